This is an optimization exercise on Yosys and OpenROAD, whose aim is small area and a short achievable clock period, not a production implementation. The RTL was checked by simulation tests, not by an equivalence proof against the original design. The runs stand in the order in which they began. Some may have run side by side, so a run need not build on the results above it, and the first need not be the original design. The series may have gaps, and a smaller design here may also do less where the tests do not look. Power is estimated from default activity; no workload was simulated.

### flow/config.mk
export PLATFORM = sky130hd
export DESIGN_NAME = scheduler
export DESIGN_NICKNAME = scheduler
export VERILOG_FILES = /design/flow/design.v
export SDC_FILE = /design/flow/constraint.sdc
export NUM_CORES = 4
export LEC_CHECK = 0
export CAP_MARGIN = 20
export CORE_MARGIN = 2
export CORE_UTILIZATION = 40
export PLACE_DENSITY = 0.6
export SLEW_MARGIN = 20
### flow/constraint.sdc
create_clock -name core_clock -period 11.0 [get_ports {clk}]
set_input_delay 2.2000 -clock core_clock [delete_from_list [all_inputs] [get_ports {clk}]]
set_output_delay 2.2000 -clock core_clock [all_outputs]
set_load 0.01 [all_outputs]
### flow/design.v
package CORE_PKG;
parameter NUM_PREGS = 64;
parameter NUM_AREGS = 32;
parameter RS_ENTRIES = 16;
parameter NUM_FUS = 4;
typedef struct packed {
    logic [$clog2(NUM_PREGS)-1:0] dst_preg;
    logic [$clog2(NUM_PREGS)-1:0] src1_preg;
    logic [$clog2(NUM_PREGS)-1:0] src2_preg;
    logic [31:0] imm_val;
    logic instr_valid;
    logic [31:0] pc;
} disp_packet_t;
endpackage
module rotating_priority_arbiter #(
    parameter NUM_REQUESTS = 4
)(
    input logic     clk,
    input logic     rst,
    input logic     [(NUM_REQUESTS-1):0] req,
    output logic    [($clog2(NUM_REQUESTS)-1):0] gnt,
    output logic    gnt_valid
);
logic [(NUM_REQUESTS-1):0] mask;
logic [($clog2(NUM_REQUESTS)-1):0] curr_priority;
always_comb begin : MaskSelect
    mask = '1;
    mask = mask >> curr_priority;
end
logic [(NUM_REQUESTS-1):0] masked_req;
logic [(NUM_REQUESTS-1):0] curr_req;
logic flag;
always_comb begin
    flag = 1'b0;
    gnt = '0;
    gnt_valid = 1'b0;
    masked_req = req & mask;
    curr_req = masked_req == 0 ? req : masked_req;
    for(int i = NUM_REQUESTS-1; i >= 0; i--) begin
        if(curr_req[i] == 1'b1) begin
            flag = 1'b1;
            gnt = i;
            gnt_valid = 1'b1;
        end
    end 
end
always_ff @(posedge clk) begin
    if(rst) begin
        curr_priority <= '0;
    end else if(gnt_valid) begin
        curr_priority <= curr_priority + 1;
    end else begin
        curr_priority <= curr_priority;
    end
end
endmodule
import CORE_PKG::*;
module select
#()(
    input logic clk,
    input logic rst,
    input logic [RS_ENTRIES-1:0] reqs,                        
    output logic [$clog2(RS_ENTRIES)-1:0] grant,              
    output logic grant_valid                                 
);
rotating_priority_arbiter #(
    .NUM_REQUESTS(RS_ENTRIES)
) request_arbiter (
        .clk(clk),
        .rst(rst),
        .req(reqs),
        .gnt(grant),
        .gnt_valid(grant_valid)
);
endmodule
import CORE_PKG::*;
module wakeup
(
    input logic clk,
    input logic rst,
    input logic disp_valid,                                    
    input logic  [(RS_ENTRIES * NUM_FUS)-1:0] dependency_mask,  
    output logic [$clog2(RS_ENTRIES)-1:0] free_entry_out,      
    output logic full_out,                                     
    output logic [RS_ENTRIES-1:0] reqs,                        
    input logic [$clog2(RS_ENTRIES)-1:0] grant,                
    input logic grant_valid,                                   
    input logic [(RS_ENTRIES * NUM_FUS)-1:0] ready_mask,       
    input logic [$clog2(RS_ENTRIES)-1:0] retire_entry,         
    input logic retire_valid                                   
);
logic [RS_ENTRIES-1:0] entry_valid;
logic [RS_ENTRIES-1:0] entry_granted;
logic [$clog2(RS_ENTRIES)-1:0] free_entry;
logic full;
logic [(RS_ENTRIES*NUM_FUS)-1:0] dependency_matrix_row [RS_ENTRIES];  
always_ff @( posedge clk ) begin 
    if (rst) begin
        for(int i = 0; i < RS_ENTRIES; i++) begin
            entry_valid[i] <= 1'b0;
            entry_granted[i] <= 1'b0;
            for(int j =0; j < RS_ENTRIES * NUM_FUS; j++) begin
                dependency_matrix_row[i][j] <= 0;
            end
        end 
    end else begin
        for (int i = 0; i < RS_ENTRIES; i++) begin
            if (disp_valid && !full && i == free_entry) begin
                dependency_matrix_row[i] <= dependency_mask & ~ready_mask;
                entry_valid[i] <= 1'b1;
            end else begin
                dependency_matrix_row[i] <= dependency_matrix_row[i] & ~ready_mask;
            end
        end
        if(grant_valid) begin
            entry_granted[grant] <= 1'b1; 
        end
        if(retire_valid) begin
            entry_valid[retire_entry] <= 1'b0;
            entry_granted[retire_entry] <= 1'b0;
        end
    end     
end
always_comb begin
    for(int i = 0; i < RS_ENTRIES; i++) begin
        reqs[i] = (dependency_matrix_row[i] == '0) & entry_valid[i] & ~entry_granted[i];  
    end 
end
logic flag;  
always_comb begin
    free_entry = '0;
    full = 1'b1;
    flag = 1'b0;
    for (int i = 0; i < RS_ENTRIES; i++) begin
        if (!entry_valid[i] && !flag) begin
            free_entry = i;
            full = 1'b0;
            flag = 1'b1;
        end
    end
    free_entry_out = free_entry;
    full_out = full;
end
endmodule
import CORE_PKG::*;
module scheduler #(
    parameter PKT_W = 3*$clog2(NUM_PREGS) + 32 + 1 + 32    
)(
    input logic clk,
    input logic rst,
    output logic [RS_ENTRIES-1:0] local_ready_mask,
    input logic [(RS_ENTRIES * NUM_FUS)-1:0] global_ready_mask,
    input logic [PKT_W-1:0] disp_pkt,
    input logic disp_valid,
    input logic [(RS_ENTRIES * NUM_FUS)-1:0] dependency_mask,
    output logic [$clog2(RS_ENTRIES)-1:0] rs_entry_idx,
    output logic rs_full,
    input logic [($clog2(RS_ENTRIES))-1:0] retire_rs_entry,
    input logic retire_rs_valid,
    output logic [PKT_W-1:0] sched_pkt,
    output logic fire_valid,
    output logic [($clog2(RS_ENTRIES))-1:0] fire_entry
);
logic [(RS_ENTRIES)-1:0] reqs;
logic [($clog2(RS_ENTRIES))-1:0] grant;
logic grant_valid;
logic [$clog2(RS_ENTRIES)-1:0] free_entry;
logic full;
assign rs_entry_idx = free_entry;
assign rs_full = full;
wakeup wakeup (
    .clk(clk),
    .rst(rst),
    .disp_valid(disp_valid),                                 
    .dependency_mask(dependency_mask), 
    .free_entry_out(free_entry),
    .full_out(full),
    .reqs(reqs),
    .grant(grant),
    .grant_valid(grant_valid),
    .ready_mask(global_ready_mask),
    .retire_entry(retire_rs_entry),        
    .retire_valid(retire_rs_valid)        
);
always_comb begin : ClearDepedencies
    local_ready_mask = '0;
    if(retire_rs_valid) begin
        local_ready_mask[retire_rs_entry] = 1'b1;
    end
end
select select (
    .clk(clk),
    .rst(rst),
    .reqs(reqs),
    .grant(grant),
    .grant_valid(grant_valid) 
);
logic [PKT_W-1:0] payload_ram [RS_ENTRIES];
logic [PKT_W-1:0] payload_ram_out;
always_comb begin
    payload_ram_out = payload_ram[grant];
end
always_ff @(posedge clk) begin
    if(rst) begin
        for(int i = 0; i < RS_ENTRIES; i++) begin
            payload_ram[i] <= '0;
        end
    end else begin
        if(disp_valid && !full) begin
           payload_ram[free_entry] <= disp_pkt;
        end
    end
end
assign sched_pkt = payload_ram_out;
assign fire_valid = grant_valid; 
assign fire_entry = grant;
endmodule
### flow/run.sh
#!/bin/bash
# synth_recipe.tcl (not shown) runs the flow's synth.tcl, then flattens the netlist and writes it again
# the make line also repeats each setting of config.mk as NAME=value (left out here)
make -C /OpenROAD-flow-scripts/flow DESIGN_CONFIG=/design/flow/config.mk WORK_HOME=/design/flow/orfs CLKGATE_MAP_FILE= SYNTH_SCRIPT=/design/flow/synth_recipe.tcl finish
==> results of run 1 <==
[through the flow]
| stage | setup WS [ps] | power [µW] | util, % | hold slack [ps] |
|---|---|---|---|---|
| 4_1_cts | 637 | 20400 | 46.0 | 452 |
| 3_5_place_dp | 1630 | 11400 | 42.6 | 444 |
| 3_3_place_gp | 1600 | 11400 | 42.6 | 436 |
| 5_1_grt | 468 | 20800 | 46.0 | 466 |
| 2_1_floorplan | 4730 | 10700 | - | 431 |
| 6_report | 315 | 20300 | 46.0 | 451 |
[worst max-delay path by stage]
stage	startpoint	endpoint	slack, ps
finish	wakeup.dependency_matrix_row[13][13]	sched_pkt[72]	320
global route	wakeup.dependency_matrix_row[13][13]	sched_pkt[72]	470
CTS	wakeup.dependency_matrix_row[13][13]	sched_pkt[72]	640
detailed placement	wakeup.dependency_matrix_row[13][13]	sched_pkt[72]	1630
global placement	wakeup.dependency_matrix_row[13][8]	sched_pkt[72]	1600
floorplan	select.request_arbiter.curr_priority[1]	sched_pkt[61]	4730
[cell type report]
cell class	count	area (µm²)
diodes	19	47.5
well taps	3496	4370
repair buffers	527	5030
clock buffers	367	7750
multi-input cells	6923	40100
flip-flops and latches	2388	61100
inverters	32	160
clock inverters	110	1050
fillers	23800	140000
[worst min-delay path, stage by stage, from the launching register on]
cell and delay, ps:
dfxtp_1 300, nand2_1 50, a21oi_1 50
[per-layer routing]
metal	GRT usage (%)	up-vias
met3	5.84	1139
met5	0	-
li1	-	36100
met1	38.7	41400
met4	15.3	32
met2	47.3	5073
[cells by family (layout without fill, tap and decap cells)]
group / after synthesis / in the layout / share of synthesized area [%]
other: 0 / 19 / 0
multiplexers: 452 / 452 / 4.40
AND/OR/NAND/NOR: 4900 / 4900 / 23.4
flip-flops: 2388 / 2388 / 58.3
XOR/XNOR: 5 / 5 / 0.0418
adder cells (fa/ha/maj): 12 / 12 / 0.143
buffers and inverters: 983 / 1036 / 3.85
AO/OA/AOI/OAI: 1554 / 1554 / 9.87
[cell usage after synthesis (4+ instances only)]
master | n | share of area, %
a32oi_1 | 4 | 0.033
mux2i_1 | 381 | 3.6
inv_1 | 32 | 0.11
o211a_1 | 20 | 0.19
nand3b_1 | 4 | 0.029
mux2_2 | 71 | 0.76
a221o_1 | 35 | 0.33
or4_1 | 20 | 0.14
and2_1 | 1347 | 8.0
a31oi_1 | 138 | 0.82
nor2_1 | 649 | 2.3
nand3_1 | 254 | 1.2
or2_2 | 66 | 0.39
buf_6 | 14 | 0.15
a21oi_1 | 541 | 2.6
ha_1 | 12 | 0.14
nand2_1 | 1725 | 6.2
buf_1 | 114 | 0.41
a211oi_1 | 35 | 0.25
a21boi_1 | 36 | 0.26
buf_2 | 77 | 0.37
nor4_1 | 410 | 2.4
clkbuf_1 | 713 | 2.6
o21a_1 | 20 | 0.14
a211o_1 | 25 | 0.21
dfxtp_1 | 1060 | 20
a21o_1 | 4 | 0.029
nor2b_1 | 6 | 0.036
a22oi_1 | 517 | 3.7
buf_4 | 30 | 0.21
a21boi_0 | 4 | 0.029
o221a_1 | 16 | 0.17
and3_1 | 201 | 1.2
o221ai_1 | 18 | 0.15
nor4b_1 | 24 | 0.20
and4_1 | 5 | 0.042
nand4_1 | 105 | 0.63
nor3_1 | 50 | 0.24
o21ai_1 | 4 | 0.019
o21ai_0 | 51 | 0.24
edfxtp_1 | 1328 | 38
o2111ai_1 | 23 | 0.19
nand2b_1 | 14 | 0.084
o211ai_1 | 34 | 0.24
[flip-flops by register name (all words and copies together) (netlist names)]
| signal | count |
|---|---|
| payload_ram | 1328 |
| wakeup.dependency_matrix_row | 1024 |
| wakeup.entry_granted | 16 |
| wakeup.entry_valid | 16 |
| select.request_arbiter.curr_priority | 4 |
[power groups by stage]
stage / clock (µW) / combinational [µW] / sequential, µW
2_1_floorplan: 0 / 733 / 9920
3_3_place_gp: 0 / 1460 / 9920
3_5_place_dp: 0 / 1460 / 9930
4_1_cts: 9150 / 1470 / 9740
5_1_grt: 9490 / 1540 / 9760
6_report: 9090 / 1490 / 9740
==> summary.txt, run 1 <==
R2R depth=18; Clock Tree Root=clkbuf_16; Worst setup SP type=flip-flop; num ports=roughly 330; Final Skew=107 ps; slowest CP cell=nor4_1; worst rel slew slack=11.2%; uppermost layer routed=met5; reg2reg start=wakeup.dependency_matrix_row[13][13]; Bufs and invs on worst path=3; DR pass1 iterations=8; core box area=approximately 260,000 µm²; die width=between 500 and 600 µm; power share of the clock group=roughly 45%; clock latency (worst-skew pair)=960 ps; WL per Instance=29.6 µm; metal2 WL=187,000 µm; Seq/Total Area, Yosys=58.3%; Tcrit/Tclk final=97.1%; Sw Pwr=4870 µW; post-synthesis instance total=10,300; Reg power frac=47.9%; pwr dens=170 nW/µm²; drt drc=0; Congestion Overflow GR=0; Nets=slightly above 10,000; Gate power share=7.3%; gpl congestion=0.969; Layout area overhead=14.1%; critical path peak fanout=73; most common cell after layout, fill and taps aside=nand2_1; port bufs=327; P_int=~15,000 µW; Crit path depth=17; fin. max-slew vios=0; worst slew pin tran=1320 ps; Setup Viol. Count Final=0; synthesized area=105,000 µm²; routed via count=about 84,000; Detail Route met3 WL=42,400 µm; Post-CTS Resized=0; vias in the first global route=79,500; DP Area=111,000 µm²; syn_nets=10,500; first-pass GRT wire length=about 580,000 µm; HPWL after detailed placement=240,000 µm; critical path's largest stage delay=1100 ps; max frequency=about 94 MHz; M1 wire length=roughly 160,000 µm; Distinct cells, synth=80; syn_area_per_cell=10.2 µm²; Yosys reg bits=around 2,400; Worst EP arrival=~8500 ps; row count=187; Fin Setup TNS=0 ps; DRT iter0 DRCs=11,700; CTS buffer count=~280; top_reg_cell synth=edfxtp_1; worst hold endpoint=wakeup.dependency_matrix_row[7][27]; Sw Ratio=24.0%; largest net degree at the start of global routing=148; cell mode on critical path=nor4_1; maximum VDD drop=0.164 mV; non-filler cells, final=13,900; R2R Setup Slk=just under 4000 ps; setup bufs post-CTS=0; max-cap violation count=0; final hold violations=0; DR vias/cell=6.04; Post-Place Cells=13,400; CTS tree=yes; RSZ-0062 raised after global routing=false; H-tree levels=5; Initial Util=40.3%; CP Capture Type=output pin; Period minus WS final=10,680 ps; cell family with most CP delay=compound AO/OA/AOI/OAI gates; HP Class=reg2reg; cell depth of the worst hold path=2; leakage=0.0442 µW; gr usage total=29.8%; CP Cell Sequence=nor4_1, nand4_1, nor4_1, nand3_1, o2111ai_1, nor3_1, buf_4, a31oi_1, a22oi_1, a311oi_2, o21a_4, nor3_4, buf_12, a221o_1, a21boi_1, o221ai_1, clkdlybuf4s50_1; maximum clock path buffer count=4; initial antenna violation count=44; most frequent cells in the layout=nand2_1, and2_1, edfxtp_1; crit path kind=reg2out; final instance area=120,000 µm²; min-delay src=wakeup.dependency_matrix_row[7][27]; Post-synth EDFFs=1,328; layout cell share with drive strength beyond 1=slightly below 8%; Clk pin slew, worst setup/hold paths=approximately 60 ps; status=finished clean; CTS Sinks=about 2,400; Post-DRT Antenna Nets=0; WL final=slightly above 400,000 µm; Synth Warn #=4; Die Ht=516 µm; post-cts hold buffer count=0; CP required=8800 ps; Die ar.=266,000 µm²; Async SR Flop Fraction=0%; R2R Path End=wakeup.entry_granted[10]
==> run 2: changes to the inputs <==
==> flow/design.v (replaced) <==
package CORE_PKG;
parameter NUM_PREGS = 64;
parameter NUM_AREGS = 32;
parameter RS_ENTRIES = 16;
parameter NUM_FUS = 4;
typedef struct packed {
    logic [$clog2(NUM_PREGS)-1:0] dst_preg;
    logic [$clog2(NUM_PREGS)-1:0] src1_preg;
    logic [$clog2(NUM_PREGS)-1:0] src2_preg;
    logic [31:0] imm_val;
    logic instr_valid;
    logic [31:0] pc;
} disp_packet_t;
endpackage
import CORE_PKG::*;
module scheduler #(
    parameter PKT_W = 3*$clog2(NUM_PREGS) + 32 + 1 + 32    
)(
    input logic clk,
    input logic rst,
    output logic [RS_ENTRIES-1:0] local_ready_mask,
    input logic [(RS_ENTRIES * NUM_FUS)-1:0] global_ready_mask,
    input logic [PKT_W-1:0] disp_pkt,
    input logic disp_valid,
    input logic [(RS_ENTRIES * NUM_FUS)-1:0] dependency_mask,
    output logic [$clog2(RS_ENTRIES)-1:0] rs_entry_idx,
    output logic rs_full,
    input logic [($clog2(RS_ENTRIES))-1:0] retire_rs_entry,
    input logic retire_rs_valid,
    output logic [PKT_W-1:0] sched_pkt,
    output logic fire_valid,
    output logic [($clog2(RS_ENTRIES))-1:0] fire_entry
);
localparam int N = RS_ENTRIES;
localparam int M = RS_ENTRIES * NUM_FUS;
localparam int IW = $clog2(RS_ENTRIES);
logic [N-1:0]     valid_q;
logic [N-1:0]     granted_q;
logic [M-1:0]     dep_q [N];
logic [PKT_W-1:0] payload_q [N];
logic [N-1:0]     free_oh_q;
logic [N-1:0]     gnt_oh_q;
logic             fire_valid_q;
logic [IW-1:0]    fire_entry_q;
logic             full_q;
logic [IW-1:0]    free_idx_q;
logic [N-1:0] retire_oh;
always_comb begin
    retire_oh = '0;
    if (retire_rs_valid) retire_oh[retire_rs_entry] = 1'b1;
end
assign local_ready_mask = retire_oh;
logic [M-1:0]  keep_col;      
logic [M-1:0]  new_col;       
logic [N-1:0]  disp_row;
logic [M-1:0]  dep_d [N];
logic [N-1:0]  valid_d, granted_d, req_d, gnt_oh_d, free_oh_d;
logic [IW-1:0] fire_entry_d, free_idx_d;
assign keep_col = ~(global_ready_mask | {M{rst}});
assign new_col  = dependency_mask & keep_col;
assign disp_row = {N{disp_valid}} & free_oh_q;
always_comb begin
    for (int i = 0; i < N; i++) begin
        dep_d[i]     = (dep_q[i] & keep_col) | (new_col & {M{disp_row[i]}});
        valid_d[i]   = ~rst & ~retire_oh[i] & (valid_q[i] | disp_row[i]);
        granted_d[i] = ~rst & ~retire_oh[i] & (granted_q[i] | gnt_oh_q[i]);
        req_d[i]     = valid_d[i] & ~granted_d[i] & ~(|dep_d[i]);
    end
end
always_comb begin
    logic seen_r, seen_f;
    seen_r = 1'b0;
    seen_f = 1'b0;
    fire_entry_d = '0;
    free_idx_d = '0;
    for (int i = 0; i < N; i++) begin
        gnt_oh_d[i]  = req_d[i] & ~seen_r;
        free_oh_d[i] = ~valid_d[i] & ~seen_f;
        if (gnt_oh_d[i])  fire_entry_d = i[IW-1:0];
        if (free_oh_d[i]) free_idx_d = i[IW-1:0];
        seen_r = seen_r | req_d[i];
        seen_f = seen_f | ~valid_d[i];
    end
end
always_ff @(posedge clk) begin
    valid_q      <= valid_d;
    granted_q    <= granted_d;
    gnt_oh_q     <= gnt_oh_d;
    fire_valid_q <= |req_d;
    fire_entry_q <= fire_entry_d;
    free_oh_q    <= free_oh_d;
    full_q       <= &valid_d;
    free_idx_q   <= free_idx_d;
    for (int i = 0; i < N; i++) dep_q[i] <= dep_d[i];
end
always_ff @(posedge clk) begin
    for (int i = 0; i < N; i++)
        if (free_oh_q[i]) payload_q[i] <= disp_pkt;
end
always_comb begin
    sched_pkt = '0;
    for (int i = 0; i < N; i++)
        sched_pkt = sched_pkt | (payload_q[i] & {PKT_W{gnt_oh_q[i]}});
end
assign fire_valid   = fire_valid_q;
assign fire_entry   = fire_entry_q;
assign rs_full      = full_q;
assign rs_entry_idx = free_idx_q;
endmodule
==> summary.txt, run 2 <==
area fraction of the dominant cell type after synthesis=a little under half; setup bufs post-CTS=0; vias in the first global route=59,000; CTS Sinks=2,426; Sw Ratio=between 20% and 30%; gr usage total=26.2%; status=finished clean; most frequent cells in the layout=edfxtp_1, nor2_1, dfxtp_1; biggest regs=payload_q (1328), dep_q (1024); fin. max-slew vios=0; pwr dens=184 nW/µm²; row count=171; drt drc=0; P_int=~14,000 µW; Post-synth EDFFs=about 1,300; CP required=8800 ps; top post-synthesis cells by count=edfxtp_1, dfxtp_1, nor2_1; Layout area overhead=14.6%; CTS buffer count=228; HPWL after detailed placement=167,000 µm; syn_area_per_cell=12.8 µm²; Final Skew=70.4 ps; RSZ-0062 raised after global routing=false; Initial Util=around two fifths; Reg power frac=52.7%; Gate power share=4.0%; syn_nets=7,021; gpl congestion=about 0.91; top_reg_cell synth=edfxtp_1; num ports=328; worst hold endpoint=dep_q[1][42]; max FFs per register=~1,300; max-cap violation count=0; most common cell after layout, fill and taps aside=edfxtp_1; R2R Path End=fire_entry_q[0]; layout cell share with drive strength beyond 1=8.28%; CTS tree=yes; worst rel slew slack=~17%; Fill cells=19,000; R2R Setup Slk=between 6000 and 7000 ps; Clk pin slew, worst setup/hold paths=60 ps; core box area=217,000 µm²; min-delay src=dep_q[1][42]; CP Capture Type=output pin; critical path peak fanout=10; Fin Hold WS=450 ps; maximum VDD drop=0.181 mV; Async SR Flop Fraction=0%; first-pass GRT wire length=426,000 µm; DRT iter0 DRCs=slightly above 9,000; power share of the clock group=43.3%; crit path kind=in2out; Worst setup SP type=primary input; die width=~470 µm; final hold violations=0; Worst EP arrival=approximately 5200 ps; post-synthesis instance total=between 6,000 and 7,000; largest net degree at the start of global routing=210; DR pass1 iterations=8; Period minus WS final=7360 ps; WL final=~300,000 µm; DR vias/cell=6.39; fin util=46.0%; routed via count=63,100; Yosys top cell by area=edfxtp_1; HP Class=reg2reg; register area=62,000 µm²; cell depth of the worst hold path=2; Synth Warn #=4; Die ar.=221,000 µm²; Seq/Total Area, Yosys=71.1%; Distinct cells, synth=56; Nets=around 7,000; WL per Instance=between 30 and 40 µm; worst slew pin tran=1230 ps; reg2reg start=free_oh_q[12]; Yosys reg bits=2,426; Sw Pwr=4060 µW; Die Ht=about 470 µm; Tcrit/Tclk final=approximately two thirds; maximum clock path buffer count=3; port bufs=327; leakage=0.0319 µW; Post-DRT Antenna Nets=0; count leader, synth=edfxtp_1; Worst setup startpoint=retire_rs_entry[0]; Top reg by flops=payload_q; Post-CTS Resized=0; Clock Tree Root=clkbuf_16; worst slack at placement=3670 ps; Setup Viol. Count Final=0; synthesized area=87,000 µm²; multi-input logic area=21,900 µm²; Congestion Overflow GR=0; max frequency=136 MHz; clock latency (worst-skew pair)=910 ps; H-tree levels=4; R2R depth=10; final setup margin=about 3600 ps; post-cts hold buffer count=0; Synth area leaders=edfxtp_1, dfxtp_1, a31oi_1; Fin Setup TNS=0 ps; initial antenna violation count=35
-- run 2: changes by cell type after synthesis, sizes merged, moves of 381 or more --
cell,delta
a21oi,-514
nor2,+441
mux2i,-381
nand2,-1711
a31oi,+881
a22oi,-516
and2,-1339
-- run 2: kinds of logic after synthesis --
logic type               share of synthesized area (%)
flip-flops                                        71.1
AO/OA/AOI/OAI                                     16.9
AND/OR/NAND/NOR                                   8.13
buffers and inverters                             3.76
adder cells (fa/ha/maj)                         0.0575
-- run 2: how the worst max path moves through the flow --
stage                           endpoint  cells after the start
floorplan           local_ready_mask[12]                      4
global placement    local_ready_mask[15]                      6
global route        local_ready_mask[15]                      8
detailed placement   local_ready_mask[0]                      6
finish               local_ready_mask[0]                      6
CTS                 local_ready_mask[15]                      6
-- run 2: layer usage --
| metal | GRT usage (%) | part of all wire (%) | vias to the layer above |
|---|---|---|---|
| met3 | 4.60 | 9.5 | 570 |
| li1 | - | - | 26600 |
| met1 | 36.4 | 41 | 32200 |
| met4 | 11.1 | 4.3 | 16 |
| met5 | 0 | 0.033 | - |
| met2 | 40.5 | 45 | 3652 |
-- run 2: worst max-delay path, cell delays in order --
cell and delay [ps]:
clkdlybuf4s50_1 740, inv_1 130, ha_1 410, or4b_1 510, nor2_2 490, clkdlybuf4s50_1 660
-- run 2: layout make-up --
class | instances | share of cell area [%]
timing repair buffer | 476 | 4.49
sequential | 2426 | 62.2
antenna | 13 | 0.0326
multi-input combinational | 3655 | 22.0
clock buffer | 324 | 6.42
clock inverter | 100 | 1.16
tap | 2854 | 3.58
inverter | 21 | 0.0791
-- run 2: per-stage QoR --
step / area (µm²) / instances / total power (µW)
2_1_floorplan: 87000 / 6798 / 10200
3_3_place_gp: 92000 / 9430 / 10500
3_5_place_dp: 92100 / 9432 / 10600
4_1_cts: 99600 / 9856 / 18400
5_1_grt: 99600 / 9865 / 18700
6_report: 99600 / 9869 / 18300
-- run 2: power groups by stage --
| stage | clock network, µW | logic [µW] | registers (µW) |
|---|---|---|---|
| 6_report | 7940 | 724 | 9650 |
| 5_1_grt | 8350 | 748 | 9650 |
| 4_1_cts | 8000 | 705 | 9650 |
| 3_5_place_dp | 0 | 703 | 9850 |
| 3_3_place_gp | 0 | 692 | 9850 |
| 2_1_floorplan | 0 | 334 | 9850 |
==> run 3: changes to the inputs <==
--- a/flow/design.v
+++ b/flow/design.v
@@ -14,2 +14,59 @@
 endpackage
+import CORE_PKG::*;
+module onehot_dec (
+    input  logic        v,
+    input  logic [3:0]  idx,
+    output logic [15:0] y
+);
+logic [3:0] lo, hi;
+for (genvar k = 0; k < 4; k++) begin : g_pre
+    assign lo[k] = v & (idx[1:0] == k);
+    assign hi[k] = (idx[3:2] == k);
+end
+for (genvar i = 0; i < 16; i++) begin : g_out
+    assign y[i] = hi[i/4] & lo[i%4];
+end
+endmodule
+import CORE_PKG::*;
+module aoi222 (
+    input  logic [2:0] a,
+    input  logic [2:0] b,
+    output logic       y
+);
+assign y = ~|(a & b);
+endmodule
+module nand6 (
+    input  logic [5:0] a,
+    output logic       y
+);
+assign y = ~&a;
+endmodule
+module pkt_bit_mux #(
+    parameter int N = RS_ENTRIES
+)(
+    input  logic [N-1:0] sel,
+    input  logic [N-1:0] data,
+    output logic         y
+);
+logic [5:0] t;
+for (genvar k = 0; k < 5; k++) begin : g_aoi
+    aoi222 u_aoi (.a(sel[3*k +: 3]), .b(data[3*k +: 3]), .y(t[k]));
+end
+assign t[5] = ~(sel[15] & data[15]);
+nand6 u_or (.a(t), .y(y));
+endmodule
+import CORE_PKG::*;
+module dep_row #(
+    parameter int M = RS_ENTRIES * NUM_FUS
+)(
+    input  logic [M-1:0] d,
+    input  logic [M-1:0] keep,
+    input  logic [M-1:0] newc,
+    input  logic         wr,
+    output logic [M-1:0] nxt,
+    output logic         zero
+);
+assign nxt  = (d & keep) | (newc & {M{wr}});
+assign zero = ~(|nxt);
+endmodule
 import CORE_PKG::*;
@@ -47,7 +104,4 @@
 logic [N-1:0] retire_oh;
-always_comb begin
-    retire_oh = '0;
-    if (retire_rs_valid) retire_oh[retire_rs_entry] = 1'b1;
-end
-assign local_ready_mask = retire_oh;
+onehot_dec u_lrm_dec (.v(retire_rs_valid), .idx(retire_rs_entry), .y(local_ready_mask));
+onehot_dec u_ret_dec (.v(retire_rs_valid), .idx(retire_rs_entry), .y(retire_oh));
 logic [M-1:0]  keep_col;      
@@ -61,8 +115,14 @@
 assign disp_row = {N{disp_valid}} & free_oh_q;
+logic [N-1:0] dep_zero;
+for (genvar i = 0; i < N; i++) begin : g_row
+    dep_row #(.M(M)) u_row (
+        .d(dep_q[i]), .keep(keep_col), .newc(new_col), .wr(disp_row[i]),
+        .nxt(dep_d[i]), .zero(dep_zero[i])
+    );
+end
 always_comb begin
     for (int i = 0; i < N; i++) begin
-        dep_d[i]     = (dep_q[i] & keep_col) | (new_col & {M{disp_row[i]}});
         valid_d[i]   = ~rst & ~retire_oh[i] & (valid_q[i] | disp_row[i]);
         granted_d[i] = ~rst & ~retire_oh[i] & (granted_q[i] | gnt_oh_q[i]);
-        req_d[i]     = valid_d[i] & ~granted_d[i] & ~(|dep_d[i]);
+        req_d[i]     = valid_d[i] & ~granted_d[i] & dep_zero[i];
     end
@@ -99,6 +159,8 @@
 end
-always_comb begin
-    sched_pkt = '0;
-    for (int i = 0; i < N; i++)
-        sched_pkt = sched_pkt | (payload_q[i] & {PKT_W{gnt_oh_q[i]}});
+for (genvar b = 0; b < PKT_W; b++) begin : g_rd
+    logic [N-1:0] col;
+    for (genvar i = 0; i < N; i++) begin : g_col
+        assign col[i] = payload_q[i][b];
+    end
+    pkt_bit_mux #(.N(N)) u_mux (.sel(gnt_oh_q), .data(col), .y(sched_pkt[b]));
 end
--- a/flow/config.mk
+++ b/flow/config.mk
@@ -11,2 +11,5 @@
 export PLACE_DENSITY = 0.6
+export SETUP_SLACK_MARGIN = 5
 export SLEW_MARGIN = 20
+export SYNTH_HIERARCHICAL = 1
+export SYNTH_MINIMUM_KEEP_SIZE = 0
==> summary.txt, run 3 <==
CTS Sinks=2,426; area fraction of the dominant cell type after synthesis=about half; Clk pin slew, worst setup/hold paths=60 ps; Yosys top cell by area=edfxtp_1; Setup Viol. Count Final=0; leakage=about 0.033 µW; met3 GRT Util=around 4.2%; DR vias/cell=6.16; Post-DRT Antenna Nets=0; Die Ht=~460 µm; Die ar.=209,000 µm²; Tcrit/Tclk final=54.5%; multi-input logic area=a little under 20,000 µm²; syn_nets=roughly 5,300; reg2reg start=free_oh_q[15]; Initial Util=40.2%; row count=166; CP required=11,770 ps; core box area=roughly 200,000 µm²; maximum VDD drop=0.174 mV; DRT iter0 DRCs=7,043; top_reg_cell synth=edfxtp_1; num ports=328; RSZ-0062 raised after global routing=true; Yosys reg bits=about 2,400; Top Usage Layer GRT=met2; max FFs per register=between 1,000 and 1,500; Synth Warn #=12; syn_area_per_cell=around 16 µm²; gr usage total=23.2%; final instance area=97,000 µm²; Congestion Overflow GR=0; Post-synth EDFFs=1,328; crit path kind=in2reg; worst slew pin tran=approximately 1200 ps; Synth area leaders=edfxtp_1, dfxtp_1, a22o_1; biggest regs=payload_q (1328), dep_q (1024); Nets=around 5,800; drt drc=0; critical path peak fanout=33; CTS buffer count=233; pwr dens=around 190 nW/µm²; top post-synthesis cells by count=edfxtp_1, dfxtp_1, a22o_1; Period minus WS final=6000 ps; GR Layer Usage met1=between 30 and 40%; layout cell share with drive strength beyond 1=10.5%; max frequency=167 MHz; WL per Instance=29.6 µm; min-delay src=granted_q[0]; most frequent cells in the layout=edfxtp_1, dfxtp_1, a22o_1; port bufs=327; cell depth of the worst hold path=1; Async SR Flop Fraction=0%; routed via count=52,300; fin. max-slew vios=0; status=finished clean; Top reg by flops=payload_q; Final Skew=around 78 ps; CTS tree=yes; H-tree levels=4; Clock Tree Root=clkbuf_16; Distinct cells, synth=62; R2R depth=9; DP Area=88,900 µm²; worst rel slew slack=22.5%; most common cell after layout, fill and taps aside=edfxtp_1; total power=18,300 µW; Fill cells=17,300; clock latency (worst-skew pair)=just under 900 ps; CP Capture Type=flip-flop; largest net degree at the start of global routing=65; register area=just over 60,000 µm²; Fin Setup TNS=0 ps; Worst EP arrival=6760 ps; synthesized area=between 80,000 and 90,000 µm²; vias in the first global route=a little over 50,000; max-cap violation count=0; DR pass1 iterations=9; maximum clock path buffer count=3; Seq/Total Area, Yosys=about three quarters; post-cts hold buffer count=0; initial antenna violation count=22; gpl congestion=0.822; count leader, synth=edfxtp_1; Fin Hold WS=roughly 460 ps; Worst setup SP type=primary input; final hold violations=0; first-pass GRT wire length=between 300,000 and 400,000 µm; GR Util met2=37.6%; HP Class=reg2reg; post-synthesis instance total=slightly above 5,000; Worst setup startpoint=disp_valid; HPWL after detailed placement=139,000 µm; Layout area overhead=18.0%; die width=around 460 µm; WL final=roughly 250,000 µm
-- run 3: cell count changes after synthesis, sizes merged, moves of 178 or more --
cell    delta
clkbuf   -352
a222oi   +415
a22o     +692
buf      -215
nor2     -959
a31oi   -1020
a221oi   -332
nand2    +178
o22ai    -327
-- run 3: modules after synthesis, one instance, submodules excluded, excerpt --
module,times used,area [µm²],cells
aoi222,415,10.0,1
scheduler,1,64000,2787
nand6,83,13.8,2
onehot_dec,2,118,23
-- run 3: path summary, 6_finish.rpt --
kind,to,slack (ps)
max,fire_entry_q[0],5000
min,granted_q[0],460
max reg2reg,fire_entry_q[0],6240
min reg2reg,granted_q[0],460
-- run 3: metal layers --
layer,up-vias,share of wire (%),wire length (µm)
li1,22600,-,-
met1,26700,40,102000
met2,2546,47,119000
met3,433,8.5,21500
met4,30,3.9,9750
met5,-,0.070,177
-- run 3: area by class of cell --
| class | instances | area share (%) |
|---|---|---|
| repair buffers | 462 | 4.53 |
| inverters | 10 | 0.0387 |
| well taps | 2688 | 3.47 |
| diodes | 5 | 0.0129 |
| flip-flops and latches | 2426 | 63.9 |
| multi-input cells | 2468 | 20.0 |
| clock buffers | 321 | 6.66 |
| clock inverters | 113 | 1.39 |
-- run 3: critical path, cell delays in order --
cell and delay (ps):
clkdlybuf4s50_1 400, buf_4 240, and2_2 540, buf_4 460
a22o_1 300, nor4_1 720, nand4_1 490, nor4b_2 680
nand3_2 200, o31a_1 300, o221ai_2 140
-- run 3: cell families after synthesis --
logic type	count (synthesis)	synth area share, %
compound gates	1485	16.4
buf+inv	139	1.34
flops	2426	75.2
simple gates	983	7.07
-- run 3: power by group --
group	switching, µW	internal [µW]	total (µW)
combinational	352	166	518
sequential	44.4	9620	9660
clock	3460	4640	8090
-- run 3: per-stage QoR --
stage	utilization, %	setup WS, ps	std cells
after floorplan	-	5020	5033
after global placement	43.5	3610	8052
after detailed placement	43.5	3610	8052
after CTS	47.4	5010	8488
after global routing	47.4	4960	8492
final	47.4	5000	8493
-- run 3: repair_timing --
action                                  4_1_cts  5_1_grt
resized for setup                            37       26
pin swaps                                     0        1
endpoints found under the setup margin       84       22
setup buffers                                 2        0
==> run 4: changes to the inputs <==
--- a/flow/design.v
+++ b/flow/design.v
@@ -100,3 +100,2 @@
 logic             fire_valid_q;
-logic [IW-1:0]    fire_entry_q;
 logic             full_q;
@@ -111,5 +110,5 @@
 logic [N-1:0]  valid_d, granted_d, req_d, gnt_oh_d, free_oh_d;
-logic [IW-1:0] fire_entry_d, free_idx_d;
+logic [IW-1:0] free_idx_d;
 assign keep_col = ~(global_ready_mask | {M{rst}});
-assign new_col  = dependency_mask & keep_col;
+assign new_col  = dependency_mask & keep_col & {M{disp_valid}};
 assign disp_row = {N{disp_valid}} & free_oh_q;
@@ -118,3 +117,3 @@
     dep_row #(.M(M)) u_row (
-        .d(dep_q[i]), .keep(keep_col), .newc(new_col), .wr(disp_row[i]),
+        .d(dep_q[i]), .keep(keep_col), .newc(new_col), .wr(free_oh_q[i]),
         .nxt(dep_d[i]), .zero(dep_zero[i])
@@ -133,3 +132,2 @@
     seen_f = 1'b0;
-    fire_entry_d = '0;
     free_idx_d = '0;
@@ -138,3 +136,2 @@
         free_oh_d[i] = ~valid_d[i] & ~seen_f;
-        if (gnt_oh_d[i])  fire_entry_d = i[IW-1:0];
         if (free_oh_d[i]) free_idx_d = i[IW-1:0];
@@ -149,3 +146,2 @@
     fire_valid_q <= |req_d;
-    fire_entry_q <= fire_entry_d;
     free_oh_q    <= free_oh_d;
@@ -167,3 +163,7 @@
 assign fire_valid   = fire_valid_q;
-assign fire_entry   = fire_entry_q;
+always_comb begin
+    fire_entry = '0;
+    for (int i = 0; i < N; i++)
+        if (gnt_oh_q[i]) fire_entry = fire_entry | IW'(i);
+end
 assign rs_full      = full_q;
==> flow/flow/run.sh (new file) <==
#!/bin/bash
# Standard layout, with two changes to how it is made:
#  - port buffers are plain buf_2 cells (buffer_ports otherwise picks a slow
#    delay buffer, since nothing is critical at the design's period);
#  - timing repair aims for a setup margin well above zero, so the resizer
#    works on the paths that set the achieved period.
# Each step's full output is in orfs/logs/; make's own output is in
# flow_make.log here.
set -euo pipefail
export BUFFER_PORTS_ARGS="-buffer_cell sky130_fd_sc_hd__buf_2"
export SETUP_SLACK_MARGIN=6.0
bash standard.sh > flow_make.log 2>&1
==> flow/standard.sh (new file) <==
#!/bin/bash
# synth_recipe.tcl (not shown) runs the flow's synth.tcl, then flattens the netlist and writes it again
# the make line also repeats each setting of config.mk as NAME=value (left out here)
make -C /OpenROAD-flow-scripts/flow DESIGN_CONFIG=/design/flow/config.mk WORK_HOME=/design/flow/orfs CLKGATE_MAP_FILE= SYNTH_SCRIPT=/design/flow/synth_recipe.tcl "${@:-finish}"
--- a/flow/config.mk
+++ b/flow/config.mk
@@ -9,5 +9,7 @@
 export CORE_MARGIN = 2
-export CORE_UTILIZATION = 40
-export PLACE_DENSITY = 0.6
-export SETUP_SLACK_MARGIN = 5
+export CORE_UTILIZATION = 55
+export CTS_BUF_LIST = sky130_fd_sc_hd__clkbuf_16
+export CTS_CLUSTER_DIAMETER = 50
+export CTS_CLUSTER_SIZE = 18
+export PLACE_DENSITY = 0.65
 export SLEW_MARGIN = 20
removed: flow/run.sh
==> summary.txt, run 4 <==
DR vias/cell=slightly below 7; row count=141; Post-DRT Antenna Nets=0; first-pass GRT wire length=346,000 µm; Async SR Flop Fraction=0%; HP Class=reg2reg; largest net degree at the start of global routing=between 100 and 150; reg2reg start=free_oh_q[4]; Setup Viol. Count Final=0; Die ar.=between 150,000 and 200,000 µm²; Congestion Overflow GR=0; drt drc=0; most common cell after layout, fill and taps aside=edfxtp_1; core box area=148,000 µm²; Distinct cells, synth=53; CP Capture Type=output pin; DP Area=86,000 µm²; Top reg by flops=payload_q; WL per Instance=32.0 µm; Initial Util=55.4%; Final Skew=30.2 ps; CP required=8800 ps; Period minus WS final=5460 ps; syn_area_per_cell=16.3 µm²; routed via count=52,200; crit path kind=in2out; Clk pin slew, worst setup/hold paths=70 ps; Synth area leaders=edfxtp_1, dfxtp_1, a22o_1; synthesized area=about 82,000 µm²; layout cell share with drive strength beyond 1=16.8%; final instance area=93,200 µm²; CTS tree=yes; Yosys top cell by area=edfxtp_1; Yosys reg bits=~2,400; Tcrit/Tclk final=49.7%; Worst setup startpoint=retire_rs_entry[1]; Seq/Total Area, Yosys=approximately three quarters; gr usage total=31.0%; CTS Sinks=2,422; fin. max-slew vios=0; maximum VDD drop=between 0.15 and 0.2 mV; WL final=242,000 µm; die width=between 300 and 400 µm; clock latency (worst-skew pair)=830 ps; num ports=328; status=finished clean; pwr dens=180 nW/µm²; DRT iter0 DRCs=roughly 6,800; syn_nets=5,232; Layout area overhead=13.8%; min-delay src=dep_q[3][25]; leakage=0.0328 µW; final hold violations=0; count leader, synth=edfxtp_1; port bufs=327; max frequency=183 MHz; gpl congestion=about 0.88; worst slew pin tran=about 1100 ps; initial antenna violation count=30; most frequent cells in the layout=edfxtp_1, dfxtp_1, a22o_1; area fraction of the dominant cell type after synthesis=around 50%; max-cap violation count=0; Nets=5,686; Fin Setup TNS=0 ps; max FFs per register=1,328; critical path peak fanout=2; CTS buffer count=180; post-synthesis instance total=5,013; DR pass1 iterations=9; Worst setup SP type=primary input; Post-synth EDFFs=1,328; Clock Tree Root=clkbuf_16; HPWL after detailed placement=126,000 µm; top post-synthesis cells by count=edfxtp_1, dfxtp_1, a22o_1; Synth Warn #=12; Worst EP arrival=3260 ps; Die Ht=about 390 µm; RSZ-0062 raised after global routing=true; worst rel slew slack=around a quarter; vias in the first global route=50,200; H-tree levels=4; biggest regs=payload_q (1328), dep_q (1024); top_reg_cell synth=edfxtp_1; maximum clock path buffer count=3
run 4: cell count changes in the layout (fill, tap and decap cells not counted), moves of 54 or more:
cell | before | now
buf_2 | 0 | 321
buf_4 | 115 | 35
clkbuf_1 | 62 | 0
nor2_1 | 128 | 70
nor2_4 | 0 | 55
clkdlybuf4s50_1 | 321 | 0
and2_1 | 63 | 9
run 4: logic make-up after synthesis:
family / count (synthesis) / share of synthesized area, %
flip-flops: 2422 / 75.4
AO/OA/AOI/OAI: 1471 / 16.3
AND/OR/NAND/NOR: 975 / 6.92
buffers and inverters: 145 / 1.36
run 4: layout make-up:
cell class / instances / area, µm²
antenna: 8 / 20.0
clock buffer: 188 / 4700
clock inverter: 125 / 1180
fill: 10700 / 54600
inverter: 7 / 26.3
multi-input combinational: 2446 / 20000
sequential: 2422 / 61900
tap: 1930 / 2410
timing repair buffer: 410 / 3010
run 4: worst paths after layout:
kind,slack (ps),endpoint,depth (start not counted)
setup / recovery,5540,local_ready_mask[0],4
hold / removal,490,dep_q[3][25],1
setup reg to reg,7010,fire_valid_q,11
hold reg to reg,490,dep_q[3][25],1
run 4: per-module statistics from Yosys, one instance, submodules excluded, excerpt:
module | flops+latches | cells
scheduler | 2422 | 2767
aoi222 | 0 | 1
onehot_dec | 0 | 23
nand6 | 0 | 2
run 4: per-layer routing:
layer	up-vias	global-route usage [%]	share of wire (%)
li1	22300	-	-
met1	26500	43.2	40
met2	2900	48.2	46
met3	461	6.59	11
met4	28	11.8	3.8
met5	-	0	0.076
run 4: repair_timing:
action / 4_1_cts / 5_1_grt
setup buffers: 17 / 5
gates resized for setup: 114 / 27
hold buffers: 0 / 0
pin swaps: 5 / 8
setup endpoints to repair: 120 / 30
cloned: 4 / 1
run 4: critical path: stages:
cell	delay, ps
buf_12	100
or3b_4	430
nor3_4	310
buf_2	210
run 4: where the power goes:
| group | switching, µW | internal (µW) |
|---|---|---|
| logic | 348 | 113 |
| registers | 36.4 | 9590 |
| clock network | 3220 | 3460 |
| total | 3610 | 13200 |
run 4: metrics by stage:
stage / cells / hold slack (ps) / utilization, % / power (µW) / setup slack, ps
after floorplan: 5013 / 456 / - / 10000 / 6000
after global placement: 7188 / 466 / 58.2 / 10300 / 3960
after detailed placement: 7188 / 469 / 58.2 / 10300 / 3930
after CTS: 7522 / 488 / 62.9 / 16800 / 5500
after global routing: 7531 / 496 / 63.0 / 17200 / 5540
final: 7536 / 486 / 63.1 / 16800 / 5540
==> run 5: changes to the inputs <==
--- a/flow/config.mk
+++ b/flow/config.mk
@@ -9,7 +9,4 @@
 export CORE_MARGIN = 2
-export CORE_UTILIZATION = 55
-export CTS_BUF_LIST = sky130_fd_sc_hd__clkbuf_16
-export CTS_CLUSTER_DIAMETER = 50
-export CTS_CLUSTER_SIZE = 18
-export PLACE_DENSITY = 0.65
+export CORE_UTILIZATION = 65
+export PLACE_DENSITY = 0.72
 export SLEW_MARGIN = 20
==> summary.txt, run 5 <==
port bufs=327; synthesized area=81,900 µm²; Period minus WS final=5190 ps; count leader, synth=edfxtp_1; cell family with most CP delay=simple AND/OR/NAND/NOR gates; Sw Pwr=3680 µW; Fill cells=7,589; Tcrit/Tclk final=47.2%; HP Class=reg2reg; fin. max-slew vios=0; syn_area_per_cell=16.3 µm²; final hold violations=0; WL per Instance=around 33 µm; drt drc=0; top_reg_cell synth=edfxtp_1; Synth area leaders=edfxtp_1, dfxtp_1, a22o_1; Synth Warn #=12; reg2reg start=free_oh_q[7]; leakage=0.0337 µW; R2R Path End=fire_valid_q; RSZ-0062 raised after global routing=true; Seq/Total Area, Yosys=75.4%; Final Skew=about 32 ps; Yosys top cell by area=edfxtp_1; min-delay src=dep_q[1][15]; status=finished clean; register area=61,900 µm²; largest net degree at the start of global routing=about 110; post-synthesis instance total=~5,000; core box area=125,000 µm²; power share of the clock group=approximately 43%; Bufs and invs on worst path=2; CTS Sinks=~2,400; die width=359 µm; most common cell after layout, fill and taps aside=edfxtp_1; layout cell share with drive strength beyond 1=17.8%; worst hold endpoint=dep_q[1][15]; maximum VDD drop=0.183 mV; final instance area=around 94,000 µm²; Gate power share=under 10%; DRT iter0 DRCs=just over 9,000; first-pass GRT wire length=346,000 µm; Sw Ratio=20.7%; clock latency (worst-skew pair)=between 800 and 900 ps; Initial Util=65.3%; worst rel slew slack=24.7%; DR vias/cell=7.26; Nets=5,755; Post-DRT Antenna Nets=0; Congestion Overflow GR=0; Fin Setup TNS=0 ps; Reg power frac=54.2%; H-tree levels=4; syn_nets=5,232; CTS buffer count=between 200 and 250; maximum clock path buffer count=3; area fraction of the dominant cell type after synthesis=48.7%; P_int=between 10,000 and 15,000 µW; Layout area overhead=15.4%; pwr dens=188 nW/µm²; Fin Hold WS=483 ps; vias in the first global route=51,900; WL final=242,000 µm; R2R Setup Slk=7000 ps; initial antenna violation count=28; slowest CP cell=or3b_4; max FFs per register=1,328; num ports=328; Setup Viol. Count Final=0; max-cap violation count=0; crit path kind=in2out; fin util=75.3%; routed via count=~54,000; Top reg by flops=payload_q; max frequency=approximately 190 MHz; non-filler cells, final=7,393; row count=130; cell depth of the worst hold path=1; Die Ht=359 µm; Die ar.=129,000 µm²; CP required=roughly 8800 ps; critical path's largest stage delay=roughly 410 ps; CP Cell Sequence=buf_12, or3b_4, nor3_2, buf_2; biggest regs=payload_q (1328), dep_q (1024); Yosys reg bits=~2,400; Async SR Flop Fraction=0%; CP Capture Type=output pin; HPWL after detailed placement=125,000 µm; most frequent cells in the layout=edfxtp_1, dfxtp_1, a22o_1; Worst setup SP type=primary input; gr usage total=36.4%; critical path peak fanout=4; gpl congestion=0.882; Post-synth EDFFs=1,328; Clock Tree Root=clkbuf_16; Distinct cells, synth=53; Post-Place Cells=6,919; DR pass1 iterations=8; R2R depth=11; CTS tree=yes; multi-input logic area=just under 20,000 µm²; worst slew pin tran=1130 ps; Worst EP arrival=2990 ps; top post-synthesis cells by count=edfxtp_1, dfxtp_1, a22o_1; Clk pin slew, worst setup/hold paths=60 ps; DP Area=85,700 µm²
## run 5: cell count changes in the layout (fill, tap and decap cells not counted), moves of 12 or more
cell / delta
clkbuf_1: +49
clkbuf_16: +43
buf_4: +27
clkbuf_8: +26
clkinv_2: +25
clkinv_1: +16
inv_1: -14
buf_12: -13
clkinv_4: -12
## run 5: worst max path at each step
stage / slack (ps) / depth (start not counted) / startpoint / to
2_1_floorplan: 6000 / 15 / rst / fire_valid_q
3_3_place_gp: 4150 / 13 / rst / fire_valid_q
3_5_place_dp: 4050 / 13 / rst / fire_valid_q
4_1_cts: 5840 / 4 / retire_rs_entry[0] / local_ready_mask[0]
5_1_grt: 5780 / 4 / retire_rs_entry[0] / local_ready_mask[0]
6_report: 5810 / 4 / retire_rs_entry[0] / local_ready_mask[0]
## run 5: stage by stage
step	worst slack, ps	power (µW)
CTS	5840	17800
floorplan	6000	10000
global placement	4150	10200
finish	5810	17800
detailed placement	4050	10300
global route	5780	18200
## run 5: final cells by class
class,instances,area share (%)
flip-flops and latches,2422,65.5
diodes,14,0.0371
multi-input cells,2446,21.0
inverters,7,0.0278
clock inverters,112,1.09
repair buffers,437,3.47
well taps,1650,2.18
clock buffers,305,6.64
## run 5: per-module statistics from Yosys, one instance, submodules excluded, excerpt
| module | flops+latches | cells inside |
|---|---|---|
| onehot_dec | 0 | 23 |
| aoi222 | 0 | 1 |
| scheduler | 2422 | 2767 |
| nand6 | 0 | 2 |
## run 5: power by group through the flow
stage,registers (µW),clock network [µW],logic [µW]
3_3_place_gp,9830,0,414
4_1_cts,9630,7700,442
5_1_grt,9640,8070,479
2_1_floorplan,9840,0,180
3_5_place_dp,9830,0,423
6_report,9640,7700,461
## run 5: timing repair
item,CTS,global route
hold endpoints to repair,0,0
resized for setup,104,31
setup buffers,19,16
cloned,4,4
hold buffers,0,0
endpoints found under the setup margin,120,44
pin swaps,4,10
## run 5: cells by family (layout without fill, tap and decap cells)
kind of cell	count (synthesis)	count (layout)	share of synthesized area [%]
DFF	2422	2422	75.4
AOI/OAI and AO/OA	1471	1471	16.3
other	0	14	0
and+or+nand+nor	975	975	6.92
buffers and inverters	145	861	1.36
## run 5: routing by layer
| metal | up-vias | global-route usage, % | part of all wire, % | wire length (µm) |
|---|---|---|---|---|
| met3 | 617 | 8.71 | 13 | 30900 |
| met5 | - | 0 | 0.062 | 151 |
| li1 | 22500 | - | - | - |
| met2 | 3815 | 55.2 | 45 | 110000 |
| met1 | 26700 | 49.9 | 37 | 89900 |
| met4 | 22 | 18.0 | 4.8 | 11700 |
## run 5: worst register-to-register path: cells and delay by family, from the launching register on
kind | cells | cell delay (ps)
AO/OA/AOI/OAI | 1 | 320
buffers and inverters | 3 | 1750
flip-flops | 1 | 810
AND/OR/NAND/NOR | 7 | 1000
==> run 6: changes to the inputs <==
--- a/flow/design.v
+++ b/flow/design.v
@@ -15,2 +15,6 @@
 import CORE_PKG::*;
+module g_inv  (input logic a, output logic y); assign y = ~a; endmodule
+module g_nand2 (input logic a, b, output logic y); assign y = ~(a & b); endmodule
+module g_nand3 (input logic a, b, c, output logic y); assign y = ~(a & b & c); endmodule
+module g_nor2 (input logic a, b, output logic y); assign y = ~(a | b); endmodule
 module onehot_dec (
@@ -20,9 +24,17 @@
 );
-logic [3:0] lo, hi;
+logic [3:0] idx_n, lo_n, hi_n;
+for (genvar j = 0; j < 4; j++) begin : g_in
+    g_inv u_inv (.a(idx[j]), .y(idx_n[j]));
+end
 for (genvar k = 0; k < 4; k++) begin : g_pre
-    assign lo[k] = v & (idx[1:0] == k);
-    assign hi[k] = (idx[3:2] == k);
+    g_nand3 u_lo (.a(v),
+                  .b(k[1] ? idx[1] : idx_n[1]),
+                  .c(k[0] ? idx[0] : idx_n[0]),
+                  .y(lo_n[k]));
+    g_nand2 u_hi (.a(k[1] ? idx[3] : idx_n[3]),
+                  .b(k[0] ? idx[2] : idx_n[2]),
+                  .y(hi_n[k]));
 end
 for (genvar i = 0; i < 16; i++) begin : g_out
-    assign y[i] = hi[i/4] & lo[i%4];
+    g_nor2 u_y (.a(lo_n[i%4]), .b(hi_n[i/4]), .y(y[i]));
 end
@@ -71,2 +83,13 @@
 endmodule
+module dep_col (
+    input  logic dm,
+    input  logic ready,
+    input  logic rst,
+    input  logic dv,
+    output logic keep,
+    output logic newc
+);
+assign keep = ~(ready | rst);
+assign newc = dm & dv & ~ready & ~rst;
+endmodule
 import CORE_PKG::*;
@@ -111,4 +134,6 @@
 logic [IW-1:0] free_idx_d;
-assign keep_col = ~(global_ready_mask | {M{rst}});
-assign new_col  = dependency_mask & keep_col & {M{disp_valid}};
+for (genvar j = 0; j < M; j++) begin : g_colsig
+    dep_col u_col (.dm(dependency_mask[j]), .ready(global_ready_mask[j]), .rst(rst),
+                   .dv(disp_valid), .keep(keep_col[j]), .newc(new_col[j]));
+end
 assign disp_row = {N{disp_valid}} & free_oh_q;
==> flow/flow/run.sh (replaced) <==
#!/bin/bash
# Standard layout, with three changes to how it is made:
#  - port buffers are plain buf_2 cells (buffer_ports otherwise picks a slow
#    delay buffer, since nothing is critical at the design's period);
#  - timing repair aims for a setup margin well above zero, so the resizer
#    works on the paths that set the achieved period;
#  - the retire pins and the local_ready_mask pins are placed together.
# Each step's full output is in orfs/logs/; make's own output is in
# flow_make.log here.
set -euo pipefail
export BUFFER_PORTS_ARGS="-buffer_cell sky130_fd_sc_hd__buf_2"
export SETUP_SLACK_MARGIN=6.0
export PRE_IO_PLACEMENT_TCL="$(pwd)/flow/io.tcl"
bash standard.sh > flow_make.log 2>&1
==> flow/flow/io.tcl (new file) <==
# Keep the retire inputs and the local_ready_mask outputs they drive
# (a purely combinational path) next to each other on one edge.
set lrm_lo {}
set lrm_hi {}
for {set i 0} {$i < 8} {incr i} { lappend lrm_lo "local_ready_mask\[$i\]" }
for {set i 8} {$i < 16} {incr i} { lappend lrm_hi "local_ready_mask\[$i\]" }
set ret {retire_rs_valid retire_rs_entry[0] retire_rs_entry[1] retire_rs_entry[2] retire_rs_entry[3]}
set names [concat $lrm_lo $ret $lrm_hi]
set pins {}
foreach n $names { lappend pins [get_ports $n] }
set_io_pin_constraint -group -order -pin_names $pins -region top:*
--- a/flow/config.mk
+++ b/flow/config.mk
@@ -9,4 +9,7 @@
 export CORE_MARGIN = 2
-export CORE_UTILIZATION = 65
-export PLACE_DENSITY = 0.72
+export CORE_UTILIZATION = 60
+export CTS_BUF_LIST = sky130_fd_sc_hd__clkbuf_16
+export CTS_CLUSTER_DIAMETER = 60
+export CTS_CLUSTER_SIZE = 24
+export PLACE_DENSITY = 0.68
 export SLEW_MARGIN = 20
==> summary.txt, run 6 <==
Yosys reg bits=2,422; syn_nets=between 5,000 and 6,000; H-tree levels=4; max frequency=201 MHz; routed via count=52,600; most common cell after layout, fill and taps aside=edfxtp_1; Nets=5,724; row count=135; syn_area_per_cell=16.4 µm²; Fin Setup TNS=0 ps; num ports=between 300 and 400; Post-synth EDFFs=about 1,300; worst slew pin tran=1120 ps; max FFs per register=1,328; port bufs=between 300 and 400; Tcrit/Tclk final=45.3%; crit path kind=reg2out; top post-synthesis cells by count=edfxtp_1, dfxtp_1, a22o_1; CP Capture Type=output pin; Setup Viol. Count Final=0; Worst setup startpoint=gnt_oh_q[10]; Layout area overhead=11.6%; RSZ-0062 raised after global routing=true; drt drc=0; Die Ht=374 µm; gpl congestion=0.865; Worst EP arrival=roughly 2800 ps; die width=374 µm; HPWL after detailed placement=approximately 130,000 µm; non-filler cells, final=between 7,000 and 8,000; Die ar.=140,000 µm²; core box area=136,000 µm²; register area=61,900 µm²; Fill cells=9,324; initial antenna violation count=27; Async SR Flop Fraction=0%; Synth Warn #=12; post-synthesis instance total=5,016; Synth area leaders=edfxtp_1, dfxtp_1, a22o_1; Period minus WS final=around 5000 ps; DR vias/cell=7.11; Post-DRT Antenna Nets=0; CP required=8800 ps; Top reg by flops=payload_q; max-cap violation count=0; WL final=238,000 µm; Clk pin slew, worst setup/hold paths=90 ps; most frequent cells in the layout=edfxtp_1, dfxtp_1, a22o_1; CTS tree=yes; min-delay src=granted_q[15]; count leader, synth=edfxtp_1; fin. max-slew vios=0; final hold violations=0; vias in the first global route=50,400; layout cell share with drive strength beyond 1=15.5%; Final Skew=22.1 ps; Post-Place Cells=between 7,000 and 8,000; DR pass1 iterations=9; clock latency (worst-skew pair)=slightly above 800 ps; synthesized area=82,300 µm²; Fin Hold WS=479 ps; Seq/Total Area, Yosys=between 70% and 80%; first-pass GRT wire length=341,000 µm; top_reg_cell synth=edfxtp_1; area fraction of the dominant cell type after synthesis=48.5%; Clock Tree Root=clkbuf_16; largest net degree at the start of global routing=between 80 and 90; biggest regs=payload_q (1328), dep_q (1024); critical path peak fanout=approximately 60; WL per Instance=32.1 µm; Yosys top cell by area=edfxtp_1; CTS buffer count=140; Worst setup SP type=flip-flop; Distinct cells, synth=53; CTS Sinks=2,422; status=finished clean; maximum VDD drop=about 0.15 mV; gr usage total=32.7%; reg2reg start=free_oh_q[1]; worst rel slew slack=25.0%; Initial Util=60.6%; maximum clock path buffer count=3; pwr dens=172 nW/µm²; HP Class=reg2reg; post-cts hold buffer count=0; DRT iter0 DRCs=7,697; leakage=0.0324 µW; multi-input logic area=19,700 µm²; Congestion Overflow GR=0
run 6: worst paths after layout:
kind / to / slack [ps] / depth (start not counted)
min: granted_q[15] / 480 / 2
min reg2reg: granted_q[15] / 480 / 2
max reg2reg: fire_valid_q / 6440 / 11
max: sched_pkt[18] / 6020 / 5
run 6: stage by stage:
stage	worst slack, ps	power, µW	area [µm²]	util, %
floorplan	6250	10000	82300	-
global placement	4090	10300	86200	63.5
detailed placement	3990	10300	86200	63.5
CTS	6000	15800	91400	67.3
global route	5980	16200	91800	67.6
finish	6020	15800	91800	67.6
run 6: cell families after synthesis:
group           after synthesis  synth area share [%]
buf+inv                     140                  1.32
simple gates                983                  7.38
compound gates             1471                  16.2
flops                      2422                  75.1
run 6: repair_timing:
action,in CTS,in global routing
setup endpoints to repair,106,36
pin swaps,0,5
resized for setup,71,52
gates cloned,2,3
buffers inserted,8,8
run 6: power breakdown:
group          total (µW)  leakage, µW  switching (µW)  internal (µW)
sequential           9620       0.0209            34.2           9580
combinational         459      0.00916             341            119
clock                5730      0.00230            3050           2680
run 6: cell type report:
type | count | share of cell area, %
Clock buffer | 151 | 4.11
Tap cell | 1781 | 2.43
Clock inverter | 98 | 0.936
Multi-Input combinational cell | 2454 | 21.5
Antenna cell | 9 | 0.0245
Inverter | 17 | 0.0749
Timing Repair Buffer | 470 | 3.58
Sequential cell | 2422 | 67.4
run 6: worst max-delay path, stage by stage, from the launching register on:
cell and delay (ps):
dfxtp_4 670, buf_12 460, a222oi_1 130, and4_1 220
nand3_1 250, buf_2 200
run 6: per-module statistics from Yosys, one instance, submodules excluded, excerpt:
module	cells	flip-flops and latches	copies in the design	cell area (µm²)
scheduler	2632	2422	1	63000
dep_col	2	0	64	16.3
nand6	2	0	83	13.8
aoi222	1	0	415	10.0
g_nand3	1	0	8	5.00
g_inv	1	0	8	3.75
g_nand2	1	0	8	3.75
g_nor2	1	0	32	3.75
run 6: routing by layer:
metal	part of all wire [%]	vias up	routed length, µm	global-route usage, %
met5	0.040	-	96	0
li1	-	22400	-	-
met2	47	3052	111000	51.3
met4	2.7	18	6480	9.83
met1	40	26800	94200	46.8
met3	11	383	25800	6.16
==> run 7: changes to the inputs <==
--- a/flow/config.mk
+++ b/flow/config.mk
@@ -9,3 +9,3 @@
 export CORE_MARGIN = 2
-export CORE_UTILIZATION = 60
+export CORE_UTILIZATION = 70
 export CTS_BUF_LIST = sky130_fd_sc_hd__clkbuf_16
@@ -13,3 +13,3 @@
 export CTS_CLUSTER_SIZE = 24
-export PLACE_DENSITY = 0.68
+export PLACE_DENSITY = 0.76
 export SLEW_MARGIN = 20
==> summary.txt, run 7 <==
status=finished clean; CP required=8800 ps; count leader, synth=edfxtp_1; Reg power frac=60.4%; R2R depth=10; Yosys top cell by area=edfxtp_1; Top Usage Layer GRT=met2; synthesized area=82,300 µm²; Seq/Total Area, Yosys=75.1%; row count=125; CTS tree=yes; max FFs per register=1,328; Fin Hold WS=~470 ps; met3 GRT Util=8.74%; Initial Util=70.7%; RSZ-0062 raised after global routing=true; first-pass GRT wire length=~340,000 µm; max frequency=198 MHz; most frequent cells in the layout=edfxtp_1, dfxtp_1, a22o_1; Nets=5,707; die width=between 300 and 400 µm; mux share of post-synthesis cell area=0%; WL final=231,000 µm; vias in the first global route=51,300; Gate power share=2.8%; gr usage total=37.6%; worst slew pin tran=1150 ps; R2R Setup Slk=a little under 7000 ps; HP Class=reg2reg; HPWL after detailed placement=about 120,000 µm; GR Util met2=between 50% and 60%; WL per Instance=32.5 µm; DRT iter0 DRCs=8,728; top_reg_cell synth=edfxtp_1; Synth area leaders=edfxtp_1, dfxtp_1, a22o_1; Clock Tree Root=clkbuf_16; Sw Pwr=3350 µW; slowest CP cell=nor2_4; CTS buffer count=139; biggest regs=payload_q (1328), dep_q (1024); final hold violations=0; P_int=12,600 µW; H-tree levels=4; CP Capture Type=output pin; total power=15,900 µW; area fraction in compound gates after synthesis=16.2%; register area=61,900 µm²; Congestion Overflow GR=0; core box area=about 120,000 µm²; most common cell after layout, fill and taps aside=edfxtp_1; Post-Synth Adder-Cell Area=0%; reg2reg start=free_oh_q[8]; drt drc=0; maximum VDD drop=0.175 mV; syn_area_per_cell=16.4 µm²; multi-input logic area=between 15,000 and 20,000 µm²; Die Ht=347 µm; Sw Ratio=21.0%; Fin Setup TNS=0 ps; Distinct cells, synth=53; Setup Viol. Count Final=0; max-cap violation count=0; initial antenna violation count=26; critical path peak fanout=6; Die ar.=approximately 120,000 µm²; min-delay src=granted_q[15]; post-synthesis instance total=5,016; routed via count=about 53,000; power share of the clock group=36.8%; DR vias/cell=7.45; Yosys reg bits=roughly 2,400; area share of and/or/nand/nor cells after synthesis=roughly 7.4%; Final Skew=20.9 ps; CP Cell Sequence=buf_6, inv_4, nand3_4, nor2_4, buf_2; Async SR Flop Fraction=0%; Clk pin slew, worst setup/hold paths=90 ps; Worst setup SP type=primary input; largest net degree at the start of global routing=roughly 130; Tcrit/Tclk final=45.8%; Synth Warn #=12; Post-synth EDFFs=1,328; worst rel slew slack=23.5%; Post-DRT Antenna Nets=0; Layout area overhead=11.4%; post-cts hold buffer count=0; Worst EP arrival=roughly 2800 ps; R2R Path End=fire_valid_q; GR Layer Usage met1=a little over half; Post-Synth XOR/XNOR Area=0%; layout cell share with drive strength beyond 1=15.4%; worst hold endpoint=granted_q[15]; port bufs=327; Period minus WS final=~5000 ps; pwr dens=174 nW/µm²; Fill cells=6,602; syn_nets=5,235; maximum clock path buffer count=3; critical path's largest stage delay=around 160 ps; DR pass1 iterations=10; area fraction of the dominant cell type after synthesis=48.5%; largest family of logic cells by synthesized area=compound AO/OA/AOI/OAI gates; leakage=0.0323 µW; gpl congestion=0.891; Top reg by flops=payload_q; crit path kind=in2out; num ports=328; fin. max-slew vios=0; clock latency (worst-skew pair)=about 790 ps; cell depth of the worst hold path=2; top post-synthesis cells by count=edfxtp_1, dfxtp_1, a22o_1; CTS Sinks=2,422
[run 7: worst max-delay path: cells and delay by family]
kind          cells  cell delay [ps]
buf+inv           3              350
simple gates      2              280
[run 7: worst max path at each step]
stage | from | endpoint | slack (ps) | cells past startpoint
after floorplan | retire_rs_entry[0] | local_ready_mask[0] | 6250 | 3
after global placement | rst | gnt_oh_q[15] | 4290 | 12
after detailed placement | rst | gnt_oh_q[15] | 4140 | 12
after CTS | retire_rs_entry[0] | local_ready_mask[8] | 5970 | 5
after global routing | retire_rs_entry[3] | local_ready_mask[6] | 5940 | 5
final | retire_rs_entry[1] | local_ready_mask[13] | 5960 | 5
[run 7: per-stage QoR]
stage	std cells	util, %	area, µm²	setup WS, ps
floorplan	5016	-	82300	6250
global placement	6853	73.7	85800	4290
detailed placement	6854	73.7	85800	4140
CTS	7113	78.3	91200	5970
global route	7125	78.7	91600	5940
finish	7129	78.8	91600	5960
[run 7: what timing repair did]
item | CTS | global route
pin swaps | 1 | 8
endpoints found under the setup margin | 119 | 38
setup buffers | 13 | 4
resized for setup | 65 | 79
hold endpoints to repair | 0 | 0
[run 7: metal layers]
layer,vias to the layer above,share of wire (%)
li1,22400,-
met1,26500,37
met2,3670,46
met3,516,14
met4,26,3.6
met5,-,0.070
[run 7: kinds of logic after synthesis]
logic type	Yosys count
AO/OA/AOI/OAI	1471
flip-flops	2422
buffers and inverters	140
AND/OR/NAND/NOR	983
[run 7: power by group through the flow]
stage	Combinational, µW	Sequential, µW	Clock [µW]
2_1_floorplan	165	9840	0
3_3_place_gp	412	9830	0
3_5_place_dp	420	9840	0
4_1_cts	427	9630	5860
5_1_grt	475	9630	6190
6_report	454	9630	5860
[run 7: per-module statistics from Yosys (local to each module, per instance), a selection]
module,area [µm²],cells
aoi222,10.0,1
dep_col,16.3,2
g_inv,3.75,1
g_nand2,3.75,1
g_nand3,5.00,1
g_nor2,3.75,1
nand6,13.8,2
scheduler,63000,2632
[run 7: final cells by class]
class | instances | area share [%]
diodes | 12 | 0.0328
flip-flops and latches | 2422 | 67.5
well taps | 1524 | 2.08
clock inverters | 94 | 1.11
repair buffers | 454 | 3.35
inverters | 17 | 0.0778
clock buffers | 152 | 4.15
multi-input cells | 2454 | 21.6
==> run 8: changes to the inputs <==
--- a/flow/design.v
+++ b/flow/design.v
@@ -86,3 +86,3 @@
     input  logic ready,
-    input  logic rst,
+    input  logic rst_q,
     input  logic dv,
@@ -91,4 +91,4 @@
 );
-assign keep = ~(ready | rst);
-assign newc = dm & dv & ~ready & ~rst;
+assign keep = ~(ready | rst_q);
+assign newc = dm & dv & ~ready;
 endmodule
@@ -123,2 +123,3 @@
 logic             fire_valid_q;
+logic             rst_q;
 logic             full_q;
@@ -135,3 +136,3 @@
 for (genvar j = 0; j < M; j++) begin : g_colsig
-    dep_col u_col (.dm(dependency_mask[j]), .ready(global_ready_mask[j]), .rst(rst),
+    dep_col u_col (.dm(dependency_mask[j]), .ready(global_ready_mask[j]), .rst_q(rst_q),
                    .dv(disp_valid), .keep(keep_col[j]), .newc(new_col[j]));
@@ -167,2 +168,3 @@
 always_ff @(posedge clk) begin
+    rst_q        <= rst;
     valid_q      <= valid_d;
--- a/flow/flow/run.sh
+++ b/flow/flow/run.sh
@@ -11,3 +11,3 @@
 export BUFFER_PORTS_ARGS="-buffer_cell sky130_fd_sc_hd__buf_2"
-export SETUP_SLACK_MARGIN=6.0
+export SETUP_SLACK_MARGIN=6.3
 export PRE_IO_PLACEMENT_TCL="$(pwd)/flow/io.tcl"
--- a/flow/config.mk
+++ b/flow/config.mk
@@ -9,3 +9,3 @@
 export CORE_MARGIN = 2
-export CORE_UTILIZATION = 70
+export CORE_UTILIZATION = 60
 export CTS_BUF_LIST = sky130_fd_sc_hd__clkbuf_16
@@ -13,3 +13,3 @@
 export CTS_CLUSTER_SIZE = 24
-export PLACE_DENSITY = 0.76
+export PLACE_DENSITY = 0.68
 export SLEW_MARGIN = 20
==> summary.txt, run 8 <==
status=finished clean; WL per Instance=33.3 µm; Tcrit/Tclk final=between 40% and 50%; gr usage total=33.8%; syn_nets=approximately 5,200; area share of and/or/nand/nor cells after synthesis=7.11%; Layout area overhead=14.8%; leakage=0.0337 µW; largest net degree at the start of global routing=100; area fraction in compound gates after synthesis=16.3%; Setup Viol. Count Final=0; first-pass GRT wire length=347,000 µm; layout cell share with drive strength beyond 1=between 10% and 20%; Top reg by flops=payload_q; Post-DRT Antenna Nets=0; post-cts hold buffer count=0; worst slew pin tran=approximately 1200 ps; critical path's largest stage delay=140 ps; max frequency=202 MHz; min-delay src=granted_q[15]; WL final=between 200,000 and 250,000 µm; CP Cell Sequence=buf_12, clkinv_8, nand3_4, nor2_2, buf_2; pwr dens=around 170 nW/µm²; max-cap violation count=0; biggest regs=payload_q (1328), dep_q (1024); CTS Sinks=2,423; row count=135; largest family of logic cells by synthesized area=compound AO/OA/AOI/OAI gates; Worst setup SP type=primary input; vias in the first global route=50,400; Distinct cells, synth=53; routed via count=53,400; Yosys reg bits=2,423; Post-Synth Adder-Cell Area=0%; count leader, synth=edfxtp_1; Worst setup startpoint=retire_rs_entry[0]; Clk pin slew, worst setup/hold paths=80 ps; num ports=approximately 330; HP Class=reg2reg; Bufs and invs on worst path=3; maximum VDD drop=0.145 mV; clock latency (worst-skew pair)=810 ps; mux share of post-synthesis cell area=0%; CP required=~8800 ps; Fin Setup TNS=0 ps; DR pass1 iterations=10; RSZ-0062 raised after global routing=true; area fraction of the dominant cell type after synthesis=48.6%; Async SR Flop Fraction=0%; CTS tree=yes; Final Skew=24.2 ps; final hold violations=0; critical path peak fanout=4; Post-synth EDFFs=1,328; Post-Synth XOR/XNOR Area=0%; synthesized area=82,100 µm²; Initial Util=60.5%; Yosys top cell by area=edfxtp_1; DR vias/cell=7.13; Seq/Total Area, Yosys=75.3%; Period minus WS final=4940 ps; syn_area_per_cell=16.4 µm²; Synth Warn #=12; top post-synthesis cells by count=edfxtp_1, dfxtp_1, a22o_1; DRT iter0 DRCs=9,450; slowest CP cell=buf_2; Die Ht=between 300 and 400 µm; Worst EP arrival=2740 ps; post-synthesis instance total=5,017; port bufs=roughly 330; cell family with most CP delay=buffers and inverters; most frequent cells in the layout=edfxtp_1, dfxtp_1, a22o_1; crit path kind=in2out; Nets=between 5,000 and 6,000; worst rel slew slack=20.3%; CTS buffer count=141; HPWL after detailed placement=~120,000 µm; Clock Tree Root=clkbuf_16; core box area=136,000 µm²; most common cell after layout, fill and taps aside=edfxtp_1; initial antenna violation count=29; die width=374 µm; gpl congestion=0.869; H-tree levels=4; drt drc=0; maximum clock path buffer count=3; fin util=69.4%; max FFs per register=1,328; final instance area=94,200 µm²; Fin Hold WS=about 500 ps; top_reg_cell synth=edfxtp_1; CP Capture Type=output pin; Die ar.=140,000 µm²; Synth area leaders=edfxtp_1, dfxtp_1, a22o_1; total power=between 15,000 and 20,000 µW; Congestion Overflow GR=0; fin. max-slew vios=0; DP Area=86,000 µm²; reg2reg start=free_oh_q[1]
-- run 8: cell types whose count changed after synthesis --
cell / previous run / this run
dfxtp_1: 1094 / 1095
and3b_1: 0 / 64
and4bb_2: 64 / 0
-- run 8: worst reg2reg max path, stage by stage (launching register included) --
cell and delay, ps:
dfxtp_4 1000, buf_4 810, a22o_1 280, nor4_1 80
nand2_1 210, nor4_2 130, nor4b_2 180, and2_1 180
a2111oi_4 470, nand4_4 220, or4b_1 560
-- run 8: path summary, 6_finish.rpt --
check | depth (start not counted) | slack [ps] | end
setup / recovery | 5 | 6060 | local_ready_mask[4]
hold reg to reg | 2 | 490 | granted_q[15]
setup reg to reg | 10 | 6740 | fire_valid_q
hold / removal | 2 | 490 | granted_q[15]
-- run 8: through the flow --
| step | std cells | worst slack [ps] |
|---|---|---|
| 3_5_place_dp | 7121 | 4550 |
| 6_report | 7492 | 6060 |
| 3_3_place_gp | 7120 | 4230 |
| 5_1_grt | 7483 | 6040 |
| 2_1_floorplan | 5017 | 6260 |
| 4_1_cts | 7436 | 6090 |
-- run 8: kinds of logic (layout without fill, tap and decap cells) --
group,after synthesis,after routing
buf+inv,140,816
compound gates,1471,1471
flops,2423,2423
other cells,0,17
simple gates,983,984
-- run 8: where the power goes --
part / total [µW] / internal (µW) / leakage [µW] / switching, µW
clock: 5970 / 2890 / 0.00244 / 3080
sequential: 9640 / 9600 / 0.0209 / 41.5
combinational: 476 / 126 / 0.0104 / 351
-- run 8: what timing repair did --
item | CTS | global route
setup endpoints to repair | 120 | 97
buffers inserted | 51 | 14
cloned | 9 | 25
pin swaps | 56 | 164
gates resized for setup | 243 | 111
-- run 8: Yosys stat by module, one instance, submodules excluded, excerpt --
module / copies in the design / area [µm²] / cells / flops+latches
g_nor2: 32 / 3.75 / 1 / 0
g_nand2: 8 / 3.75 / 1 / 0
scheduler: 1 / 63000 / 2633 / 2423
g_nand3: 8 / 5.00 / 1 / 0
aoi222: 415 / 10.0 / 1 / 0
dep_col: 64 / 12.5 / 2 / 0
nand6: 83 / 13.8 / 2 / 0
g_inv: 8 / 3.75 / 1 / 0
-- run 8: layout make-up --
class / count / area [µm²]
Multi-Input combinational cell: 2455 / 20000
Timing Repair Buffer: 544 / 4930
Clock inverter: 101 / 1060
Tap cell: 1781 / 2230
Antenna cell: 17 / 42.5
Inverter: 17 / 114
Sequential cell: 2423 / 61900
Clock buffer: 154 / 3850
Fill cell: 9054 / 41400
-- run 8: layer usage --
metal | up-vias | global-route usage [%] | wire (µm)
met5 | - | 0 | 132
met4 | 22 | 11.5 | 8800
met2 | 3327 | 51.4 | 112000
li1 | 22500 | - | -
met1 | 27100 | 48.5 | 97400
met3 | 460 | 7.45 | 30800
==> run 9: changes to the inputs <==
--- a/flow/design.v
+++ b/flow/design.v
@@ -69,2 +69,10 @@
 endmodule
+module fanout_copy #(
+    parameter int W = RS_ENTRIES
+)(
+    input  logic [W-1:0] a,
+    output logic [W-1:0] y
+);
+assign y = a;
+endmodule
 import CORE_PKG::*;
@@ -122,2 +130,6 @@
 logic [N-1:0]     gnt_oh_q;
+localparam int NCOPY = 4;
+localparam int GRP = (PKT_W + NCOPY - 1) / NCOPY;
+logic [N-1:0]     gnt_rd_q [NCOPY];
+logic [N-1:0]     gnt_rd_d [NCOPY];
 logic             fire_valid_q;
@@ -167,3 +179,8 @@
 end
+for (genvar c = 0; c < NCOPY; c++) begin : g_copy
+    fanout_copy #(.W(N)) u_copy (.a(gnt_oh_d), .y(gnt_rd_d[c]));
+end
+assign gnt_oh_q = gnt_rd_q[0];
 always_ff @(posedge clk) begin
+    for (int c = 0; c < NCOPY; c++) gnt_rd_q[c] <= gnt_rd_d[c];
     rst_q        <= rst;
@@ -171,3 +188,2 @@
     granted_q    <= granted_d;
-    gnt_oh_q     <= gnt_oh_d;
     fire_valid_q <= |req_d;
@@ -187,3 +203,3 @@
     end
-    pkt_bit_mux #(.N(N)) u_mux (.sel(gnt_oh_q), .data(col), .y(sched_pkt[b]));
+    pkt_bit_mux #(.N(N)) u_mux (.sel(gnt_rd_q[b / GRP]), .data(col), .y(sched_pkt[b]));
 end
==> summary.txt, run 9 <==
status=finished clean; min-delay src=granted_q[15]; reg2reg start=free_oh_q[1]; Sw Ratio=21.5%; DR vias/cell=7.02; Async SR Flop Fraction=0%; leakage=0.0336 µW; final hold violations=0; Post-Synth Adder-Cell Area=0%; Top reg by flops=payload_q; RSZ-0062 raised after global routing=true; Worst setup SP type=primary input; maximum VDD drop=0.138 mV; Post-DRT Antenna Nets=0; final setup margin=slightly above 6000 ps; max FFs per register=between 1,000 and 1,500; critical path's largest stage delay=150 ps; layout cell share with drive strength beyond 1=~17%; Tcrit/Tclk final=45.1%; clock latency (worst-skew pair)=810 ps; DR pass1 iterations=9; gr usage total=31.9%; drt drc=0; H-tree levels=4; Fin Setup TNS=0 ps; DRT iter0 DRCs=7,604; most frequent cells in the layout=edfxtp_1, dfxtp_1, a22o_1; initial antenna violation count=29; port bufs=327; Post-Synth XOR/XNOR Area=0%; maximum clock path buffer count=3; WL final=233,000 µm; area share of and/or/nand/nor cells after synthesis=under 10%; CTS buffer count=141; power share of the clock group=a little over a third; Yosys reg bits=2,471; Seq/Total Area, Yosys=between 70% and 80%; Detail Route met3 WL=between 20,000 and 25,000 µm; Post-synth EDFFs=1,328; worst hold endpoint=granted_q[15]; slowest CP cell=buf_2; R2R depth=10; Synth Warn #=15; cell family with most CP delay=buffers and inverters; Congestion Overflow GR=0; WL per Instance=31.0 µm; Bufs and invs on worst path=3; most common cell after layout, fill and taps aside=edfxtp_1; count leader, synth=edfxtp_1; die width=between 300 and 400 µm; crit path kind=in2out; Distinct cells, synth=53; row count=136; metal2 WL=107,000 µm; worst slack at placement=4400 ps; R2R Setup Slk=6620 ps; CTS Sinks=approximately 2,500; Initial Util=60.6%; R2R Path End=fire_valid_q; CP required=8800 ps; num ports=328; Synth area leaders=edfxtp_1, dfxtp_1, a22o_1; worst slew pin tran=1120 ps; vias in the first global route=50,000; fin. max-slew vios=0; gpl congestion=0.868; largest family of logic cells by synthesized area=compound AO/OA/AOI/OAI gates; Reg power frac=60.6%; mux share of post-synthesis cell area=0%; uppermost layer routed=met5; Clk pin slew, worst setup/hold paths=90 ps; P_int=between 10,000 and 15,000 µW; HP Class=reg2reg; Nets=5,853; post-synthesis instance total=5,129; CP Capture Type=output pin; Die ar.=about 140,000 µm²; Worst EP arrival=between 2000 and 3000 ps; max-cap violation count=0; Sw Pwr=~3500 µW; Layout area overhead=12.4%; area fraction of the dominant cell type after synthesis=47.8%; CTS tree=yes; Final Skew=approximately 35 ps; critical path peak fanout=4; Yosys top cell by area=edfxtp_1; top_reg_cell synth=edfxtp_1; Die Ht=377 µm; largest net degree at the start of global routing=roughly 110; pwr dens=approximately 170 nW/µm²; biggest regs=payload_q (1328), dep_q (1024), gnt_rd_q (64); Fill cells=9,386; Gate power share=3.0%; area fraction in compound gates after synthesis=16.0%; Post-Place Cells=7,230; top post-synthesis cells by count=edfxtp_1, dfxtp_1, a22o_1; Period minus WS final=4970 ps; first-pass GRT wire length=335,000 µm; CP Cell Sequence=buf_12, clkinv_8, nand3_4, nor2_1, buf_2; HPWL after detailed placement=130,000 µm; max frequency=between 200 and 250 MHz; non-filler cells, final=7,540; Setup Viol. Count Final=0; post-cts hold buffer count=0; syn_area_per_cell=between 15 and 20 µm²; syn_nets=5,348; routed via count=52,900; Clock Tree Root=clkbuf_16; M1 wire length=95,100 µm; worst rel slew slack=25.2%; core box area=138,000 µm²; cell depth of the worst hold path=2; synthesized area=83,500 µm²
==> run 9: cell count changes in the layout (fill, tap and decap cells not counted), moves of 22 or more <==
cell,change
nand3_2,-22
nor4_1,-32
and3b_2,-36
buf_16,-26
buf_12,-28
dfxtp_1,+64
and3b_4,+39
nand3_1,+30
clkbuf_16,-24
buf_4,+78
==> run 9: worst min-delay path, delay by kind of cell, from the launching register on <==
kind                   cells  cell delay (ps)
buffers and inverters      1               50
AOI/OAI and AO/OA          1               70
DFF                        1              320
==> run 9: cell type report <==
type,instances,area (µm²),area share (%)
Tap cell,1794,2240,2.39
Sequential cell,2471,62800,66.9
Clock inverter,96,978,1.04
Antenna cell,7,17.5,0.0187
Multi-Input combinational cell,2458,20400,21.7
Inverter,17,114,0.121
Clock buffer,152,3800,4.05
Timing Repair Buffer,545,3520,3.75
==> run 9: Yosys stat by module, one instance, submodules excluded, a selection <==
| module | copies in the design | cell area, µm² | flip-flops and latches |
|---|---|---|---|
| g_inv | 8 | 3.75 | 0 |
| dep_col | 64 | 12.5 | 0 |
| g_nand3 | 8 | 5.00 | 0 |
| g_nor2 | 32 | 3.75 | 0 |
| aoi222 | 415 | 10.0 | 0 |
| g_nand2 | 8 | 3.75 | 0 |
| nand6 | 83 | 13.8 | 0 |
==> run 9: how the worst max path moves through the flow <==
stage / startpoint / to / slack, ps / cells after the start
global route: retire_rs_entry[1] / local_ready_mask[12] / 6010 / 5
floorplan: retire_rs_entry[3] / local_ready_mask[0] / 6250 / 3
global placement: disp_valid / gnt_rd_q[1][12] / 4510 / 12
detailed placement: disp_valid / gnt_rd_q[1][11] / 4400 / 12
finish: retire_rs_entry[1] / local_ready_mask[12] / 6030 / 5
CTS: retire_rs_entry[0] / local_ready_mask[10] / 6100 / 5
==> run 9: what timing repair did <==
| action | CTS | global route |
|---|---|---|
| cloned | 0 | 4 |
| setup buffers | 5 | 45 |
| gates resized for setup | 213 | 109 |
| endpoints found under the setup margin | 87 | 79 |
| pin swaps | 16 | 53 |
==> run 9: routing by layer <==
layer	global-route usage (%)	vias up
met4	9.34	28
met3	6.38	434
met1	46.3	26900
met5	0	-
met2	49.0	2891
li1	-	22600
==> run 9: cell families after synthesis <==
family | Yosys count
buffers and inverters | 204
flip-flops | 2471
AO/OA/AOI/OAI | 1471
AND/OR/NAND/NOR | 983
==> run 9: through the flow <==
step	cell area [µm²]	utilization, %	hold slack [ps]	total power (µW)
floorplan	83600	-	420	10200
global placement	87300	63.3	442	10400
detailed placement	87300	63.3	437	10500
CTS	92900	67.4	458	16200
global route	93900	68.1	494	16600
finish	93900	68.1	460	16200
==> run 9: power groups by stage <==
| stage | Sequential, µW | Clock (µW) | Combinational (µW) |
|---|---|---|---|
| after floorplan | 10000 | 0 | 171 |
| after global placement | 10000 | 0 | 418 |
| after detailed placement | 10000 | 0 | 427 |
| after CTS | 9820 | 5950 | 452 |
| after global routing | 9830 | 6270 | 508 |
| final | 9820 | 5900 | 485 |
==> run 10: changes to the inputs <==
--- a/flow/design.v
+++ b/flow/design.v
@@ -69,10 +69,2 @@
 endmodule
-module fanout_copy #(
-    parameter int W = RS_ENTRIES
-)(
-    input  logic [W-1:0] a,
-    output logic [W-1:0] y
-);
-assign y = a;
-endmodule
 import CORE_PKG::*;
@@ -130,6 +122,2 @@
 logic [N-1:0]     gnt_oh_q;
-localparam int NCOPY = 4;
-localparam int GRP = (PKT_W + NCOPY - 1) / NCOPY;
-logic [N-1:0]     gnt_rd_q [NCOPY];
-logic [N-1:0]     gnt_rd_d [NCOPY];
 logic             fire_valid_q;
@@ -179,8 +167,3 @@
 end
-for (genvar c = 0; c < NCOPY; c++) begin : g_copy
-    fanout_copy #(.W(N)) u_copy (.a(gnt_oh_d), .y(gnt_rd_d[c]));
-end
-assign gnt_oh_q = gnt_rd_q[0];
 always_ff @(posedge clk) begin
-    for (int c = 0; c < NCOPY; c++) gnt_rd_q[c] <= gnt_rd_d[c];
     rst_q        <= rst;
@@ -188,2 +171,3 @@
     granted_q    <= granted_d;
+    gnt_oh_q     <= gnt_oh_d;
     fire_valid_q <= |req_d;
@@ -203,3 +187,3 @@
     end
-    pkt_bit_mux #(.N(N)) u_mux (.sel(gnt_rd_q[b / GRP]), .data(col), .y(sched_pkt[b]));
+    pkt_bit_mux #(.N(N)) u_mux (.sel(gnt_oh_q), .data(col), .y(sched_pkt[b]));
 end
--- a/flow/flow/run.sh
+++ b/flow/flow/run.sh
@@ -2,3 +2,3 @@
 # Standard layout, with three changes to how it is made:
-#  - port buffers are plain buf_2 cells (buffer_ports otherwise picks a slow
+#  - port buffers are plain buf_1 cells (buffer_ports otherwise picks a slow
 #    delay buffer, since nothing is critical at the design's period);
@@ -10,4 +10,4 @@
 set -euo pipefail
-export BUFFER_PORTS_ARGS="-buffer_cell sky130_fd_sc_hd__buf_2"
-export SETUP_SLACK_MARGIN=6.3
+export BUFFER_PORTS_ARGS="-buffer_cell sky130_fd_sc_hd__buf_1"
+export SETUP_SLACK_MARGIN=6.15
 export PRE_IO_PLACEMENT_TCL="$(pwd)/flow/io.tcl"
--- a/flow/config.mk
+++ b/flow/config.mk
@@ -9,7 +9,7 @@
 export CORE_MARGIN = 2
-export CORE_UTILIZATION = 60
+export CORE_UTILIZATION = 62
 export CTS_BUF_LIST = sky130_fd_sc_hd__clkbuf_16
 export CTS_CLUSTER_DIAMETER = 60
-export CTS_CLUSTER_SIZE = 24
-export PLACE_DENSITY = 0.68
+export CTS_CLUSTER_SIZE = 27
+export PLACE_DENSITY = 0.7
 export SLEW_MARGIN = 20
==> summary.txt, run 10 <==
area share of and/or/nand/nor cells after synthesis=7.11%; crit path kind=in2out; Fill cells=8,791; reg2reg start=free_oh_q[8]; H-tree levels=4; Synth area leaders=edfxtp_1, dfxtp_1, a22o_1; worst rel slew slack=26.8%; Setup Viol. Count Final=0; CTS Sinks=2,423; CP Capture Type=output pin; Congestion Overflow GR=0; status=finished clean; Worst setup SP type=primary input; max FFs per register=about 1,300; Top reg by flops=payload_q; worst slew pin tran=1100 ps; Seq/Total Area, Yosys=approximately 75%; WL per Instance=32.0 µm; mux share of post-synthesis cell area=0%; Yosys top cell by area=edfxtp_1; port bufs=327; Die ar.=135,000 µm²; P_int=about 13,000 µW; Post-DRT Antenna Nets=0; first-pass GRT wire length=between 300,000 and 400,000 µm; layout cell share with drive strength beyond 1=~11%; synthesized area=82,100 µm²; Post-Synth Adder-Cell Area=0%; critical path peak fanout=4; max frequency=201 MHz; top post-synthesis cells by count=edfxtp_1, dfxtp_1, a22o_1; final hold violations=0; Async SR Flop Fraction=0%; worst slack at placement=4390 ps; CP required=8800 ps; row count=approximately 130; Final Skew=36.8 ps; HP Class=reg2reg; num ports=around 330; leakage=0.0319 µW; Yosys reg bits=2,423; R2R Setup Slk=~6600 ps; count leader, synth=edfxtp_1; DRT iter0 DRCs=8,518; die width=368 µm; HPWL after detailed placement=124,000 µm; DR vias/cell=7.15; Sw Ratio=21.9%; fin. max-slew vios=0; most common cell after layout, fill and taps aside=edfxtp_1; Clk pin slew, worst setup/hold paths=90 ps; Nets=5,749; pwr dens=174 nW/µm²; DR pass1 iterations=10; Worst setup startpoint=retire_rs_entry[1]; core box area=131,000 µm²; initial antenna violation count=20; maximum clock path buffer count=3; Gate power share=2.8%; syn_nets=5,236; largest net degree at the start of global routing=127; worst setup path end=local_ready_mask[13]; Period minus WS final=4990 ps; area fraction of the dominant cell type after synthesis=48.6%; biggest regs=payload_q (1328), dep_q (1024); Sw Pwr=~3500 µW; power share of the clock group=between 30% and 40%; Worst EP arrival=2790 ps; RSZ-0062 raised after global routing=true; drt drc=0; Fin Setup TNS=0 ps; Post-synth EDFFs=between 1,000 and 1,500; largest family of logic cells by synthesized area=compound AO/OA/AOI/OAI gates; most frequent cells in the layout=edfxtp_1, dfxtp_1, a22o_1; Clock Tree Root=clkbuf_16; gr usage total=34.0%; CTS tree=yes; Synth Warn #=12; vias in the first global route=50,400; area fraction in compound gates after synthesis=between 10% and 20%; final setup margin=6010 ps; R2R depth=11; CTS buffer count=142; maximum VDD drop=0.137 mV; Die Ht=368 µm; top_reg_cell synth=edfxtp_1; Fin Hold WS=469 ps; max-cap violation count=0; WL final=~240,000 µm; gpl congestion=0.875; Layout area overhead=12.1%; clock latency (worst-skew pair)=800 ps; Post-Synth XOR/XNOR Area=0%; post-synthesis instance total=between 5,000 and 6,000; routed via count=52,900; R2R Path End=fire_valid_q; syn_area_per_cell=between 15 and 20 µm²; Initial Util=62.4%; Distinct cells, synth=53; Reg power frac=around three fifths; Tcrit/Tclk final=between 40% and 50%
==> run 10: cell families after synthesis <==
kind of cell | Yosys count
buffers and inverters | 140
and+or+nand+nor | 983
DFF | 2423
AOI/OAI and AO/OA | 1471
==> run 10: worst min-delay path by stage <==
stage	slack [ps]	end	start	depth (start not counted)
floorplan	420	granted_q[15]	granted_q[15]	2
global placement	440	granted_q[15]	granted_q[15]	2
detailed placement	440	granted_q[15]	granted_q[15]	2
CTS	470	granted_q[15]	granted_q[15]	2
global route	490	granted_q[15]	granted_q[15]	2
finish	470	granted_q[15]	granted_q[15]	2
==> run 10: worst max-delay path, stage by stage <==
cell,delay (ps)
buf_12,120
inv_8,60
nand3_4,100
nor2_2,140
buf_2,150
==> run 10: layout make-up <==
class                   instances  area [µm²]  area share (%)
multi-input cells            2454       19700            21.4
diodes                         10        25.0          0.0272
repair buffers                492        3250            3.53
inverters                      17         104           0.113
well taps                    1755        2200            2.39
flip-flops and latches       2423       61900            67.3
clock inverters               108        1210            1.32
clock buffers                 145        3630            3.94
==> run 10: per-stage QoR <==
step           util, %  std cells  instance area (µm²)  power (µW)
3_3_place_gp      65.1       7099                85600       10300
5_1_grt           70.0       7400                92000       16400
2_1_floorplan        -       5017                82100       10000
3_5_place_dp      65.1       7099                85600       10300
6_report          70.0       7404                92000       16000
4_1_cts           69.6       7382                91600       16000
==> run 10: per-module statistics from Yosys, one instance, submodules excluded, excerpt <==
module / times used / area (µm²) / cells inside
scheduler: 1 / 63000 / 2633
nand6: 83 / 13.8 / 2
dep_col: 64 / 12.5 / 2
aoi222: 415 / 10.0 / 1
g_nand3: 8 / 5.00 / 1
g_inv: 8 / 3.75 / 1
g_nand2: 8 / 3.75 / 1
g_nor2: 32 / 3.75 / 1
==> run 10: metal layers <==
layer	up-vias	GRT usage, %	share of wire (%)
met2	3238	51.7	46
met5	-	0	0.036
met3	435	6.79	12
li1	22400	-	-
met4	16	12.0	3.5
met1	26800	49.1	39
==> run 10: timing repair <==
| item | in CTS | in global routing |
|---|---|---|
| gates resized for setup | 185 | 70 |
| setup endpoints to repair | 120 | 40 |
| hold buffers | 0 | 0 |
| pin swaps | 8 | 14 |
| buffers inserted | 28 | 11 |
| cloned | 2 | 1 |
==> run 10: power by group through the flow <==
stage	combinational (µW)	sequential [µW]	clock, µW
3_3_place_gp	408	9850	0
3_5_place_dp	416	9850	0
4_1_cts	427	9640	5960
2_1_floorplan	170	9850	0
6_report	448	9640	5920
5_1_grt	467	9650	6290
==> run 11: changes to the inputs <==
--- a/flow/config.mk
+++ b/flow/config.mk
@@ -11,4 +11,4 @@
 export CTS_BUF_LIST = sky130_fd_sc_hd__clkbuf_16
-export CTS_CLUSTER_DIAMETER = 60
-export CTS_CLUSTER_SIZE = 27
+export CTS_CLUSTER_DIAMETER = 100
+export CTS_CLUSTER_SIZE = 26
 export PLACE_DENSITY = 0.7
==> summary.txt, run 11 <==
status=finished clean; R2R Setup Slk=6560 ps; core box area=approximately 130,000 µm²; CP Capture Type=output pin; die width=368 µm; max-cap violation count=0; Sw Pwr=about 3000 µW; syn_nets=about 5,200; critical path peak fanout=4; CTS buffer count=103; Post-synth EDFFs=1,328; R2R depth=11; area share of and/or/nand/nor cells after synthesis=about 7.1%; register area=around 62,000 µm²; WL final=234,000 µm; maximum VDD drop=roughly 0.13 mV; max frequency=200 MHz; Fill cells=9,040; HPWL after detailed placement=124,000 µm; Yosys reg bits=~2,400; reg2reg start=free_oh_q[8]; Period minus WS final=approximately 5000 ps; mux share of post-synthesis cell area=0%; count leader, synth=edfxtp_1; Post-Synth XOR/XNOR Area=0%; Async SR Flop Fraction=0%; Post-Synth Adder-Cell Area=0%; Top Usage Layer GRT=met2; layout cell share with drive strength beyond 1=under 10%; post-cts hold buffer count=0; Reg power frac=about two thirds; worst slew pin tran=around 1000 ps; area fraction of the dominant cell type after synthesis=48.6%; crit path kind=in2out; cell depth of the worst hold path=2; min-delay src=granted_q[15]; GR Util met2=50.9%; most common cell after layout, fill and taps aside=edfxtp_1; multi-input logic area=19,700 µm²; Worst EP arrival=2800 ps; RSZ-0062 raised after global routing=true; area fraction in compound gates after synthesis=16.3%; Fin Setup TNS=0 ps; initial antenna violation count=20; Nets=5,699; DRT iter0 DRCs=8,420; Worst setup SP type=primary input; synthesized area=82,100 µm²; CTS Sinks=2,423; Layout area overhead=9.52%; Setup Viol. Count Final=0; Initial Util=between 60% and 70%; gpl congestion=a little under 0.9; Synth Warn #=12; CTS tree=yes; gr usage total=33.4%; port bufs=327; HP Class=reg2reg; Die Ht=368 µm; CP required=8800 ps; maximum clock path buffer count=3; Die ar.=135,000 µm²; biggest regs=payload_q (1328), dep_q (1024); syn_area_per_cell=16.4 µm²; Distinct cells, synth=53; worst hold endpoint=granted_q[15]; num ports=328; first-pass GRT wire length=335,000 µm; DR vias/cell=7.20; R2R Path End=fire_valid_q; Gate power share=3.1%; Post-DRT Antenna Nets=0; leakage=just over 0.03 µW; pwr dens=approximately 160 nW/µm²; Clock Tree Root=clkbuf_16; H-tree levels=3; Sw Ratio=21.0%; Synth area leaders=edfxtp_1, dfxtp_1, a22o_1; Seq/Total Area, Yosys=75.3%; clock latency (worst-skew pair)=760 ps; post-synthesis instance total=5,017; Congestion Overflow GR=0; fin util=between 60% and 70%; max FFs per register=1,328; Tcrit/Tclk final=45.5%; row count=between 100 and 150; Final Skew=42.6 ps; P_int=~11,000 µW; worst rel slew slack=30.4%; DR pass1 iterations=9; met3 GRT Util=under 10%; GR Layer Usage met1=48.8%; top_reg_cell synth=edfxtp_1; top post-synthesis cells by count=edfxtp_1, dfxtp_1, a22o_1; largest family of logic cells by synthesized area=compound AO/OA/AOI/OAI gates; largest net degree at the start of global routing=127; WL per Instance=32.0 µm; drt drc=0; power share of the clock group=30.3%; fin. max-slew vios=0; Clk pin slew, worst setup/hold paths=100 ps; vias in the first global route=49,800; most frequent cells in the layout=edfxtp_1, dfxtp_1, a22o_1; routed via count=52,600; Top reg by flops=payload_q; final hold violations=0; Yosys top cell by area=edfxtp_1
run 11: routing by layer:
metal	routed length, µm	up-vias
met2	106000	3282
met1	91900	26700
met5	73	-
met4	7790	12
met3	27400	367
li1	-	22200
run 11: how the worst max path moves through the flow:
stage          cells after the start  slack (ps)             endpoint                from
2_1_floorplan                      3        6250  local_ready_mask[0]  retire_rs_entry[0]
4_1_cts                            4        6110  local_ready_mask[3]     retire_rs_valid
6_report                           5        6000  local_ready_mask[8]  retire_rs_entry[1]
3_3_place_gp                      11        4370         gnt_oh_q[13]          disp_valid
3_5_place_dp                      10        4390         gnt_oh_q[15]          disp_valid
5_1_grt                            5        6000  local_ready_mask[8]  retire_rs_entry[1]
run 11: timing repair:
item / in CTS / in global routing
cloned: 1 / 1
pin swaps: 10 / 11
resized for setup: 186 / 74
setup endpoints to repair: 120 / 49
buffers inserted: 16 / 13
run 11: metrics by stage:
stage               instance area (µm²)  setup WS, ps  hold WS (ps)  power, µW  std cells
CTS                               89400          6110           469      14500       7273
finish                            89900          6000           472      14500       7299
global placement                  85600          4370           440      10300       7099
floorplan                         82100          6250           420      10000       5017
global route                      89900          6000           494      14900       7293
detailed placement                85600          4390           445      10300       7099
run 11: critical path, cell delays in order:
cell and delay [ps]:
buf_12 120, clkinv_8 50, nand3_4 100, nor2_2 170, buf_2 160
run 11: power by group through the flow:
stage | clock network (µW) | registers (µW) | logic [µW]
2_1_floorplan | 0 | 9850 | 170
3_3_place_gp | 0 | 9850 | 408
3_5_place_dp | 0 | 9850 | 416
4_1_cts | 4420 | 9640 | 428
5_1_grt | 4730 | 9650 | 470
6_report | 4400 | 9640 | 449
run 11: logic make-up after synthesis:
group / count (synthesis)
flip-flops: 2423
buffers and inverters: 140
AO/OA/AOI/OAI: 1471
AND/OR/NAND/NOR: 983
run 11: final cells by class:
type	count	area share [%]
Clock inverter	52	0.270
Timing Repair Buffer	481	3.39
Multi-Input combinational cell	2454	21.9
Clock buffer	105	2.92
Sequential cell	2423	68.9
Tap cell	1755	2.44
Inverter	17	0.121
Antenna cell	12	0.0334
run 11: per-module statistics from Yosys, one instance, submodules excluded, excerpt:
module | cells inside | cell area, µm² | times used | flops+latches
g_nand2 | 1 | 3.75 | 8 | 0
g_nand3 | 1 | 5.00 | 8 | 0
scheduler | 2633 | 63000 | 1 | 2423
dep_col | 2 | 12.5 | 64 | 0
g_nor2 | 1 | 3.75 | 32 | 0
g_inv | 1 | 3.75 | 8 | 0
nand6 | 2 | 13.8 | 83 | 0
aoi222 | 1 | 10.0 | 415 | 0
==> run 12: changes to the inputs <==
--- a/flow/design.v
+++ b/flow/design.v
@@ -121,3 +121,6 @@
 logic [N-1:0]     free_oh_q;
-logic [N-1:0]     gnt_oh_q;
+localparam int H = N / 2;
+logic [N-1:0]     gnt_half_q;    
+logic             none_lo_q;     
+logic [N-1:0]     gnt_oh_q;      
 logic             fire_valid_q;
@@ -133,3 +136,3 @@
 logic [M-1:0]  dep_d [N];
-logic [N-1:0]  valid_d, granted_d, req_d, gnt_oh_d, free_oh_d;
+logic [N-1:0]  valid_d, granted_d, req_d, gnt_half_d, free_oh_d;
 logic [IW-1:0] free_idx_d;
@@ -160,3 +163,4 @@
     for (int i = 0; i < N; i++) begin
-        gnt_oh_d[i]  = req_d[i] & ~seen_r;
+        if (i == H) seen_r = 1'b0;
+        gnt_half_d[i] = req_d[i] & ~seen_r;
         free_oh_d[i] = ~valid_d[i] & ~seen_f;
@@ -167,2 +171,3 @@
 end
+assign gnt_oh_q = {gnt_half_q[N-1:H] & {H{none_lo_q}}, gnt_half_q[H-1:0]};
 always_ff @(posedge clk) begin
@@ -171,3 +176,4 @@
     granted_q    <= granted_d;
-    gnt_oh_q     <= gnt_oh_d;
+    gnt_half_q   <= gnt_half_d;
+    none_lo_q    <= ~(|req_d[H-1:0]);
     fire_valid_q <= |req_d;
--- a/flow/flow/run.sh
+++ b/flow/flow/run.sh
@@ -11,3 +11,3 @@
 export BUFFER_PORTS_ARGS="-buffer_cell sky130_fd_sc_hd__buf_1"
-export SETUP_SLACK_MARGIN=6.15
+export SETUP_SLACK_MARGIN=6.1
 export PRE_IO_PLACEMENT_TCL="$(pwd)/flow/io.tcl"
--- a/flow/config.mk
+++ b/flow/config.mk
@@ -11,4 +11,4 @@
 export CTS_BUF_LIST = sky130_fd_sc_hd__clkbuf_16
-export CTS_CLUSTER_DIAMETER = 100
-export CTS_CLUSTER_SIZE = 26
+export CTS_CLUSTER_DIAMETER = 60
+export CTS_CLUSTER_SIZE = 27
 export PLACE_DENSITY = 0.7
==> summary.txt, run 12 <==
status=finished clean; Worst setup SP type=flip-flop; top_reg_cell synth=edfxtp_1; Fin Setup TNS=0 ps; Setup Viol. Count Final=0; CTS buffer count=138; Layout area overhead=12.8%; crit path kind=reg2out; worst rel slew slack=23.4%; CP Capture Type=output pin; CP Cell Sequence=buf_8, and2_4, buf_12, clkbuf_16, a222oi_1, and4_1, nand3_2, buf_2; Tcrit/Tclk final=between 40% and 50%; most common cell after layout, fill and taps aside=edfxtp_1; final instance area=92,600 µm²; reg2reg start=rst_q; RSZ-0062 raised after global routing=true; DR vias/cell=7.15; pwr dens=171 nW/µm²; vias in the first global route=50,200; max frequency=between 150 and 200 MHz; syn_area_per_cell=16.4 µm²; Top reg by flops=payload_q; critical path peak fanout=13; fin util=a little over two thirds; Period minus WS final=5010 ps; HPWL after detailed placement=approximately 120,000 µm; CTS tree=yes; post-synthesis instance total=around 5,000; Final Skew=29.3 ps; worst slew pin tran=1150 ps; maximum clock path buffer count=3; DRT iter0 DRCs=between 8,000 and 9,000; non-filler cells, final=7,431; Congestion Overflow GR=0; maximum VDD drop=between 0.15 and 0.2 mV; routed via count=53,100; CTS Sinks=about 2,400; Die Ht=368 µm; Post-DRT Antenna Nets=0; register area=between 60,000 and 70,000 µm²; clock latency (worst-skew pair)=820 ps; Fill cells=~8,700; Yosys reg bits=approximately 2,400; multi-input logic area=19,900 µm²; HP Class=reg2reg; Yosys top cell by area=edfxtp_1; Initial Util=62.4%; final hold violations=0; R2R depth=12; top post-synthesis cells by count=edfxtp_1, dfxtp_1, a22o_1; syn_nets=5,236; Synth Warn #=12; layout cell share with drive strength beyond 1=between 10% and 20%; H-tree levels=4; fin. max-slew vios=0; Die ar.=around 140,000 µm²; die width=368 µm; Post-synth EDFFs=1,328; Async SR Flop Fraction=0%; R2R Path End=none_lo_q; num ports=328; Clock Tree Root=clkbuf_16; Distinct cells, synth=50; worst setup path end=sched_pkt[62]; initial antenna violation count=32; core box area=131,000 µm²; Fin Hold WS=roughly 480 ps; Post-Place Cells=7,110; largest net degree at the start of global routing=108; gr usage total=roughly a third; first-pass GRT wire length=342,000 µm; Worst EP arrival=2810 ps; synthesized area=just over 80,000 µm²; area fraction of the dominant cell type after synthesis=48.6%; CP required=8800 ps; most frequent cells in the layout=edfxtp_1, dfxtp_1, a22o_1; Synth area leaders=edfxtp_1, dfxtp_1, a22o_1; R2R Setup Slk=6380 ps; WL per Instance=32.6 µm; Clk pin slew, worst setup/hold paths=80 ps; Nets=between 5,000 and 6,000; critical path's largest stage delay=about 400 ps; biggest regs=payload_q (1328), dep_q (1024); DP Area=85,600 µm²; max-cap violation count=0; count leader, synth=edfxtp_1; Seq/Total Area, Yosys=75.3%; drt drc=0; leakage=between 0.03 and 0.04 µW; Worst setup startpoint=none_lo_q; WL final=242,000 µm; port bufs=327; slowest CP cell=dfxtp_4; DR pass1 iterations=10; gpl congestion=0.876; row count=133; max FFs per register=1,328
## run 12: cell types whose count changed in the layout (fill, tap and decap cells not counted), sizes merged, moves of 7 or more
cell / change
clkbuf: +61
clkinvlp: +15
clkinv: +35
nand3: -12
a21oi: +7
and2: +21
## run 12: critical path, delay by kind of cell (launching register included)
| family | cells | cell delay [ps] |
|---|---|---|
| DFF | 1 | 390 |
| buffers and inverters | 4 | 710 |
| AOI/OAI and AO/OA | 1 | 280 |
| and+or+nand+nor | 3 | 620 |
## run 12: layer usage
metal  up-vias  global-route usage (%)  wire, µm
met4        26                    13.0      9220
met1     26800                    49.2     93800
met2      3435                    52.6    110000
met3       446                    6.39     29000
met5         -                       0       164
li1      22500                       -         -
## run 12: how the worst min path moves through the flow
stage             startpoint            end  slack [ps]  cells after the start
3_3_place_gp    granted_q[2]   granted_q[2]         450                      1
4_1_cts         granted_q[2]   granted_q[2]         480                      1
2_1_floorplan   granted_q[2]   granted_q[2]         420                      1
3_5_place_dp    granted_q[2]   granted_q[2]         460                      1
5_1_grt        dep_q[14][62]  dep_q[14][62]         500                      1
6_report        granted_q[2]   granted_q[2]         480                      1
## run 12: report_power, final
part	internal, µW	total (µW)	switching [µW]	leakage, µW
Combinational	115	464	349	0.00912
Clock	2610	5740	3140	0.00225
Sequential	9610	9640	33.6	0.0209
Total	12300	15800	3520	0.0323
## run 12: timing repair
action,CTS,global route
hold endpoints to repair,0,0
gates resized for setup,233,152
cloned,22,17
setup endpoints to repair,120,99
hold buffers,0,0
pin swaps,88,100
setup buffers,20,6
## run 12: cells by family (layout without fill, tap and decap cells)
group / count (synthesis) / in the layout / share of synthesized area [%]
AOI/OAI and AO/OA: 1480 / 1480 / 16.3
buffers and inverters: 140 / 773 / 1.33
DFF: 2424 / 2424 / 75.3
other: 0 / 12 / 0
and+or+nand+nor: 973 / 987 / 7.04
## run 12: layout make-up
| cell class | instances | share of cell area [%] |
|---|---|---|
| Sequential cell | 2424 | 66.9 |
| Multi-Input combinational cell | 2467 | 21.5 |
| Clock buffer | 143 | 3.86 |
| Tap cell | 1755 | 2.37 |
| Clock inverter | 101 | 1.14 |
| Inverter | 20 | 0.119 |
| Antenna cell | 12 | 0.0324 |
| Timing Repair Buffer | 509 | 4.12 |
## run 12: per-module statistics from Yosys, one instance, submodules excluded, excerpt
module | area [µm²] | copies in the design | cells | flops+latches
scheduler | 63000 | 1 | 2633 | 2424
nand6 | 13.8 | 83 | 2 | 0
dep_col | 12.5 | 64 | 2 | 0
aoi222 | 10.0 | 415 | 1 | 0
g_nand3 | 5.00 | 8 | 1 | 0
g_inv | 3.75 | 8 | 1 | 0
g_nand2 | 3.75 | 8 | 1 | 0
g_nor2 | 3.75 | 32 | 1 | 0
## run 12: through the flow
| step | total power, µW | worst slack (ps) |
|---|---|---|
| CTS | 15800 | 6050 |
| global route | 16200 | 5970 |
| floorplan | 10000 | 6180 |
| finish | 15800 | 5990 |
| detailed placement | 10300 | 4450 |
| global placement | 10300 | 4460 |
==> run 13: changes to the inputs <==
--- a/flow/config.mk
+++ b/flow/config.mk
@@ -11,4 +11,4 @@
 export CTS_BUF_LIST = sky130_fd_sc_hd__clkbuf_16
-export CTS_CLUSTER_DIAMETER = 60
-export CTS_CLUSTER_SIZE = 27
+export CTS_CLUSTER_DIAMETER = 100
+export CTS_CLUSTER_SIZE = 26
 export PLACE_DENSITY = 0.7
==> summary.txt, run 13 <==
status=finished clean; Worst setup startpoint=retire_rs_entry[2]; Distinct cells, synth=50; max-cap violation count=0; pwr dens=161 nW/µm²; Post-synth EDFFs=1,328; total power=14,500 µW; Nets=5,722; post-cts hold buffer count=0; initial antenna violation count=32; num ports=328; area fraction of the dominant cell type after synthesis=approximately half; R2R depth=12; Yosys top cell by area=edfxtp_1; most frequent cells in the layout=edfxtp_1, dfxtp_1, a22o_1; Clock Tree Root=clkbuf_16; WL per Instance=between 30 and 40 µm; CTS buffer count=103; Top reg by flops=payload_q; syn_area_per_cell=16.4 µm²; max frequency=202 MHz; most common cell after layout, fill and taps aside=edfxtp_1; Period minus WS final=4950 ps; Worst EP arrival=roughly 2800 ps; top_reg_cell synth=edfxtp_1; Async SR Flop Fraction=0%; die width=368 µm; Initial Util=roughly 62%; maximum clock path buffer count=3; CTS Sinks=2,424; Fill cells=8,976; final hold violations=0; R2R Setup Slk=around 6500 ps; final instance area=90,100 µm²; core box area=~130,000 µm²; Setup Viol. Count Final=0; non-filler cells, final=7,308; post-synthesis instance total=5,017; R2R Path End=none_lo_q; HP Class=reg2reg; maximum VDD drop=about 0.13 mV; crit path kind=in2out; row count=about 130; worst rel slew slack=24.6%; DR vias/cell=7.18; H-tree levels=3; DRT iter0 DRCs=8,341; worst hold endpoint=granted_q[2]; DR pass1 iterations=9; port bufs=327; CP required=8800 ps; Congestion Overflow GR=0; Post-Place Cells=7,110; Fin Setup TNS=0 ps; uppermost layer routed=met5; routed via count=~52,000; gr usage total=around a third; largest net degree at the start of global routing=about 110; Yosys reg bits=2,424; HPWL after detailed placement=123,000 µm; RSZ-0062 raised after global routing=true; CTS tree=yes; Clk pin slew, worst setup/hold paths=roughly 100 ps; reg2reg start=rst_q; max FFs per register=1,328; gpl congestion=0.876; WL final=237,000 µm; DP Area=85,600 µm²; metal2 WL=~110,000 µm; Detail Route met3 WL=between 20,000 and 30,000 µm; leakage=just over 0.03 µW; drt drc=0; first-pass GRT wire length=about 340,000 µm; Synth Warn #=12; Final Skew=around 27 ps; min-delay src=granted_q[2]; Post-DRT Antenna Nets=0; layout cell share with drive strength beyond 1=a little under a tenth; critical path peak fanout=6; Seq/Total Area, Yosys=75.3%; biggest regs=payload_q (1328), dep_q (1024); clock latency (worst-skew pair)=770 ps; Synth area leaders=edfxtp_1, dfxtp_1, a22o_1; top post-synthesis cells by count=edfxtp_1, dfxtp_1, a22o_1; count leader, synth=edfxtp_1; Die Ht=368 µm; vias in the first global route=49,400; fin. max-slew vios=0; Worst setup SP type=primary input; Layout area overhead=9.75%; Tcrit/Tclk final=45.0%; cell depth of the worst hold path=1; worst slew pin tran=1130 ps; CP Capture Type=output pin; syn_nets=5,236; synthesized area=82,100 µm²; M1 wire length=slightly above 90,000 µm; Die ar.=135,000 µm²
==> run 13: cell counts after synthesis <==
Identical to the previous run, type by type.
==> run 13: how the worst max path moves through the flow <==
stage / to / slack (ps)
after global placement: none_lo_q / 4460
after floorplan: sched_pkt[0] / 6180
after global routing: sched_pkt[66] / 6010
final: local_ready_mask[9] / 6050
after CTS: sched_pkt[35] / 6000
after detailed placement: none_lo_q / 4450
==> run 13: layout make-up <==
| type | instances | area, µm² | share of cell area [%] |
|---|---|---|---|
| well taps | 1755 | 2200 | 2.44 |
| clock buffers | 104 | 2600 | 2.89 |
| diodes | 11 | 27.5 | 0.0306 |
| multi-input cells | 2463 | 19700 | 21.9 |
| flip-flops and latches | 2424 | 61900 | 68.8 |
| inverters | 20 | 108 | 0.119 |
| clock inverters | 40 | 230 | 0.256 |
| repair buffers | 491 | 3250 | 3.61 |
==> run 13: kinds of logic (layout without fill, tap and decap cells) <==
group / Yosys count / in the layout / synth area share [%]
DFF: 2424 / 2424 / 75.3
AOI/OAI and AO/OA: 1480 / 1480 / 16.3
and+or+nand+nor: 973 / 983 / 7.04
buffers and inverters: 140 / 655 / 1.33
other: 0 / 11 / 0
==> run 13: worst max-delay path, stage by stage <==
cell,delay [ps]
buf_6,130
inv_4,80
nand2_4,60
nor2_1,140
buf_2,150
==> run 13: layer usage <==
metal	global-route usage, %	vias to the layer above
met5	0	-
met4	10.7	30
met3	5.83	408
met2	52.4	3241
met1	48.4	26500
li1	-	22200
==> run 13: timing repair <==
| action | CTS | global route |
|---|---|---|
| resized for setup | 172 | 106 |
| pin swaps | 53 | 46 |
| endpoints found under the setup margin | 120 | 106 |
| gates cloned | 15 | 8 |
| buffers inserted | 14 | 6 |
==> run 13: where the power goes <==
| group | internal (µW) | total [µW] | switching [µW] | leakage [µW] |
|---|---|---|---|---|
| clock network | 1730 | 4390 | 2660 | 0.00150 |
| registers | 9610 | 9640 | 33.5 | 0.0209 |
| logic | 111 | 457 | 346 | 0.00871 |
==> run 13: Yosys stat by module, one instance, submodules excluded, a selection <==
module,flops+latches,cell area [µm²],cells inside,copies in the design
g_nand2,0,3.75,1,8
nand6,0,13.8,2,83
g_inv,0,3.75,1,8
aoi222,0,10.0,1,415
g_nand3,0,5.00,1,8
dep_col,0,12.5,2,64
g_nor2,0,3.75,1,32
scheduler,2424,63000,2633,1
==> run 13: through the flow <==
| stage | util, % | worst slack [ps] | hold WS [ps] |
|---|---|---|---|
| global placement | 65.1 | 4460 | 454 |
| global route | 68.5 | 6010 | 505 |
| detailed placement | 65.1 | 4450 | 458 |
| floorplan | - | 6180 | 421 |
| finish | 68.5 | 6050 | 490 |
| CTS | 68.0 | 6000 | 485 |
==> run 14: changes to the inputs <==
--- a/flow/design.v
+++ b/flow/design.v
@@ -121,6 +121,3 @@
 logic [N-1:0]     free_oh_q;
-localparam int H = N / 2;
-logic [N-1:0]     gnt_half_q;    
-logic             none_lo_q;     
-logic [N-1:0]     gnt_oh_q;      
+logic [N-1:0]     gnt_oh_q;
 logic             fire_valid_q;
@@ -136,3 +133,3 @@
 logic [M-1:0]  dep_d [N];
-logic [N-1:0]  valid_d, granted_d, req_d, gnt_half_d, free_oh_d;
+logic [N-1:0]  valid_d, granted_d, req_d, gnt_oh_d, free_oh_d;
 logic [IW-1:0] free_idx_d;
@@ -163,4 +160,3 @@
     for (int i = 0; i < N; i++) begin
-        if (i == H) seen_r = 1'b0;
-        gnt_half_d[i] = req_d[i] & ~seen_r;
+        gnt_oh_d[i]  = req_d[i] & ~seen_r;
         free_oh_d[i] = ~valid_d[i] & ~seen_f;
@@ -171,3 +167,2 @@
 end
-assign gnt_oh_q = {gnt_half_q[N-1:H] & {H{none_lo_q}}, gnt_half_q[H-1:0]};
 always_ff @(posedge clk) begin
@@ -176,4 +171,3 @@
     granted_q    <= granted_d;
-    gnt_half_q   <= gnt_half_d;
-    none_lo_q    <= ~(|req_d[H-1:0]);
+    gnt_oh_q     <= gnt_oh_d;
     fire_valid_q <= |req_d;
--- a/flow/flow/run.sh
+++ b/flow/flow/run.sh
@@ -11,3 +11,3 @@
 export BUFFER_PORTS_ARGS="-buffer_cell sky130_fd_sc_hd__buf_1"
-export SETUP_SLACK_MARGIN=6.1
+export SETUP_SLACK_MARGIN=6.0
 export PRE_IO_PLACEMENT_TCL="$(pwd)/flow/io.tcl"
==> summary.txt, run 14 <==
gpl congestion=between 0.8 and 0.9; WL per Instance=31.7 µm; post-synthesis instance total=5,017; final instance area=~89,000 µm²; Yosys top cell by area=edfxtp_1; CTS Sinks=2,423; gr usage total=33.1%; DRT iter0 DRCs=8,190; cell family with most CP delay=simple AND/OR/NAND/NOR gates; vias in the first global route=49,700; area fraction in compound gates after synthesis=between 10% and 20%; DR pass1 iterations=8; slowest CP cell=nor4_1; R2R depth=11; top post-synthesis cells by count=edfxtp_1, dfxtp_1, a22o_1; Crit path depth=10; pwr dens=162 nW/µm²; largest net degree at the start of global routing=about 130; crit path kind=in2reg; biggest regs=payload_q (1328), dep_q (1024); fin. max-slew vios=0; register area=61,900 µm²; Tcrit/Tclk final=46.0%; non-filler cells, final=7,281; Worst EP arrival=5710 ps; CP Cell Sequence=buf_2, buf_8, and3b_4, a22o_1, nor4_1, nand2_1, nor4_4, nor4b_4, nand3_1, nor4_1; Die Ht=between 300 and 400 µm; status=finished clean; Worst setup SP type=primary input; Fin Setup TNS=0 ps; count leader, synth=edfxtp_1; CP required=11,650 ps; mux share of post-synthesis cell area=0%; HP Class=reg2reg; Post-Synth Adder-Cell Area=0%; Layout area overhead=8.95%; Yosys reg bits=2,423; critical path peak fanout=81; critical path's largest stage delay=between 600 and 700 ps; Distinct cells, synth=53; Die ar.=roughly 140,000 µm²; CP Capture Type=flip-flop; H-tree levels=3; CTS tree=yes; top_reg_cell synth=edfxtp_1; DR vias/cell=~7; Congestion Overflow GR=0; drt drc=0; syn_nets=5,236; initial antenna violation count=18; most frequent cells in the layout=edfxtp_1, dfxtp_1, a22o_1; fin util=68.0%; routed via count=52,100; worst rel slew slack=between 30% and 40%; RSZ-0062 raised after global routing=true; syn_area_per_cell=16.4 µm²; layout cell share with drive strength beyond 1=~8.1%; WL final=231,000 µm; area fraction of the dominant cell type after synthesis=48.6%; core box area=131,000 µm²; largest family of logic cells by synthesized area=compound AO/OA/AOI/OAI gates; most common cell after layout, fill and taps aside=edfxtp_1; CTS buffer count=103; max-cap violation count=0; Synth Warn #=12; HPWL after detailed placement=124,000 µm; leakage=0.0308 µW; multi-input logic area=19,600 µm²; Post-DRT Antenna Nets=0; synthesized area=82,100 µm²; Async SR Flop Fraction=0%; maximum VDD drop=0.131 mV; Fill cells=9,117; num ports=328; Clk pin slew, worst setup/hold paths=100 ps; final hold violations=0; row count=133; Bufs and invs on worst path=2; Post-synth EDFFs=1,328; worst slew pin tran=1030 ps; max FFs per register=approximately 1,300; port bufs=327; Synth area leaders=edfxtp_1, dfxtp_1, a22o_1; cell mode on critical path=nor4_1; Post-Place Cells=7,099; area share of and/or/nand/nor cells after synthesis=7.11%; maximum clock path buffer count=3; Post-Synth XOR/XNOR Area=0%; clock latency (worst-skew pair)=760 ps; Period minus WS final=5060 ps; max frequency=just under 200 MHz; die width=368 µm; Final Skew=about 39 ps; Initial Util=a little over three fifths; Top reg by flops=payload_q; DP Area=between 80,000 and 90,000 µm²; Nets=around 5,700; Setup Viol. Count Final=0; first-pass GRT wire length=333,000 µm; Seq/Total Area, Yosys=between 70% and 80%; cell depth of the worst hold path=2; Clock Tree Root=clkbuf_16
-- run 14: final cells by class --
| cell class | instances | share of cell area (%) |
|---|---|---|
| diodes | 11 | 0.0308 |
| clock buffers | 105 | 2.94 |
| clock inverters | 52 | 0.271 |
| inverters | 17 | 0.0770 |
| multi-input cells | 2454 | 21.9 |
| flip-flops and latches | 2423 | 69.3 |
| well taps | 1755 | 2.46 |
| repair buffers | 464 | 3.03 |
-- run 14: cells by family (layout without fill, tap and decap cells) --
kind of cell | after synthesis | after routing
other | 0 | 11
AOI/OAI and AO/OA | 1471 | 1471
DFF | 2423 | 2423
and+or+nand+nor | 983 | 983
buffers and inverters | 140 | 638
-- run 14: metal layers --
layer	share of wire [%]	vias to the layer above	track usage (%)
li1	-	22200	-
met1	40	26400	48.5
met2	45	3087	50.4
met3	11	389	6.36
met4	3.6	14	11.1
met5	0.036	-	0
-- run 14: what timing repair did --
action                                  4_1_cts  5_1_grt
cloned                                        0        0
endpoints found under the setup margin      119       41
pin swaps                                     1        7
gates resized for setup                     125       66
buffers inserted                             11        3
hold buffers                                  0        0
-- run 14: per-module statistics from Yosys (local to each module, per instance), a selection --
module,times used,area [µm²],flops+latches
g_nor2,32,3.75,0
nand6,83,13.8,0
scheduler,1,63000,2423
dep_col,64,12.5,0
g_nand2,8,3.75,0
g_inv,8,3.75,0
g_nand3,8,5.00,0
aoi222,415,10.0,0
-- run 14: worst min-delay path, delay by kind of cell, from the launching register on --
family | cells | cell delay [ps]
AOI/OAI and AO/OA | 1 | 80
buffers and inverters | 1 | 50
DFF | 1 | 320
-- run 14: worst paths after layout --
path	startpoint	slack, ps	end
max	disp_valid	5940	gnt_oh_q[15]
min	granted_q[15]	470	granted_q[15]
max reg2reg	free_oh_q[8]	6530	fire_valid_q
min reg2reg	granted_q[15]	470	granted_q[15]
-- run 14: power breakdown --
part | switching [µW] | total [µW] | leakage (µW) | internal, µW
clock network | 2650 | 4400 | 0.00157 | 1740
logic | 337 | 439 | 0.00830 | 102
registers | 42.0 | 9640 | 0.0209 | 9600
-- run 14: through the flow --
stage	power [µW]	worst slack [ps]	hold slack [ps]
6_report	14500	5940	473
4_1_cts	14500	5990	469
5_1_grt	14800	5920	494
3_5_place_dp	10300	4390	445
2_1_floorplan	10000	6250	420
3_3_place_gp	10300	4370	440
==> run 15: changes to the inputs <==
--- a/flow/design.v
+++ b/flow/design.v
@@ -121,3 +121,6 @@
 logic [N-1:0]     free_oh_q;
-logic [N-1:0]     gnt_oh_q;
+localparam int H = N / 2;
+logic [N-1:0]     gnt_half_q;    
+logic             none_lo_q;     
+logic [N-1:0]     gnt_oh_q;      
 logic             fire_valid_q;
@@ -133,3 +136,3 @@
 logic [M-1:0]  dep_d [N];
-logic [N-1:0]  valid_d, granted_d, req_d, gnt_oh_d, free_oh_d;
+logic [N-1:0]  valid_d, granted_d, req_d, gnt_half_d, free_oh_d;
 logic [IW-1:0] free_idx_d;
@@ -160,3 +163,4 @@
     for (int i = 0; i < N; i++) begin
-        gnt_oh_d[i]  = req_d[i] & ~seen_r;
+        if (i == H) seen_r = 1'b0;
+        gnt_half_d[i] = req_d[i] & ~seen_r;
         free_oh_d[i] = ~valid_d[i] & ~seen_f;
@@ -167,2 +171,3 @@
 end
+assign gnt_oh_q = {gnt_half_q[N-1:H] & {H{none_lo_q}}, gnt_half_q[H-1:0]};
 always_ff @(posedge clk) begin
@@ -171,3 +176,4 @@
     granted_q    <= granted_d;
-    gnt_oh_q     <= gnt_oh_d;
+    gnt_half_q   <= gnt_half_d;
+    none_lo_q    <= ~(|req_d[H-1:0]);
     fire_valid_q <= |req_d;
--- a/flow/flow/run.sh
+++ b/flow/flow/run.sh
@@ -11,3 +11,3 @@
 export BUFFER_PORTS_ARGS="-buffer_cell sky130_fd_sc_hd__buf_1"
-export SETUP_SLACK_MARGIN=6.0
+export SETUP_SLACK_MARGIN=6.2
 export PRE_IO_PLACEMENT_TCL="$(pwd)/flow/io.tcl"
==> summary.txt, run 15 <==
HP Class=reg2reg; biggest regs=payload_q (1328), dep_q (1024); Bufs and invs on worst path=3; gr usage total=34.7%; Congestion Overflow GR=0; initial antenna violation count=27; num ports=around 330; Async SR Flop Fraction=0%; Post-Place Cells=between 7,000 and 8,000; post-cts hold buffer count=0; Layout area overhead=11.3%; DP Area=85,600 µm²; first-pass GRT wire length=roughly 350,000 µm; cell family with most CP delay=buffers and inverters; status=finished clean; maximum VDD drop=0.196 mV; gpl congestion=approximately 0.87; R2R depth=11; synthesized area=82,100 µm²; Post-DRT Antenna Nets=0; Yosys reg bits=2,424; max-cap violation count=0; cell depth of the worst hold path=1; pwr dens=roughly 160 nW/µm²; routed via count=between 50,000 and 60,000; top_reg_cell synth=edfxtp_1; critical path peak fanout=4; drt drc=0; CP Cell Sequence=buf_12, clkinv_8, nand3_4, nor2_2, buf_2; critical path's largest stage delay=140 ps; crit path kind=in2out; final setup margin=6090 ps; R2R Setup Slk=6880 ps; most frequent cells in the layout=edfxtp_1, dfxtp_1, a22o_1; DRT iter0 DRCs=8,686; largest net degree at the start of global routing=113; worst rel slew slack=23.7%; R2R Path End=none_lo_q; final instance area=roughly 91,000 µm²; Top reg by flops=payload_q; clock latency (worst-skew pair)=770 ps; Worst setup startpoint=retire_rs_entry[0]; Tcrit/Tclk final=~45%; HPWL after detailed placement=between 100,000 and 150,000 µm; CTS Sinks=2,424; Die ar.=135,000 µm²; Setup Viol. Count Final=0; Period minus WS final=4910 ps; Distinct cells, synth=50; maximum clock path buffer count=3; top post-synthesis cells by count=edfxtp_1, dfxtp_1, a22o_1; core box area=131,000 µm²; leakage=roughly 0.032 µW; row count=133; Synth area leaders=edfxtp_1, dfxtp_1, a22o_1; WL final=243,000 µm; H-tree levels=3; worst hold endpoint=granted_q[2]; post-synthesis instance total=approximately 5,000; syn_nets=between 5,000 and 6,000; DR pass1 iterations=9; max frequency=about 200 MHz; Worst setup SP type=primary input; count leader, synth=edfxtp_1; non-filler cells, final=7,354; reg2reg start=free_oh_q[6]; Die Ht=368 µm; CTS buffer count=103; slowest CP cell=buf_2; worst slack at placement=approximately 4400 ps; Worst EP arrival=2710 ps; vias in the first global route=50,100; Seq/Total Area, Yosys=75.3%; Fin Setup TNS=0 ps; max FFs per register=1,328; CTS tree=yes; worst slew pin tran=approximately 1100 ps; syn_area_per_cell=16.4 µm²; Yosys top cell by area=edfxtp_1; die width=368 µm; final hold violations=0; DR vias/cell=7.21; port bufs=327; CP required=a little under 9000 ps; Synth Warn #=12; layout cell share with drive strength beyond 1=11.1%; min-delay src=granted_q[2]; Initial Util=between 60% and 70%; Final Skew=42.7 ps; WL per Instance=approximately 33 µm; Clk pin slew, worst setup/hold paths=roughly 100 ps; Post-synth EDFFs=1,328; CP Capture Type=output pin; most common cell after layout, fill and taps aside=edfxtp_1; RSZ-0062 raised after global routing=true; area fraction of the dominant cell type after synthesis=around 49%; Nets=5,779; fin. max-slew vios=0; Clock Tree Root=clkbuf_16
-- run 15: changes by cell type in the layout (fill, tap and decap cells not counted), moves of 13 or more --
| cell | delta |
|---|---|
| buf_2 | +13 |
| nand3_2 | +22 |
| buf_1 | -47 |
| inv_1 | -13 |
| nor2_1 | -14 |
| nand3_1 | -44 |
| buf_16 | +21 |
| and2_4 | +22 |
| buf_4 | +44 |
| buf_6 | +26 |
| and3b_1 | +19 |
| and3b_2 | -29 |
-- run 15: routing by layer --
layer  up-vias  routed length (µm)  share of wire (%)  global-route usage (%)
li1      22400                   -                  -                       -
met1     26700               93600                 39                    49.9
met2      3521              110000                 45                    53.0
met3       457               30000                 12                    7.11
met4        38                8900                3.7                    12.1
met5         -                 250               0.10                       0
-- run 15: report_power, final --
group | internal (µW) | switching [µW] | total (µW)
registers | 9600 | 35.9 | 9640
logic | 119 | 353 | 472
clock network | 1720 | 2640 | 4360
total | 11400 | 3030 | 14500
-- run 15: metrics by stage --
stage | hold WS [ps] | power (µW) | utilization [%]
after floorplan | 421 | 10000 | -
after global placement | 432 | 10300 | 65.1
after detailed placement | 438 | 10300 | 65.1
after CTS | 461 | 14500 | 68.8
after global routing | 501 | 14800 | 69.4
final | 473 | 14500 | 69.5
-- run 15: cell families after synthesis --
family                 count (synthesis)  synth area share [%]
AO/OA/AOI/OAI                       1480                  16.3
flip-flops                          2424                  75.3
buffers and inverters                140                  1.33
AND/OR/NAND/NOR                      973                  7.04
-- run 15: worst max-delay path by stage --
stage / to / slack, ps / depth (start not counted)
floorplan: local_ready_mask[0] / 6250 / 3
global placement: none_lo_q / 4420 / 13
detailed placement: none_lo_q / 4430 / 13
CTS: local_ready_mask[3] / 6110 / 4
global route: sched_pkt[14] / 6040 / 8
finish: local_ready_mask[0] / 6090 / 5
-- run 15: timing repair --
item                                    4_1_cts  5_1_grt
endpoints found under the setup margin      121      110
cloned                                       32        9
buffers inserted                             43       16
gates resized for setup                     305      119
pin swaps                                   130      100
-- run 15: final cells by class --
| class | count | area [µm²] |
|---|---|---|
| Sequential cell | 2424 | 61900 |
| Fill cell | 8874 | 40200 |
| Multi-Input combinational cell | 2469 | 20000 |
| Timing Repair Buffer | 542 | 4210 |
| Clock buffer | 104 | 2600 |
| Tap cell | 1755 | 2200 |
| Clock inverter | 37 | 183 |
| Inverter | 20 | 125 |
| Antenna cell | 3 | 7.51 |
-- run 15: modules after synthesis (local to each module, per instance), a selection --
module     cell area (µm²)  times used  flops+latches  cells inside
g_nand2               3.75           8              0             1
scheduler            63000           1           2424          2633
g_nand3               5.00           8              0             1
dep_col               12.5          64              0             2
g_nor2                3.75          32              0             1
aoi222                10.0         415              0             1
g_inv                 3.75           8              0             1
nand6                 13.8          83              0             2
==> run 16: changes to the inputs <==
--- a/flow/flow/run.sh
+++ b/flow/flow/run.sh
@@ -11,3 +11,3 @@
 export BUFFER_PORTS_ARGS="-buffer_cell sky130_fd_sc_hd__buf_1"
-export SETUP_SLACK_MARGIN=6.2
+export SETUP_SLACK_MARGIN=6.15
 export PRE_IO_PLACEMENT_TCL="$(pwd)/flow/io.tcl"
==> summary.txt, run 16 <==
Clk pin slew, worst setup/hold paths=around 110 ps; Worst EP arrival=between 2000 and 3000 ps; Post-synth EDFFs=around 1,300; Period minus WS final=~5000 ps; max FFs per register=1,328; Die Ht=about 370 µm; Post-Place Cells=7,110; RSZ-0062 raised after global routing=true; Fin Hold WS=489 ps; largest net degree at the start of global routing=108; Distinct cells, synth=50; WL per Instance=33.1 µm; H-tree levels=3; worst slack at placement=between 4000 and 5000 ps; Top reg by flops=payload_q; Die ar.=135,000 µm²; post-synthesis instance total=5,017; die width=368 µm; drt drc=0; Layout area overhead=11.3%; top_reg_cell synth=edfxtp_1; top post-synthesis cells by count=edfxtp_1, dfxtp_1, a22o_1; max-cap violation count=0; Fill cells=8,806; slowest CP cell=dfxtp_4; crit path kind=reg2out; worst rel slew slack=23.3%; GR Util met2=52.9%; Yosys reg bits=2,424; synthesized area=82,100 µm²; row count=133; max frequency=203 MHz; most frequent cells in the layout=edfxtp_1, dfxtp_1, a22o_1; Synth Warn #=12; CP required=8800 ps; CTS tree=yes; port bufs=around 330; final setup margin=just over 6000 ps; Yosys top cell by area=edfxtp_1; DR pass1 iterations=7; Tcrit/Tclk final=44.9%; Initial Util=62.4%; CTS Sinks=around 2,400; Nets=5,761; gr usage total=34.0%; routed via count=roughly 53,000; leakage=about 0.032 µW; layout cell share with drive strength beyond 1=11.2%; status=finished clean; HP Class=reg2reg; R2R Setup Slk=6430 ps; Async SR Flop Fraction=0%; first-pass GRT wire length=~340,000 µm; DR vias/cell=7.20; post-cts hold buffer count=0; vias in the first global route=between 40,000 and 50,000; critical path peak fanout=8; core box area=between 100,000 and 150,000 µm²; biggest regs=payload_q (1328), dep_q (1024); pwr dens=approximately 160 nW/µm²; maximum VDD drop=0.133 mV; Clock Tree Root=clkbuf_16; most common cell after layout, fill and taps aside=edfxtp_1; initial antenna violation count=27; met3 GRT Util=6.35%; clock latency (worst-skew pair)=770 ps; Congestion Overflow GR=0; CP Capture Type=output pin; Worst setup SP type=flip-flop; DRT iter0 DRCs=8,802; syn_area_per_cell=between 15 and 20 µm²; maximum clock path buffer count=3; Setup Viol. Count Final=0; total power=between 10,000 and 15,000 µW; Top Usage Layer GRT=met2; fin. max-slew vios=0; final hold violations=0; WL final=243,000 µm; CTS buffer count=103; Seq/Total Area, Yosys=between 70% and 80%; CP Cell Sequence=buf_8, and2_4, buf_16, a222oi_1, and4_1, nand3_4, buf_6; area fraction of the dominant cell type after synthesis=48.6%; Post-DRT Antenna Nets=0; non-filler cells, final=7,344; worst slew pin tran=1150 ps; gpl congestion=0.876; count leader, synth=edfxtp_1; Final Skew=26.5 ps; critical path's largest stage delay=400 ps; Synth area leaders=edfxtp_1, dfxtp_1, a22o_1; num ports=328; Fin Setup TNS=0 ps; HPWL after detailed placement=roughly 120,000 µm; syn_nets=approximately 5,200; GR Layer Usage met1=48.9%
==> run 16: cell counts after synthesis <==
Identical to the previous run, type by type.
==> run 16: final timing paths <==
path / start / end / depth (start not counted)
max reg2reg: rst_q / gnt_half_q[15] / 12
min: granted_q[2] / granted_q[2] / 1
min reg2reg: granted_q[2] / granted_q[2] / 1
max: none_lo_q / sched_pkt[66] / 7
==> run 16: where the power goes <==
group | internal (µW) | switching, µW
logic | 118 | 353
clock network | 1730 | 2670
registers | 9610 | 33.3
==> run 16: through the flow <==
stage / utilization [%] / area [µm²]
after global routing: 69.5 / 91400
after floorplan: - / 82100
after CTS: 68.6 / 90200
final: 69.5 / 91400
after detailed placement: 65.1 / 85600
after global placement: 65.1 / 85600
==> run 16: final cells by class <==
type	instances	area, µm²	share of cell area (%)
tap	1755	2200	2.40
clock inverter	40	230	0.252
sequential	2424	61900	67.8
multi-input combinational	2467	20000	21.9
clock buffer	104	2600	2.85
antenna	8	20.0	0.0219
inverter	20	125	0.137
timing repair buffer	526	4290	4.69
==> run 16: routing by layer <==
layer	wire length, µm	vias up
met5	181	-
met3	29000	427
met1	93600	26700
met4	8470	28
li1	-	22300
met2	112000	3403
==> run 16: kinds of logic (layout without fill, tap and decap cells) <==
family                 count (synthesis)  in the layout  synth area share, %
buffers and inverters                140            690                 1.33
DFF                                 2424           2424                 75.3
and+or+nand+nor                      973            987                 7.04
AOI/OAI and AO/OA                   1480           1480                 16.3
other                                  0              8                    0
==> run 16: worst max-delay path: cells and delay by family (launching register included) <==
| kind | cells | cell delay, ps |
|---|---|---|
| simple gates | 3 | 710 |
| compound gates | 1 | 320 |
| flops | 1 | 400 |
| buf+inv | 3 | 510 |
==> run 16: per-module statistics from Yosys (local to each module, per instance), a selection <==
module     times used  cell area (µm²)  cells inside  flip-flops and latches
g_nand3             8             5.00             1                       0
g_nor2             32             3.75             1                       0
aoi222            415             10.0             1                       0
dep_col            64             12.5             2                       0
g_nand2             8             3.75             1                       0
nand6              83             13.8             2                       0
scheduler           1            63000          2633                    2424
g_inv               8             3.75             1                       0
==> run 16: timing repair <==
action,CTS,global route
resized for setup,313,149
setup endpoints to repair,120,113
gates cloned,25,22
pin swaps,126,136
buffers inserted,20,15

-- separate check: timing with driven ports --
How much do the figures lean on ideal ports? The routed layouts below were timed once more, with nothing changed but the port constraints.
Step 1 assumes that a clkbuf_16 drives the clock port and a buf_2 every other input.
Step 2 also shifts input and output timing later by t, the mid clock arrival at the registers, as if the neighbouring blocks saw the same clock.
Three values: ideal ports, drivers, drivers and shift; two values: the first two.
run | t (ns) | setup WS [ns] | worst setup path after step 2
run 1 | 1.002 | 0.315 / 0.223 / 1.225 | register to output
run 2 | 0.972 | 3.637 / 3.519 / 3.519 | input to output
run 3 | 0.942 | 5.004 / 5.028 / 4.135 | input to register
run 4 | 0.907 | 5.538 / 5.480 / 4.927 | input to register
run 5 | 0.918 | 5.805 / 5.753 / 4.917 | input to register
run 6 | 0.882 | 6.017 / 5.930 / 5.178 | input to register
run 7 | 0.861 | 5.960 / 5.902 / 5.228 | input to register
run 8 | 0.881 | 6.059 / 5.997 / 5.465 | input to register
run 9 | 0.876 | 6.035 / 5.972 / 5.398 | input to register
run 10 | 0.856 | 6.014 / 5.965 / 5.216 | input to register
run 11 | 0.829 | 5.998 / 5.943 / 5.351 | input to register
run 12 | 0.882 | 5.991 / 5.912 / 5.318 | input to register
run 13 | 0.845 | 6.045 / 5.976 / 5.336 | input to register
run 14 | 0.828 | 5.937 / 5.940 / 5.173 | input to register
run 15 | 0.824 | 6.088 / 6.018 / 5.374 | input to register
run 16 | 0.851 | 6.065 / 5.977 / 5.347 | input to register
After both steps setup and hold are still met in every run listed. For run 5, which loses most, drivers alone change the setup slack by -0.052 ns; drivers and shift together by -0.888 ns.
